Context: an optimization exercise on an open-source flow, tuned for few clock cycles per item. The choices shown serve that exercise and are no tape-out recipe. The RTL was checked by simulation tests, not by an equivalence proof against the original design. Order is by start time. A run may have started before the one above it ended, and the first run may already hold edits. Not every run is shown, and edits may drop behaviour that the tests do not exercise. Power figures rest on the tool's default switching activity, not on a simulated workload.

==> constraint.sdc <==
create_clock -name core_clock -period 5.0 [get_ports {clk}]
set_input_delay 1.0000 -clock core_clock [delete_from_list [all_inputs] [get_ports {clk}]]
set_output_delay 1.0000 -clock core_clock [all_outputs]
set_load 0.01 [all_outputs]
==> design.v <==
module sdram_controller(
	input 	wire 		clk,
	input	wire		arst_n,
	output reg			init_done,
	input	wire [24:0]		dbus_address,
	input	wire [6:0]		dbus_burstcount,
	input	wire 			dbus_read,
	output	wire 			dbus_readdatavalid,
	output	wire [15:0]		dbus_readdata,
	input	wire			dbus_write,
	input	wire [15:0]		dbus_writedata,
	input	wire [1:0]		dbus_byteenable,
	output	wire			dbus_waitrequest,
	output	reg				sdram_CKE,
	output	wire			sdram_nCS,
	output	wire			sdram_nRAS,
	output	wire			sdram_nCAS,
	output	wire			sdram_nWE,
	output	reg  [1:0]		sdram_BA,
	output	reg  [12:0]		sdram_ADDR,
	output	wire [1:0]		sdram_DM,
	input	wire [15:0]		sdram_DQ_in,
	output	wire [15:0]		sdram_DQ_out,
	output	wire			sdram_DQ_oe
);
localparam 	CMD_NOP = 4'b0111,
			CMD_ACT = 4'b0011,
			CMD_RD  = 4'b0101,
			CMD_WR  = 4'b0100,
			CMD_BST = 4'b0110,
			CMD_PRE = 4'b0010,
			CMD_REF = 4'b0001,
			CMD_LMR = 4'b0000;
localparam [12:0] INIT_WAIT_CKS = 13'd5556;	 
localparam [8:0]  INIT_EXTRA_REFS = 9'd256;	 
localparam [17:0] REF_INTERVAL = 18'd434;
localparam [17:0] REF_CREDIT_LMR = 18'd560;	 
localparam [17:0] REF_FORCE_BELOW = 18'd256;
localparam	PH_IDLE = 2'd0,	 
			PH_PREP = 2'd1,	 
			PH_WDATA = 2'd2,	 
			PH_RDATA = 2'd3;	 
localparam	IS_WAIT = 3'd0,
			IS_PRE  = 3'd1,
			IS_REF  = 3'd2,
			IS_LMR  = 3'd3,
			IS_XREF = 3'd4;
reg [3:0] command;
assign sdram_nCS  = command[3];
assign sdram_nRAS = command[2];
assign sdram_nCAS = command[1];
assign sdram_nWE  = command[0];
reg [2:0]  init_step;
reg [12:0] init_cnt;
reg [8:0]  init_refs;
reg [1:0]  phase;
reg        prev_vis;		 
reg        r_rd;
reg [1:0]  r_bank;
reg [12:0] r_row;
reg [8:0]  r_col;
reg [6:0]  r_len;
reg [6:0]  r_cnt;			 
reg [1:0]  mru;				 
reg [3:0]  bank_open;
reg [12:0] bank_row [0:3];
reg [2:0]  act_age [0:3];	 
reg [2:0]  pre_age [0:3];	 
reg [2:0]  wr_age  [0:3];	 
reg [2:0]  lastact_age;
reg [2:0]  ref_age;
reg [2:0]  lmr_age;
reg [2:0]  rdend_age;		 
reg        wb_run;			 
reg        rb_run;			 
reg [5:0]  rb_left;			 
reg [2:0]  rd_pipe;			 
reg [17:0] ref_credit;
reg        ref_force;
wire in_req = dbus_read | dbus_write;
wire idle_req = (phase == PH_IDLE) && prev_vis && in_req && !ref_force;
wire        cur_valid = init_done && (idle_req || (phase == PH_PREP));
wire        cur_rd   = (phase == PH_IDLE) ? dbus_read : r_rd;
wire [1:0]  cur_bank = (phase == PH_IDLE) ? dbus_address[11:10] : r_bank;
wire [12:0] cur_row  = (phase == PH_IDLE) ? dbus_address[24:12] : r_row;
wire [8:0]  cur_col  = (phase == PH_IDLE) ? dbus_address[9:1] : r_col;
wire        cur_len1 = (phase == PH_IDLE) ? (dbus_burstcount == 7'd1) : (r_len == 7'd1);
wire [3:0] row_eq;
genvar gb;
generate for (gb = 0; gb < 4; gb = gb + 1) begin : g_eq
	assign row_eq[gb] = bank_open[gb] && (bank_row[gb] == cur_row);
end endgenerate
wire hit    = row_eq[cur_bank];
wire open_y = bank_open[cur_bank];
wire g_ok = (ref_age >= 3'd5) && (lmr_age >= 3'd2);
wire [3:0] rw_ok, pre_ok, act_ok;
generate for (gb = 0; gb < 4; gb = gb + 1) begin : g_ok_b
	assign rw_ok[gb]  = act_age[gb] >= 3'd2;
	assign pre_ok[gb] = (act_age[gb] >= 3'd3) && (wr_age[gb] >= 3'd4);
	assign act_ok[gb] = (pre_age[gb] >= 3'd3) && (act_age[gb] >= 3'd4);
end endgenerate
wire pre_glob_ok = (rdend_age >= 3'd5) && !rb_run;
wire pre_all_ok  = pre_glob_ok && (&(~bank_open | pre_ok));
wire act_glob_ok = (lastact_age >= 3'd2) && (ref_age >= 3'd6);
wire can_rw  = hit && rw_ok[cur_bank] && !rb_run && (rd_pipe == 3'd0) &&
               (cur_rd || (phase != PH_IDLE) || !cur_len1);
wire can_pre = open_y && !hit && pre_ok[cur_bank] && pre_glob_ok;
wire can_act = !open_y && act_ok[cur_bank] && act_glob_ok;
wire do_bst = rb_run && (rb_left == 6'd0);
wire do_req = !do_bst && cur_valid && g_ok && (can_rw || can_pre || can_act);
wire ref_slot = !do_bst && !do_req && ref_force && (phase == PH_IDLE) && g_ok && init_done;
wire any_open = |bank_open;
wire ref_all_closed_ok;
assign ref_all_closed_ok = !any_open &&
	(pre_age[0] >= 3'd2) && (pre_age[1] >= 3'd2) && (pre_age[2] >= 3'd2) && (pre_age[3] >= 3'd2) &&
	(act_age[0] >= 3'd4) && (act_age[1] >= 3'd4) && (act_age[2] >= 3'd4) && (act_age[3] >= 3'd4);
wire do_ref_pre = ref_slot && any_open && pre_all_ok;
wire do_ref     = ref_slot && ref_all_closed_ok;
wire [1:0] keep = cur_valid ? cur_bank : mru;
wire [3:0] stale = bank_open & ~(4'b0001 << keep) & pre_ok;
wire bg_ok = !do_bst && !do_req && !ref_force && init_done && g_ok && pre_glob_ok &&
             (phase != PH_WDATA) && (stale != 4'd0);
wire [1:0] bg_bank = stale[0] ? 2'd0 : stale[1] ? 2'd1 : stale[2] ? 2'd2 : 2'd3;
wire req_rw  = do_req && can_rw;
wire req_pre = do_req && !can_rw && can_pre;
wire req_act = do_req && !can_rw && !can_pre;
wire req_rd  = req_rw && cur_rd;
wire req_wr  = req_rw && !cur_rd;
wire req_pre_all = req_pre && pre_all_ok;
wire take = req_wr || (phase == PH_WDATA);
assign dbus_waitrequest = !take;
assign sdram_DQ_oe = take;
assign sdram_DQ_out = dbus_writedata;
assign sdram_DM = take ? ~dbus_byteenable : (wb_run ? 2'b11 : 2'b00);
assign dbus_readdata = sdram_DQ_in;
assign dbus_readdatavalid = rd_pipe[2] && (phase == PH_RDATA);
wire init_cmd_ok = g_ok;
wire i_pre = !init_done && (init_step == IS_PRE);
wire i_ref = !init_done && (init_step == IS_REF || init_step == IS_XREF) && init_cmd_ok && ref_all_closed_ok;
wire i_lmr = !init_done && (init_step == IS_LMR) && init_cmd_ok;
wire issue_ref = i_ref || do_ref;
wire issue_pre_all = i_pre || do_ref_pre || req_pre_all;
wire issue_pre_one = (req_pre && !req_pre_all) || bg_ok;
wire [1:0] pre_bank = bg_ok ? bg_bank : cur_bank;
always @* begin
	command = CMD_NOP;
	sdram_BA = 2'd0;
	sdram_ADDR = 13'd0;
	if (i_lmr) begin
		command = CMD_LMR;
		sdram_ADDR = 13'b0000000110111;
	end else if (issue_ref) begin
		command = CMD_REF;
	end else if (issue_pre_all) begin
		command = CMD_PRE;
		sdram_ADDR[10] = 1'b1;
	end else if (do_bst) begin
		command = CMD_BST;
	end else if (req_rw) begin
		command = cur_rd ? CMD_RD : CMD_WR;
		sdram_BA = cur_bank;
		sdram_ADDR = {4'd0, cur_col};
	end else if (req_act) begin
		command = CMD_ACT;
		sdram_BA = cur_bank;
		sdram_ADDR = cur_row;
	end else if (issue_pre_one) begin
		command = CMD_PRE;
		sdram_BA = pre_bank;
	end
end
function [2:0] sat_inc(input [2:0] a);
	sat_inc = (a == 3'd7) ? a : a + 3'd1;
endfunction
wire [3:0] pre_mask = i_pre ? 4'b1111 : issue_pre_all ? bank_open :
                      issue_pre_one ? (4'b0001 << pre_bank) & bank_open : 4'd0;
wire [17:0] credit_next = ref_credit - 18'd1 + (issue_ref ? REF_INTERVAL : 18'd0);
wire w_last = (r_cnt == r_len - 7'd1);
integer b;
always @(posedge clk or negedge arst_n) begin
	if (!arst_n) begin
		init_done <= 1'b0;
		sdram_CKE <= 1'b0;
		init_step <= IS_WAIT;
		init_cnt <= INIT_WAIT_CKS;
		init_refs <= 9'd0;
		phase <= PH_IDLE;
		prev_vis <= 1'b0;
		r_rd <= 1'b0;
		r_bank <= 2'd0;
		r_row <= 13'd0;
		r_col <= 9'd0;
		r_len <= 7'd0;
		r_cnt <= 7'd0;
		mru <= 2'd0;
		bank_open <= 4'd0;
		for (b = 0; b < 4; b = b + 1) begin
			bank_row[b] <= 13'd0;
			act_age[b] <= 3'd7;
			pre_age[b] <= 3'd7;
			wr_age[b] <= 3'd7;
		end
		lastact_age <= 3'd7;
		ref_age <= 3'd7;
		lmr_age <= 3'd7;
		rdend_age <= 3'd7;
		wb_run <= 1'b0;
		rb_run <= 1'b0;
		rb_left <= 6'd0;
		rd_pipe <= 3'd0;
		ref_credit <= 18'd0;
		ref_force <= 1'b0;
	end else begin
		sdram_CKE <= 1'b1;
		prev_vis <= in_req;
		lastact_age <= sat_inc(lastact_age);
		ref_age <= sat_inc(ref_age);
		lmr_age <= sat_inc(lmr_age);
		rdend_age <= sat_inc(rdend_age);
		for (b = 0; b < 4; b = b + 1) begin
			act_age[b] <= sat_inc(act_age[b]);
			pre_age[b] <= pre_mask[b] ? 3'd1 : sat_inc(pre_age[b]);
			wr_age[b] <= sat_inc(wr_age[b]);
		end
		bank_open <= bank_open & ~pre_mask;
		if (issue_ref) ref_age <= 3'd1;
		if (i_lmr) lmr_age <= 3'd1;
		if (!init_done) begin
			case (init_step)
				IS_WAIT: begin
					if (init_cnt == 13'd0) init_step <= IS_PRE;
					else init_cnt <= init_cnt - 13'd1;
				end
				IS_PRE: init_step <= IS_REF;
				IS_REF: if (i_ref) begin
					init_refs <= init_refs + 9'd1;
					if (init_refs == 9'd1) begin
						init_step <= IS_LMR;
						init_refs <= 9'd0;
					end
				end
				IS_LMR: if (i_lmr) init_step <= IS_XREF;
				IS_XREF: if (i_ref) begin
					init_refs <= init_refs + 9'd1;
					if (init_refs == INIT_EXTRA_REFS - 9'd1) init_done <= 1'b1;
				end
				default: ;
			endcase
		end
		if (i_lmr)
			ref_credit <= REF_CREDIT_LMR;
		else if (init_step == IS_XREF)
			ref_credit <= credit_next;
		if (init_step == IS_XREF)
			ref_force <= credit_next < REF_FORCE_BELOW;
		rd_pipe <= {rd_pipe[1:0], (req_rd || (rb_run && rb_left != 6'd0))};
		if (rb_run && rb_left != 6'd0) rb_left <= rb_left - 6'd1;
		if (do_bst) begin
			rb_run <= 1'b0;
			rdend_age <= 3'd1;
		end
		if (phase == PH_IDLE && init_done && in_req && !ref_force) begin
			r_rd <= dbus_read;
			r_bank <= dbus_address[11:10];
			r_row <= dbus_address[24:12];
			r_col <= dbus_address[9:1];
			r_len <= dbus_burstcount;
			r_cnt <= 7'd0;
			phase <= PH_PREP;
		end
		if (req_act) begin
			bank_open[cur_bank] <= 1'b1;
			bank_row[cur_bank] <= cur_row;
			act_age[cur_bank] <= 3'd1;
			lastact_age <= 3'd1;
		end
		if (req_rd) begin
			rb_run <= 1'b1;
			rb_left <= (phase == PH_IDLE) ? dbus_burstcount[5:0] - 6'd1 : r_len[5:0] - 6'd1;
			wb_run <= 1'b0;
			mru <= cur_bank;
			phase <= PH_RDATA;
		end
		if (req_wr) begin
			wb_run <= 1'b1;
			mru <= cur_bank;
			r_cnt <= 7'd1;
			phase <= (phase == PH_PREP && r_len == 7'd1) ? PH_IDLE : PH_WDATA;
		end
		if (take) wr_age[cur_bank] <= 3'd1;
		if (phase == PH_WDATA) begin
			r_cnt <= r_cnt + 7'd1;
			if (w_last) phase <= PH_IDLE;
		end
		if (issue_pre_all || issue_pre_one || do_bst) wb_run <= 1'b0;
		if (phase == PH_RDATA && rd_pipe[2]) begin
			r_cnt <= r_cnt + 7'd1;
			if (w_last) phase <= PH_IDLE;
		end
	end
end
endmodule
==> config.mk <==
export PLATFORM = sky130hd
export DESIGN_NAME = sdram_controller
export DESIGN_NICKNAME = sdram_controller
export VERILOG_FILES = /design/flow/design.v
export SDC_FILE = /design/flow/constraint.sdc
export NUM_CORES = 4
export LEC_CHECK = 0
export CAP_MARGIN = 20
export CORE_MARGIN = 2
export CORE_UTILIZATION = 40
export SLEW_MARGIN = 20
==> run.sh <==
#!/bin/bash
# synth_recipe.tcl (not shown) runs the flow's synth.tcl, then flattens the netlist and writes it again
# the make line also repeats each setting of config.mk as NAME=value (left out here)
make -C /OpenROAD-flow-scripts/flow DESIGN_CONFIG=/design/flow/config.mk WORK_HOME=/design/flow/orfs CLKGATE_MAP_FILE= SYNTH_SCRIPT=/design/flow/synth_recipe.tcl finish
==> qor.txt, run 1 <==
status -> no timing/DRC/antenna violations
Layout Nets -> 1648
area grow syn2layout -> 22.1%
core area -> 31500 um2
Ys Warns -> 5
die width -> 183 um
period utilisation layout -> 98.3%
clock sink count -> 205
Num CTS Buffers -> 24
worst min-delay path class -> flip-flop to flip-flop
Die Y -> 183 um
Max Used Layer -> met5
DR vias/cell -> 5.48
shortest period the worst path allows -> 4.92 ns
vias in the first global route -> 10500
via count -> 10600
layout cells sized above 1 -> 22.3%
total length of routed wires -> 34900 um
Final WS setup -> 0.0842 ns
commonest non-fill, non-tap cell in the layout -> dfrtp_1
Worst Hold Depth -> 0
Setup crit end kind -> output port
CTS tree -> yes
Critical Path, Cell by Cell -> clkdlybuf4s50_1 -> buf_4 -> nor4b_2 -> a31oi_1 -> buf_4 -> a31oi_2 -> nor4_4 -> buf_4 -> buf_4 -> and3_4 -> buf_4 -> or4_4 -> o21ai_2 -> buf_2
RSZ-0062 raised after global routing -> yes
cell mode on critical path -> buf_4
library cells used by synthesis -> 85
diode count -> 0
Worst slew margin -> 47.7%
Layout fillers -> 2950
cell area after synthesis -> 12800 um2
drt drc -> 0
Pre-antenna DRT Iters -> 6
row cnt -> 65
worst endpoint required time -> 4.00 ns
final antenna-violating net count -> 0
Fin Hold WS -> 0.369 ns
Post-DP HPWL -> 25900 um
register area share after synthesis -> 40.7%
Pleak -> 6.94 nW
Worst setup SP type -> input pin
Post-synth top flop -> dfrtp_1
setup violators final -> 0
Clk pin slew, worst setup/hold paths -> 0.06 ns
Critical-path top delay cell -> clkdlybuf4s50_1
Post-Syn Instances -> 1379
number of synthesized register bits -> 205
CTS Root Cell -> clkbuf_16
largest stage delay on the critical path -> 0.56 ns
Avg Cell Area, Syn -> 9.27 um2
Async SR Flop Fraction -> 100%
die area -> 33400 um2
syn nets -> 1513
Clk Latency, worst-skew pair -> 0.53 ns
Arrival @ worst endpoint -> 3.92 ns
max_cap viols -> 0
Iter 0 DRT Violations -> 582
R2R cell count -> 21
Hold Buf Count CTS -> 0
Met3 Wirelength -> 1510 um
crit path kind -> input pin to output port
final number of hold-violating endpoints -> 0
initial antenna violation count -> 1
global-route wire length before repair -> 55600 um
I/O Buffers -> 61
Setup Slack @ Placement -> -0.702 ns
Max VDD drop -> 0.240 mV
I/O pin cnt -> 128
gpl congestion -> 0.927
Least-Margin Pin Slew -> 0.763 ns
H-tree levels -> 1
All-Layer GR Usage -> 20.7%
fmax -> 203 MHz
number of synthesized flops with an enable pin -> 0
largest net degree at the start of global routing -> 91
global route overflow -> 0
clock skew -> 0.0251 ns
Initial Util -> 40.6%
maximum buffer depth of the clock tree -> 3
most frequent cells in the layout -> 150 x dfrtp_1, 133 x nand2_1, 126 x buf_4
DRT met1 WL -> 15300 um
metal2 WL -> 17000 um
pwr/cell area -> 237 nW/um2
crit-path max FO -> 6
wire per inst -> 18.0 um
Slew Limit Fails -> 0
[metrics by stage]
stage	cell area, um2	power [mW]	util, %	cells	setup TNS, ns
after global routing	15600	3.83	49.6	1934	-0.294
after CTS	15300	3.72	48.7	1926	0
after detailed placement	14400	2.05	45.7	1878	-11.10
after global placement	14400	2.04	45.7	1878	-10.31
after floorplan	12800	1.92	-	1379	0
final	15600	3.69	49.6	1934	0
[repair_timing]
action / in CTS / in global routing
cloned: 0 / 0
pin swaps: 20 / 28
setup endpoints to repair: 20 / 25
gates resized for setup: 92 / 45
buffers inserted: 4 / 8
[per-layer routing]
metal  global-route usage (%)  vias to the layer above
met1                     26.9                     5177
met2                     35.8                      210
met5                        0                        -
li1                         -                     5147
met3                     3.13                       69
met4                     6.03                        2
[cell usage after synthesis (all sizes together) (40+ instances only)]
library cell    n  share of area (%)
nand2         135                4.0
clkbuf         44                1.3
nand3          40                1.6
dfstp          55                 11
nor2           95                2.8
inv            93                2.7
dfrtp         150                 29
buf            44                2.5
xor2           46                3.2
ha             63                6.2
a21oi          66                2.6
o21ai         113                4.5
xnor2          59                4.0
[cells by family after synthesis]
group           Yosys count  synth area share, %
fa+ha+maj                64                 6.33
mux                      64                 5.79
compound gates          348                 18.0
other cells               2               0.0588
flops                   205                 40.7
xor+xnor                105                 7.20
buf+inv                 181                 6.52
simple gates            410                 15.4
[cell type report]
| class | instances | area (um2) | area share (%) |
|---|---|---|---|
| Timing Repair Buffer | 197 | 1650 | 10.6 |
| Inverter | 93 | 349 | 2.24 |
| Clock inverter | 3 | 30.0 | 0.193 |
| Multi-Input combinational cell | 993 | 7160 | 45.9 |
| Tap cell | 402 | 503 | 3.23 |
| Sequential cell | 205 | 5200 | 33.3 |
| Clock buffer | 41 | 704 | 4.52 |
[power by group]
part           switching (mW)  internal, mW
combinational           0.170         0.140
sequential             0.0169          1.71
clock                   0.702         0.956
total                   0.888          2.80
[final timing paths]
check,startpoint,to,slack [ns]
max,dbus_address[10],sdram_BA[1],0.08
min,rd_pipe[1],rd_pipe[2],0.37
max reg2reg,bank_open[3],ref_force,0.18
min in group asynchronous,arst_n,r_row[12],0.53
max in group asynchronous,arst_n,rdend_age[1],3.49
min reg2reg,rd_pipe[1],rd_pipe[2],0.37
[sequential cells by signal, summed over array words and instances (netlist names), 4 cells and up]
signal      flops
pre_age        12
r_len           7
bank_row       52
r_row          13
r_cnt           7
bank_open       4
act_age        12
init_cnt       13
wr_age         12
ref_credit     18
rb_left         6
r_col           9
init_refs       9
[critical path: cells and delay by family]
| family | cells | cell delay [ns] |
|---|---|---|
| AO/OA/AOI/OAI | 3 | 0.40 |
| buffers and inverters | 7 | 1.52 |
| AND/OR/NAND/NOR | 4 | 0.99 |
Testbench counts, summed over its fixed seeds: cycles 151,226, words 130,938.
==> run 2: changes to the inputs <==
--- a/design.v
+++ b/design.v
@@ -55,6 +55,9 @@
 reg [8:0]  init_refs;
 reg [1:0]  phase;
 reg        prev_vis;		 
+reg        sh_rd, sh_wr;
+reg [23:0] sh_addr;
+reg [6:0]  sh_len;
 reg        r_rd;
 reg [1:0]  r_bank;
 reg [12:0] r_row;
@@ -106,9 +109,15 @@
                (cur_rd || (phase != PH_IDLE) || !cur_len1);
 wire can_pre = open_y && !hit && pre_ok[cur_bank] && pre_glob_ok;
 wire can_act = !open_y && act_ok[cur_bank] && act_glob_ok;
+wire [1:0]  sh_bank = sh_addr[10:9];
+wire        sh_same_old = !r_rd && (r_len == 7'd1) && ({r_row, r_bank, r_col} == sh_addr);
+wire        sh_hit = bank_open[sh_bank] && (bank_row[sh_bank] == sh_addr[23:11]);
+wire early = init_done && (phase == PH_IDLE) && !ref_force && sh_wr && !sh_rd &&
+             (sh_len == 7'd1) && !sh_same_old && sh_hit && rw_ok[sh_bank] &&
+             !rb_run && (rd_pipe == 3'd0) && g_ok;
 wire do_bst = rb_run && (rb_left == 6'd0);
-wire do_req = !do_bst && cur_valid && g_ok && (can_rw || can_pre || can_act);
-wire ref_slot = !do_bst && !do_req && ref_force && (phase == PH_IDLE) && g_ok && init_done;
+wire do_req = !early && !do_bst && cur_valid && g_ok && (can_rw || can_pre || can_act);
+wire ref_slot = !early && !do_bst && !do_req && ref_force && (phase == PH_IDLE) && g_ok && init_done;
 wire any_open = |bank_open;
 wire ref_all_closed_ok;
 assign ref_all_closed_ok = !any_open &&
@@ -118,7 +127,7 @@
 wire do_ref     = ref_slot && ref_all_closed_ok;
 wire [1:0] keep = cur_valid ? cur_bank : mru;
 wire [3:0] stale = bank_open & ~(4'b0001 << keep) & pre_ok;
-wire bg_ok = !do_bst && !do_req && !ref_force && init_done && g_ok && pre_glob_ok &&
+wire bg_ok = !early && !do_bst && !do_req && !ref_force && init_done && g_ok && pre_glob_ok &&
              (phase != PH_WDATA) && (stale != 4'd0);
 wire [1:0] bg_bank = stale[0] ? 2'd0 : stale[1] ? 2'd1 : stale[2] ? 2'd2 : 2'd3;
 wire req_rw  = do_req && can_rw;
@@ -127,7 +136,7 @@
 wire req_rd  = req_rw && cur_rd;
 wire req_wr  = req_rw && !cur_rd;
 wire req_pre_all = req_pre && pre_all_ok;
-wire take = req_wr || (phase == PH_WDATA);
+wire take = early || req_wr || (phase == PH_WDATA);
 assign dbus_waitrequest = !take;
 assign sdram_DQ_oe = take;
 assign sdram_DQ_out = dbus_writedata;
@@ -146,7 +155,11 @@
 	command = CMD_NOP;
 	sdram_BA = 2'd0;
 	sdram_ADDR = 13'd0;
-	if (i_lmr) begin
+	if (early) begin
+		command = CMD_WR;
+		sdram_BA = sh_bank;
+		sdram_ADDR = {4'd0, sh_addr[8:0]};
+	end else if (i_lmr) begin
 		command = CMD_LMR;
 		sdram_ADDR = 13'b0000000110111;
 	end else if (issue_ref) begin
@@ -186,6 +199,10 @@
 		init_refs <= 9'd0;
 		phase <= PH_IDLE;
 		prev_vis <= 1'b0;
+		sh_rd <= 1'b0;
+		sh_wr <= 1'b0;
+		sh_addr <= 24'd0;
+		sh_len <= 7'd0;
 		r_rd <= 1'b0;
 		r_bank <= 2'd0;
 		r_row <= 13'd0;
@@ -213,6 +230,10 @@
 	end else begin
 		sdram_CKE <= 1'b1;
 		prev_vis <= in_req;
+		sh_rd <= dbus_read;
+		sh_wr <= dbus_write;
+		sh_addr <= dbus_address[24:1];
+		sh_len <= dbus_burstcount;
 		lastact_age <= sat_inc(lastact_age);
 		ref_age <= sat_inc(ref_age);
 		lmr_age <= sat_inc(lmr_age);
@@ -259,7 +280,7 @@
 			rb_run <= 1'b0;
 			rdend_age <= 3'd1;
 		end
-		if (phase == PH_IDLE && init_done && in_req && !ref_force) begin
+		if (phase == PH_IDLE && init_done && in_req && !ref_force && !early) begin
 			r_rd <= dbus_read;
 			r_bank <= dbus_address[11:10];
 			r_row <= dbus_address[24:12];
@@ -287,7 +308,16 @@
 			r_cnt <= 7'd1;
 			phase <= (phase == PH_PREP && r_len == 7'd1) ? PH_IDLE : PH_WDATA;
 		end
-		if (take) wr_age[cur_bank] <= 3'd1;
+		if (take) wr_age[early ? sh_bank : cur_bank] <= 3'd1;
+		if (early) begin
+			wb_run <= 1'b1;
+			mru <= sh_bank;
+			r_rd <= 1'b0;
+			r_bank <= sh_bank;
+			r_row <= sh_addr[23:11];
+			r_col <= sh_addr[8:0];
+			r_len <= 7'd1;
+		end
 		if (phase == PH_WDATA) begin
 			r_cnt <= r_cnt + 7'd1;
 			if (w_last) phase <= PH_IDLE;
==> qor.txt, run 2 <==
Num CTS Buffers -> 29 (was 24)
crit-path max FO -> 8 (was 6)
setup violators final -> 23 (was 0)
wire per inst -> 20.8 um (was 18.0 um)
initial antenna violation count -> 0 (was 1)
Async SR Flop Fraction -> 100% (unchanged)
cell with the most instances after synthesis -> dfrtp_1 (unchanged)
Worst setup SP type -> flip-flop (was input pin)
max_cap viols -> 0 (unchanged)
RSZ-0062 raised after global routing -> yes (unchanged)
most frequent cells in the layout -> 275 x buf_4, 180 x dfrtp_1, 175 x nand2_1 (was 150 x dfrtp_1, 133 x nand2_1, 126 x buf_4)
Die Y -> 199 um (was 183 um)
gpl congestion -> 0.959 (was 0.927)
Fin Hold WS -> 0.351 ns (was 0.369 ns)
met2 Use GR -> 45.5% (was 35.8%)
diode count -> 0 (unchanged)
total power -> 4.66 mW (was 3.69 mW)
CP bufs+invs -> 18 (was 7)
largest register by flop count -> bank_row (unchanged)
number of synthesized flops with an enable pin -> 0 (unchanged)
global route overflow -> 0 (unchanged)
cell mode on critical path -> buf_4 (unchanged)
drt drc -> 0 (unchanged)
pwr/cell area -> 231 nW/um2 (was 237 nW/um2)
Pleak -> 8.95 nW (was 6.94 nW)
CP delay by family, top -> buffers and inverters (unchanged)
Final WS setup -> -0.295 ns (was 0.0842 ns)
synth cell count leaders -> 183 x dfrtp_1, 181 x nand2_1, 133 x nor2_1 (was 150 x dfrtp_1, 135 x nand2_1, 111 x o21ai_0)
largest net degree at the start of global routing -> 84 (was 91)
area share of the largest cell type after synthesis -> 30.3% (was 29.4%)
Initial Util -> 40.4% (was 40.6%)
die width -> 199 um (was 183 um)
period utilisation layout -> 106% (was 98.3%)
Iter 0 DRT Violations -> 969 (was 582)
Clk Latency, worst-skew pair -> 0.57 ns (was 0.53 ns)
Slew Limit Fails -> 0 (unchanged)
Worst slew margin -> 44.4% (was 47.7%)
syn nets -> 1812 (was 1513)
clock sink count -> 238 (was 205)
Ys Warns -> 5 (unchanged)
register area share after synthesis -> 39.8% (was 40.7%)
via count -> 13800 (was 10600)
total length of routed wires -> 52300 um (was 34900 um)
Clk pin slew, worst setup/hold paths -> 0.07 ns (was 0.06 ns)
crit path kind -> flip-flop to flip-flop (was input pin to output port)
largest stage delay on the critical path -> 0.39 ns (was 0.56 ns)
Largest regs -> bank_row x52, sh_addr x24, ref_credit x18 (was bank_row x52, ref_credit x18)
busiest grt layer -> met2 (unchanged)
largest cells by area after synthesis -> dfrtp_1 30%, dfstp_2 9.5%, ha_1 5.4% (was dfrtp_1 29%, dfstp_2 11%, ha_1 6.2%)
global-route met1 utilization -> 34.2% (was 26.9%)
Post-Syn Instances -> 1676 (was 1379)
fmax -> 189 MHz (was 203 MHz)
final number of hold-violating endpoints -> 0 (unchanged)
Layout Check Fails -> negative setup slack
vias in the first global route -> 13900 (was 10500)
area grow syn2layout -> 32.9% (was 22.1%)
GR Layer Usage met3 -> 3.78% (was 3.13%)
core area -> 37500 um2 (was 31500 um2)
flip-flop count of the largest register after layout -> 52 (unchanged)
row cnt -> 71 (was 65)
worst endpoint required time -> 5.51 ns (was 4.00 ns)
Max VDD drop -> 0.254 mV (was 0.240 mV)
Layout Nets -> 2113 (was 1648)
Setup crit end kind -> flip-flop (was output port)
layout cells sized above 1 -> 29.3% (was 22.3%)
commonest non-fill, non-tap cell in the layout -> buf_4 (was dfrtp_1)
CTS Root Cell -> clkbuf_16 (unchanged)
Post-synth top flop -> dfrtp_1 (unchanged)
Pre-antenna DRT Iters -> 6 (unchanged)
All-Layer GR Usage -> 26.8% (was 20.7%)
Avg Cell Area, Syn -> 9.03 um2 (was 9.27 um2)
DR vias/cell -> 5.48 (about the same)
Layout fillers -> 3434 (was 2950)
shortest period the worst path allows -> 5.30 ns (was 4.92 ns)
final antenna-violating net count -> 0 (unchanged)
CTS tree -> yes (unchanged)
I/O pin cnt -> 128 (unchanged)
Synth area leader -> dfrtp_1 (unchanged)
global-route wire length before repair -> 80800 um (was 55600 um)
die area -> 39400 um2 (was 33400 um2)
worst min-delay path class -> input pin to async pin (was flip-flop to flip-flop)
maximum buffer depth of the clock tree -> 3 (unchanged)
status -> finished with violations (was no timing/DRC/antenna violations)
clock skew -> 0.0109 ns (was 0.0251 ns)
I/O Buffers -> 61 (unchanged)
cell area after synthesis -> 15100 um2 (was 12800 um2)
Least-Margin Pin Slew -> 0.833 ns (was 0.763 ns)
Post-DP HPWL -> 38500 um (was 25900 um)
Arrival @ worst endpoint -> 5.80 ns (was 3.92 ns)
library cells used by synthesis -> 89 (was 85)
H-tree levels -> 1 (unchanged)
Critical-path top delay cell -> dfrtp_1 (was clkdlybuf4s50_1)
number of synthesized register bits -> 238 (was 205)
[run 2: area by class of cell]
cell class / instances / area (um2) / area share, %
well taps: 511 / 639 / 3.18
clock buffers: 42 / 835 / 4.15
repair buffers: 379 / 3190 / 15.9
inverters: 86 / 323 / 1.60
multi-input cells: 1243 / 8910 / 44.3
flip-flops and latches: 238 / 6030 / 30.0
clock inverters: 12 / 193 / 0.957
[run 2: timing repair]
| action | CTS | global route |
|---|---|---|
| buffers inserted | 58 | 22 |
| pin swaps | 54 | 28 |
| gates resized for setup | 223 | 70 |
| hold endpoints to repair | 0 | 0 |
| hold buffers | 0 | 0 |
| setup endpoints to repair | 24 | 31 |
| cloned | 1 | 0 |
[run 2: logic make-up (layout without fill, tap and decap cells)]
kind of cell	after synthesis	count (layout)	share of synthesized area [%]
adder cells (fa/ha/maj)	66	66	5.51
flip-flops	238	238	39.8
buffers and inverters	195	519	5.93
other	2	2	0.0496
AND/OR/NAND/NOR	572	572	18.4
multiplexers	78	78	6.12
XOR/XNOR	143	143	8.27
AO/OA/AOI/OAI	382	382	15.9
[run 2: worst paths after layout]
| check | startpoint | endpoint | slack [ns] | depth (start not counted) |
|---|---|---|---|---|
| min in group core_clock | rd_pipe[1] | rd_pipe[2] | 0.38 | 0 |
| min reg2reg | rd_pipe[1] | rd_pipe[2] | 0.38 | 0 |
| min | arst_n | bank_row[0][7] | 0.35 | 1 |
| max in group asynchronous | arst_n | bank_row[3][6] | 3.59 | 2 |
| max | phase[1] | pre_age[1][0] | -0.30 | 28 |
| max reg2reg | phase[1] | pre_age[1][0] | -0.30 | 28 |
[run 2: stage by stage]
step / instances / instance area [um2] / utilization, % / TNS, ns / worst slack (ns)
2_1_floorplan: 1676 / 15100 / - / 0 / 0.0257
3_3_place_gp: 2382 / 17700 / 47.1 / -17.19 / -0.998
3_5_place_dp: 2382 / 17700 / 47.1 / -17.44 / -0.965
4_1_cts: 2492 / 19700 / 52.5 / -1.89 / -0.257
5_1_grt: 2511 / 20100 / 53.7 / -5.92 / -0.362
6_report: 2511 / 20100 / 53.7 / -3.30 / -0.295
[run 2: worst reg2reg max path, delay by kind of cell, from the launching register on]
kind | cells | cell delay, ns
buffers and inverters | 18 | 2.30
AO/OA/AOI/OAI | 7 | 1.77
AND/OR/NAND/NOR | 3 | 0.79
flip-flops | 1 | 0.39
[run 2: metal layers]
| metal | part of all wire [%] | vias to the layer above |
|---|---|---|
| met5 | 0 | - |
| met4 | 4.7 | 0 |
| met3 | 4.5 | 127 |
| met2 | 48 | 381 |
| met1 | 43 | 6762 |
| li1 | - | 6488 |
[run 2: where the power goes]
part	switching, mW	internal [mW]	total (mW)
logic	0.211	0.175	0.386
registers	0.0246	1.96	1.99
clock network	0.873	1.41	2.28
total	1.11	3.55	4.66
Testbench counts for the RTL of run 2, summed over its fixed seeds: cycles 151,115, words 130,938.
==> run 3: changes to the inputs <==
==> design.v (replaced) <==
module sdram_controller(
	input 	wire 		clk,
	input	wire		arst_n,
	output reg			init_done,
	input	wire [24:0]		dbus_address,
	input	wire [6:0]		dbus_burstcount,
	input	wire 			dbus_read,
	output	wire 			dbus_readdatavalid,
	output	wire [15:0]		dbus_readdata,
	input	wire			dbus_write,
	input	wire [15:0]		dbus_writedata,
	input	wire [1:0]		dbus_byteenable,
	output	wire			dbus_waitrequest,
	output	reg				sdram_CKE,
	output	wire			sdram_nCS,
	output	wire			sdram_nRAS,
	output	wire			sdram_nCAS,
	output	wire			sdram_nWE,
	output	reg  [1:0]		sdram_BA,
	output	reg  [12:0]		sdram_ADDR,
	output	wire [1:0]		sdram_DM,
	input	wire [15:0]		sdram_DQ_in,
	output	wire [15:0]		sdram_DQ_out,
	output	wire			sdram_DQ_oe
);
localparam 	CMD_NOP = 4'b0111,
			CMD_ACT = 4'b0011,
			CMD_RD  = 4'b0101,
			CMD_WR  = 4'b0100,
			CMD_BST = 4'b0110,
			CMD_PRE = 4'b0010,
			CMD_REF = 4'b0001,
			CMD_LMR = 4'b0000;
localparam [12:0] INIT_WAIT_CKS = 13'd5556;	 
localparam [8:0]  INIT_EXTRA_REFS = 9'd256;	 
localparam [17:0] REF_INTERVAL = 18'd434;
localparam [17:0] REF_CREDIT_LMR = 18'd560;	 
localparam [17:0] REF_FORCE_BELOW = 18'd256;
localparam	PH_IDLE = 2'd0,	 
			PH_PREP = 2'd1,	 
			PH_WDATA = 2'd2,	 
			PH_RDATA = 2'd3;	 
localparam	IS_WAIT = 3'd0,
			IS_PRE  = 3'd1,
			IS_REF  = 3'd2,
			IS_LMR  = 3'd3,
			IS_XREF = 3'd4;
reg [3:0] command;
assign sdram_nCS  = command[3];
assign sdram_nRAS = command[2];
assign sdram_nCAS = command[1];
assign sdram_nWE  = command[0];
reg [2:0]  init_step;
reg [12:0] init_cnt;
reg [8:0]  init_refs;
reg [1:0]  phase;
reg        prev_vis;		 
reg        sh_rd, sh_wr;
reg [23:0] sh_addr;
reg [6:0]  sh_len;
reg        r_rd;
reg [1:0]  r_bank;
reg [12:0] r_row;
reg [8:0]  r_col;
reg [6:0]  r_len;
reg [6:0]  r_cnt;			 
reg [1:0]  mru;				 
reg [3:0]  bank_open;
reg [12:0] bank_row [0:3];
reg [2:0]  act_age [0:3];	 
reg [2:0]  pre_age [0:3];	 
reg [2:0]  wr_age  [0:3];	 
reg [2:0]  lastact_age;
reg [2:0]  ref_age;
reg [2:0]  lmr_age;
reg [2:0]  rdend_age;		 
reg        wb_run;			 
reg        rb_run;			 
reg [5:0]  rb_left;			 
reg [2:0]  rd_pipe;			 
reg [17:0] ref_credit;
reg        ref_force;
wire in_req = dbus_read | dbus_write;
wire g_ok = (ref_age >= 3'd5) && (lmr_age >= 3'd2);
wire pre_glob_ok = (rdend_age >= 3'd5) && !rb_run;
wire act_glob_ok = (lastact_age >= 3'd2) && (ref_age >= 3'd6);
wire bus_ok = !rb_run && (rd_pipe == 3'd0);
wire [3:0] rw_ok, pre_ok, act_ok;		 
wire [3:0] rw_okx, pre_okx, act_okx;	 
genvar gb;
generate for (gb = 0; gb < 4; gb = gb + 1) begin : g_ok_b
	assign rw_ok[gb]  = act_age[gb] >= 3'd2;
	assign pre_ok[gb] = (act_age[gb] >= 3'd3) && (wr_age[gb] >= 3'd4);
	assign act_ok[gb] = (pre_age[gb] >= 3'd3) && (act_age[gb] >= 3'd4);
	assign rw_okx[gb]  = rw_ok[gb] && bus_ok;
	assign pre_okx[gb] = bank_open[gb] && pre_ok[gb] && pre_glob_ok;
	assign act_okx[gb] = !bank_open[gb] && act_ok[gb] && act_glob_ok;
end endgenerate
wire pre_all_ok = pre_glob_ok && (&(~bank_open | pre_ok));
wire [1:0]  sh_bank = sh_addr[10:9];
wire        sh_same_old = !r_rd && (r_len == 7'd1) && ({r_row, r_bank, r_col} == sh_addr);
wire        sh_hit = bank_open[sh_bank] && (bank_row[sh_bank] == sh_addr[23:11]);
wire early = init_done && (phase == PH_IDLE) && !ref_force && sh_wr && !sh_rd &&
             (sh_len == 7'd1) && !sh_same_old && sh_hit && rw_okx[sh_bank] && g_ok;
wire do_bst = rb_run && (rb_left == 6'd0);
wire [3:0] p_eqv;
wire [3:0] i_eqv;
generate for (gb = 0; gb < 4; gb = gb + 1) begin : g_eq
	assign p_eqv[gb] = bank_open[gb] && (bank_row[gb] == r_row);
	assign i_eqv[gb] = bank_open[gb] && (bank_row[gb] == dbus_address[24:12]);
end endgenerate
wire p_go  = init_done && (phase == PH_PREP) && g_ok && !do_bst;
wire p_rw  = p_eqv[r_bank] && rw_okx[r_bank];
wire p_pre = !p_eqv[r_bank] && pre_okx[r_bank];
wire p_act = act_okx[r_bank];
wire p_rw_f  = p_go && p_rw;
wire p_pre_f = p_go && p_pre;
wire p_act_f = p_go && p_act;
wire p_fire  = p_rw_f || p_pre_f || p_act_f;
wire [1:0] i_bank = dbus_address[11:10];
wire       i_len1 = (dbus_burstcount == 7'd1);
wire idle_base = init_done && (phase == PH_IDLE) && prev_vis && !ref_force && !early && g_ok;
wire i_go = idle_base && in_req;
wire [3:0] i_rwv, i_prev;
generate for (gb = 0; gb < 4; gb = gb + 1) begin : g_iv
	assign i_rwv[gb]  = i_eqv[gb] && rw_okx[gb] && (dbus_read || !i_len1);
	assign i_prev[gb] = !i_eqv[gb] && pre_okx[gb];
end endgenerate
wire i_rw  = i_rwv[i_bank];
wire i_pre = i_prev[i_bank];
wire i_act = act_okx[i_bank];
wire i_rw_f  = i_go && i_rw;
wire i_pre_f = i_go && i_pre;
wire i_act_f = i_go && i_act;
wire i_fire  = i_rw_f || i_pre_f || i_act_f;
wire ref_slot = ref_force && (phase == PH_IDLE) && g_ok && init_done && !early && !do_bst;
wire any_open = |bank_open;
wire ref_all_closed_ok = !any_open &&
	(pre_age[0] >= 3'd2) && (pre_age[1] >= 3'd2) && (pre_age[2] >= 3'd2) && (pre_age[3] >= 3'd2) &&
	(act_age[0] >= 3'd4) && (act_age[1] >= 3'd4) && (act_age[2] >= 3'd4) && (act_age[3] >= 3'd4);
wire do_ref_pre = ref_slot && any_open && pre_all_ok;
wire do_ref     = ref_slot && ref_all_closed_ok;
wire [1:0] keep = (phase == PH_PREP) ? r_bank : mru;
wire [3:0] stale = bank_open & ~(4'b0001 << keep) & pre_ok;
wire bg_ok = !early && !do_bst && !p_fire && !(idle_base && in_req) && !ref_force && init_done &&
             g_ok && pre_glob_ok && (phase != PH_WDATA) && (stale != 4'd0);
wire [1:0] bg_bank = stale[0] ? 2'd0 : stale[1] ? 2'd1 : stale[2] ? 2'd2 : 2'd3;
wire init_pre = !init_done && (init_step == IS_PRE);
wire init_ref = !init_done && (init_step == IS_REF || init_step == IS_XREF) && g_ok && ref_all_closed_ok;
wire init_lmr = !init_done && (init_step == IS_LMR) && g_ok;
wire [1:0]  f_bank = (phase == PH_IDLE) ? i_bank : r_bank;
wire [12:0] f_row  = (phase == PH_IDLE) ? dbus_address[24:12] : r_row;
wire f_act = i_act_f || p_act_f;
wire f_rd  = (i_rw_f && dbus_read) || (p_rw_f && r_rd);
wire f_wr  = (i_rw_f && !dbus_read) || (p_rw_f && !r_rd);
wire f_pre = i_pre_f || p_pre_f;
wire issue_ref = init_ref || do_ref;
wire issue_pre_all = init_pre || do_ref_pre || (f_pre && pre_all_ok);
wire issue_pre_one = (f_pre && !pre_all_ok) || bg_ok;
wire [1:0] pre_bank = bg_ok ? bg_bank : f_bank;
wire take = early || (phase == PH_WDATA) || (p_rw_f && !r_rd) || (i_rw_f && !dbus_read);
assign dbus_waitrequest = !take;
assign sdram_DQ_oe = take;
assign sdram_DQ_out = dbus_writedata;
assign sdram_DM = take ? ~dbus_byteenable : (wb_run ? 2'b11 : 2'b00);
assign dbus_readdata = sdram_DQ_in;
assign dbus_readdatavalid = rd_pipe[2] && (phase == PH_RDATA);
reg [3:0]  r_cmd;
reg [1:0]  r_ba;
reg [12:0] r_addr;
always @* begin
	r_cmd = CMD_NOP;
	r_ba = 2'd0;
	r_addr = 13'd0;
	if (early) begin
		r_cmd = CMD_WR;
		r_ba = sh_bank;
		r_addr = {4'd0, sh_addr[8:0]};
	end else if (init_lmr) begin
		r_cmd = CMD_LMR;
		r_addr = 13'b0000000110111;
	end else if (issue_ref) begin
		r_cmd = CMD_REF;
	end else if (init_pre || do_ref_pre || (p_pre_f && pre_all_ok)) begin
		r_cmd = CMD_PRE;
		r_addr[10] = 1'b1;
	end else if (do_bst) begin
		r_cmd = CMD_BST;
	end else if (p_rw_f) begin
		r_cmd = r_rd ? CMD_RD : CMD_WR;
		r_ba = r_bank;
		r_addr = {4'd0, r_col};
	end else if (p_act_f) begin
		r_cmd = CMD_ACT;
		r_ba = r_bank;
		r_addr = r_row;
	end else if (p_pre_f || bg_ok) begin
		r_cmd = CMD_PRE;
		r_ba = p_pre_f ? r_bank : bg_bank;
	end
end
always @* begin
	command = r_cmd;
	sdram_BA = r_ba;
	sdram_ADDR = r_addr;
	if (i_fire) begin
		sdram_BA = i_bank;
		if (i_rw) begin
			command = dbus_read ? CMD_RD : CMD_WR;
			sdram_ADDR = {4'd0, dbus_address[9:1]};
		end else if (i_act) begin
			command = CMD_ACT;
			sdram_ADDR = dbus_address[24:12];
		end else begin
			command = CMD_PRE;
			sdram_ADDR = {2'b00, pre_all_ok, 10'd0};
		end
	end
end
function [2:0] sat_inc(input [2:0] a);
	sat_inc = (a == 3'd7) ? a : a + 3'd1;
endfunction
wire [3:0] pre_mask = init_pre ? 4'b1111 : issue_pre_all ? bank_open :
                      issue_pre_one ? (4'b0001 << pre_bank) & bank_open : 4'd0;
wire [17:0] credit_next = ref_credit - 18'd1 + (issue_ref ? REF_INTERVAL : 18'd0);
wire w_last = (r_cnt == r_len - 7'd1);
integer b;
always @(posedge clk or negedge arst_n) begin
	if (!arst_n) begin
		init_done <= 1'b0;
		sdram_CKE <= 1'b0;
		init_step <= IS_WAIT;
		init_cnt <= INIT_WAIT_CKS;
		init_refs <= 9'd0;
		phase <= PH_IDLE;
		prev_vis <= 1'b0;
		sh_rd <= 1'b0;
		sh_wr <= 1'b0;
		sh_addr <= 24'd0;
		sh_len <= 7'd0;
		r_rd <= 1'b0;
		r_bank <= 2'd0;
		r_row <= 13'd0;
		r_col <= 9'd0;
		r_len <= 7'd0;
		r_cnt <= 7'd0;
		mru <= 2'd0;
		bank_open <= 4'd0;
		for (b = 0; b < 4; b = b + 1) begin
			bank_row[b] <= 13'd0;
			act_age[b] <= 3'd7;
			pre_age[b] <= 3'd7;
			wr_age[b] <= 3'd7;
		end
		lastact_age <= 3'd7;
		ref_age <= 3'd7;
		lmr_age <= 3'd7;
		rdend_age <= 3'd7;
		wb_run <= 1'b0;
		rb_run <= 1'b0;
		rb_left <= 6'd0;
		rd_pipe <= 3'd0;
		ref_credit <= 18'd0;
		ref_force <= 1'b0;
	end else begin
		sdram_CKE <= 1'b1;
		prev_vis <= in_req;
		sh_rd <= dbus_read;
		sh_wr <= dbus_write;
		sh_addr <= dbus_address[24:1];
		sh_len <= dbus_burstcount;
		lastact_age <= sat_inc(lastact_age);
		ref_age <= sat_inc(ref_age);
		lmr_age <= sat_inc(lmr_age);
		rdend_age <= sat_inc(rdend_age);
		for (b = 0; b < 4; b = b + 1) begin
			act_age[b] <= sat_inc(act_age[b]);
			pre_age[b] <= pre_mask[b] ? 3'd1 : sat_inc(pre_age[b]);
			wr_age[b] <= sat_inc(wr_age[b]);
		end
		bank_open <= bank_open & ~pre_mask;
		if (issue_ref) ref_age <= 3'd1;
		if (init_lmr) lmr_age <= 3'd1;
		if (!init_done) begin
			case (init_step)
				IS_WAIT: begin
					if (init_cnt == 13'd0) init_step <= IS_PRE;
					else init_cnt <= init_cnt - 13'd1;
				end
				IS_PRE: init_step <= IS_REF;
				IS_REF: if (init_ref) begin
					init_refs <= init_refs + 9'd1;
					if (init_refs == 9'd1) begin
						init_step <= IS_LMR;
						init_refs <= 9'd0;
					end
				end
				IS_LMR: if (init_lmr) init_step <= IS_XREF;
				IS_XREF: if (init_ref) begin
					init_refs <= init_refs + 9'd1;
					if (init_refs == INIT_EXTRA_REFS - 9'd1) init_done <= 1'b1;
				end
				default: ;
			endcase
		end
		if (init_lmr)
			ref_credit <= REF_CREDIT_LMR;
		else if (init_step == IS_XREF)
			ref_credit <= credit_next;
		if (init_step == IS_XREF)
			ref_force <= credit_next < REF_FORCE_BELOW;
		rd_pipe <= {rd_pipe[1:0], (f_rd || (rb_run && rb_left != 6'd0))};
		if (rb_run && rb_left != 6'd0) rb_left <= rb_left - 6'd1;
		if (do_bst) begin
			rb_run <= 1'b0;
			rdend_age <= 3'd1;
		end
		if (phase == PH_IDLE && init_done && in_req && !ref_force && !early) begin
			r_rd <= dbus_read;
			r_bank <= dbus_address[11:10];
			r_row <= dbus_address[24:12];
			r_col <= dbus_address[9:1];
			r_len <= dbus_burstcount;
			r_cnt <= 7'd0;
			phase <= PH_PREP;
		end
		if (f_act) begin
			bank_open[f_bank] <= 1'b1;
			bank_row[f_bank] <= f_row;
			act_age[f_bank] <= 3'd1;
			lastact_age <= 3'd1;
		end
		if (f_rd) begin
			rb_run <= 1'b1;
			rb_left <= (phase == PH_IDLE) ? dbus_burstcount[5:0] - 6'd1 : r_len[5:0] - 6'd1;
			wb_run <= 1'b0;
			mru <= f_bank;
			phase <= PH_RDATA;
		end
		if (f_wr) begin
			wb_run <= 1'b1;
			mru <= f_bank;
			r_cnt <= 7'd1;
			phase <= (phase == PH_PREP && r_len == 7'd1) ? PH_IDLE : PH_WDATA;
		end
		if (take) wr_age[early ? sh_bank : f_bank] <= 3'd1;
		if (early) begin
			wb_run <= 1'b1;
			mru <= sh_bank;
			r_rd <= 1'b0;
			r_bank <= sh_bank;
			r_row <= sh_addr[23:11];
			r_col <= sh_addr[8:0];
			r_len <= 7'd1;
		end
		if (phase == PH_WDATA) begin
			r_cnt <= r_cnt + 7'd1;
			if (w_last) phase <= PH_IDLE;
		end
		if (issue_pre_all || issue_pre_one || do_bst) wb_run <= 1'b0;
		if (phase == PH_RDATA && rd_pipe[2]) begin
			r_cnt <= r_cnt + 7'd1;
			if (w_last) phase <= PH_IDLE;
		end
	end
end
endmodule
==> qor.txt, run 3 <==
global route overflow -> 0 (unchanged)
Arrival @ worst endpoint -> 3.89 ns (was 5.80 ns)
drt drc -> 0 (unchanged)
crit path kind -> flip-flop to output port (was flip-flop to flip-flop)
Layout Nets -> 1854 (was 2113)
status -> no timing/DRC/antenna violations (was finished with violations)
CTS Root Cell -> clkbuf_16 (unchanged)
All-Layer GR Usage -> 23.7% (was 26.8%)
shortest period the worst path allows -> 4.89 ns (was 5.30 ns)
I/O pin cnt -> 128 (unchanged)
Iter 0 DRT Violations -> 763 (was 969)
initial antenna violation count -> 0 (unchanged)
commonest non-fill, non-tap cell in the layout -> dfrtp_1 (was buf_4)
maximum buffer depth of the clock tree -> 3 (unchanged)
Largest regs -> bank_row x52, sh_addr x24, ref_credit x18 (unchanged)
total power -> 4.28 mW (was 4.66 mW)
layout cells sized above 1 -> 20.3% (was 29.3%)
largest register by flop count -> bank_row (unchanged)
fin util -> 48.0% (was 53.7%)
gpl congestion -> 0.913 (was 0.959)
die area -> 40900 um2 (was 39400 um2)
core area -> 38700 um2 (was 37500 um2)
clock sink count -> 238 (unchanged)
global-route wire length before repair -> 75400 um (was 80800 um)
Hold Buf Count CTS -> 0 (unchanged)
largest net degree at the start of global routing -> 113 (was 84)
total length of routed wires -> 48200 um (was 52300 um)
crit-path max FO -> 27 (was 8)
Layout fillers -> 3675 (was 3434)
fmax -> 205 MHz (was 189 MHz)
max_cap viols -> 0 (unchanged)
synth cell count leaders -> 183 x dfrtp_1, 132 x nor2_1, 127 x xnor2_1 (was 183 x dfrtp_1, 181 x nand2_1, 133 x nor2_1)
Pre-antenna DRT Iters -> 5 (was 6)
row cnt -> 72 (was 71)
number of synthesized register bits -> 238 (unchanged)
final number of hold-violating endpoints -> 0 (unchanged)
final antenna-violating net count -> 0 (unchanged)
I/O Buffers -> 61 (unchanged)
setup violators final -> 0 (was 23)
Fin Hold WS -> 0.397 ns (was 0.351 ns)
pwr/cell area -> 230 nW/um2 (was 231 nW/um2)
Sum Neg Setup Slack -> 0 ns (was -3.30 ns)
die width -> 202 um (was 199 um)
Post-DP HPWL -> 35400 um (was 38500 um)
worst endpoint required time -> 4.00 ns (was 5.51 ns)
area grow syn2layout -> 18.2% (was 32.9%)
Post-synth top flop -> dfrtp_1 (unchanged)
wire per inst -> 21.4 um (was 20.8 um)
area share of the largest cell type after synthesis -> 29.1% (was 30.3%)
DR vias/cell -> 5.71 (was 5.48)
Worst setup SP type -> flip-flop (unchanged)
clock skew -> 0.0471 ns (was 0.0109 ns)
register area share after synthesis -> 38.3% (was 39.8%)
vias in the first global route -> 12700 (was 13900)
Setup crit end kind -> output port (was flip-flop)
largest cells by area after synthesis -> dfrtp_1 29%, dfstp_2 9.2%, xnor2_1 7.1% (was dfrtp_1 30%, dfstp_2 9.5%, ha_1 5.4%)
period utilisation layout -> 97.7% (was 106%)
Pleak -> 8.12 nW (was 8.95 nW)
number of synthesized flops with an enable pin -> 0 (unchanged)
largest stage delay on the critical path -> 0.57 ns (was 0.39 ns)
cell with the most instances after synthesis -> dfrtp_1 (unchanged)
H-tree levels -> 1 (unchanged)
Critical Path, Cell by Cell -> inv_1 -> ha_1 -> or3_4 -> mux4_2 -> and4_4 -> nand4_1 -> buf_6 -> buf_16 -> and3_4 -> a22o_1 -> clkdlybuf4s50_1
worst min-delay path class -> flip-flop to flip-flop (was input pin to async pin)
area of the multi-input gates -> 9090 um2 (was 8910 um2)
Max VDD drop -> 0.229 mV (was 0.254 mV)
Num CTS Buffers -> 27 (was 29)
register area -> 6020 um2 (was 6030 um2)
Initial Util -> 40.6% (was 40.4%)
Slew Limit Fails -> 0 (unchanged)
Clk pin slew, worst setup/hold paths -> 0.07 ns (about the same)
Async SR Flop Fraction -> 100% (unchanged)
Least-Margin Pin Slew -> 1.10 ns (was 0.833 ns)
Post-Syn Instances -> 1614 (was 1676)
Die Y -> 202 um (was 199 um)
most frequent cells in the layout -> 183 x dfrtp_1, 128 x nor2_1, 123 x xnor2_1 (was 275 x buf_4, 180 x dfrtp_1, 175 x nand2_1)
Critical-path top delay cell -> dfstp_2 (was dfrtp_1)
library cells used by synthesis -> 82 (was 89)
Synth area leader -> dfrtp_1 (unchanged)
diode count -> 0 (unchanged)
Clk Latency, worst-skew pair -> 0.58 ns (was 0.57 ns)
Worst slew margin -> 26.6% (was 44.4%)
CTS tree -> yes (unchanged)
via count -> 12900 (was 13800)
cell area after synthesis -> 15700 um2 (was 15100 um2)
Ys Warns -> 5 (unchanged)
flip-flop count of the largest register after layout -> 52 (unchanged)
Avg Cell Area, Syn -> 9.73 um2 (was 9.03 um2)
syn nets -> 1753 (was 1812)
==> run 3: final timing paths <==
kind	startpoint	end	slack, ns	cells past startpoint
worst max-delay path	act_age[1][0]	sdram_ADDR[11]	0.11	11
worst min-delay path	rd_pipe[0]	rd_pipe[1]	0.40	0
worst max register to register	ref_age[0]	ref_force	0.25	20
worst min register to register	rd_pipe[0]	rd_pipe[1]	0.40	0
max in group asynchronous	arst_n	wr_age[2][0]	3.49	2
min in group asynchronous	arst_n	ref_credit[4]	0.42	1
==> run 3: final cells by class <==
class                           instances  share of cell area (%)
Tap cell                              518                    3.49
Clock inverter                          6                   0.202
Clock buffer                           42                    4.71
Timing Repair Buffer                  184                    8.88
Sequential cell                       238                    32.4
Multi-Input combinational cell       1198                    48.9
Inverter                               66                    1.35
==> run 3: power by group <==
| part | switching [mW] | leakage (nW) | internal [mW] |
|---|---|---|---|
| logic | 0.149 | 4.84 | 0.111 |
| registers | 0.0209 | 2.83 | 1.95 |
| clock network | 0.853 | 0.454 | 1.20 |
| total | 1.02 | 8.12 | 3.25 |
==> run 3: worst max-delay path, delay by kind of cell (launching register included) <==
| family | cells | cell delay [ns] |
|---|---|---|
| fa+ha+maj | 1 | 0.19 |
| buf+inv | 4 | 0.93 |
| simple gates | 4 | 0.91 |
| flops | 1 | 0.57 |
| mux | 1 | 0.55 |
| compound gates | 1 | 0.17 |
==> run 3: repair_timing <==
action	4_1_cts	5_1_grt
resized for setup	57	35
cloned	1	0
hold endpoints to repair	0	0
pin swaps	11	13
setup buffers	6	7
setup endpoints to repair	22	18
==> run 3: cells by family after synthesis <==
kind of cell	count (synthesis)	synth area share (%)
DFF	238	38.3
other	2	0.0478
AOI/OAI and AO/OA	276	11.9
and+or+nand+nor	498	16.0
adders and majority gates	69	5.54
muxes	145	10.9
buffers and inverters	178	5.52
xor gates and xnor gates	208	11.7
==> run 3: routing by layer <==
metal  global-route usage [%]  part of all wire (%)
met4                     8.71                   4.2
met2                     39.1                    47
met1                     31.4                    43
met5                    0.119                     0
met3                     3.63                   6.3
==> run 3: per-stage QoR <==
step           instances  setup slack (ns)  instance area (um2)
6_report            2252             0.113                18600
4_1_cts             2245            -0.133                18400
3_3_place_gp        2190            -0.571                17200
3_5_place_dp        2190            -0.537                17200
5_1_grt             2252           -0.0201                18600
2_1_floorplan       1614             0.291                15700
Testbench counts for the RTL of run 3, summed over its fixed seeds: cycles 151,115, words 130,938.
==> run 4: changes to the inputs <==
--- a/config.mk
+++ b/config.mk
@@ -8,4 +8,7 @@
 export CAP_MARGIN = 20
 export CORE_MARGIN = 2
 export CORE_UTILIZATION = 40
+export GPL_TIMING_DRIVEN = 1
+export SETUP_SLACK_MARGIN = 0.2
 export SLEW_MARGIN = 20
+export TNS_END_PERCENT = 100
==> qor.txt, run 4 <==
Initial Util -> 40.6% (unchanged)
Clk Latency, worst-skew pair -> 0.58 ns (about the same)
initial antenna violation count -> 0 (unchanged)
largest register by flop count -> bank_row (unchanged)
number of synthesized register bits -> 238 (unchanged)
crit path kind -> flip-flop to output port (unchanged)
maximum buffer depth of the clock tree -> 3 (unchanged)
Pre-antenna DRT Iters -> 5 (unchanged)
synth cell count leaders -> 183 x dfrtp_1, 132 x nor2_1, 127 x xnor2_1 (unchanged)
cell with the most instances after synthesis -> dfrtp_1 (unchanged)
Worst Hold Depth -> 0 (unchanged)
Post-DP HPWL -> 35400 um (unchanged)
clock sink count -> 238 (unchanged)
Ys Warns -> 5 (unchanged)
CTS Root Cell -> clkbuf_16 (unchanged)
Least-Margin Pin Slew -> 1.12 ns (was 1.10 ns)
setup violators final -> 0 (unchanged)
die width -> 202 um (unchanged)
largest cells by area after synthesis -> dfrtp_1 29%, dfstp_2 9.2%, xnor2_1 7.1% (unchanged)
Slew Limit Fails -> 0 (unchanged)
status -> no timing/DRC/antenna violations (unchanged)
die area -> 40900 um2 (unchanged)
Iter 0 DRT Violations -> 882 (was 763)
commonest non-fill, non-tap cell in the layout -> dfrtp_1 (unchanged)
total length of routed wires -> 49300 um (was 48200 um)
Setup crit end kind -> output port (unchanged)
design area -> 19000 um2 (was 18600 um2)
I/O pin cnt -> 128 (unchanged)
Hold Buf Count CTS -> 0 (unchanged)
library cells used by synthesis -> 82 (unchanged)
crit-path max FO -> 3 (was 27)
final antenna-violating net count -> 0 (unchanged)
cell area after synthesis -> 15700 um2 (unchanged)
max_cap viols -> 0 (unchanged)
I/O Buffers -> 61 (unchanged)
period utilisation layout -> 96.9% (was 97.7%)
global-route wire length before repair -> 76400 um (was 75400 um)
Async SR Flop Fraction -> 100% (unchanged)
Fin Hold WS -> 0.397 ns (about the same)
Die Y -> 202 um (unchanged)
global route overflow -> 0 (unchanged)
DR vias/cell -> 5.68 (was 5.71)
pwr/cell area -> 225 nW/um2 (was 230 nW/um2)
Post-synth top flop -> dfrtp_1 (unchanged)
worst min-delay path class -> flip-flop to flip-flop (unchanged)
vias in the first global route -> 12900 (was 12700)
flip-flop count of the largest register after layout -> 52 (unchanged)
Cell Area, Placed -> 17200 um2 (unchanged)
clock skew -> 0.0468 ns (was 0.0471 ns)
area share of the largest cell type after synthesis -> 29.1% (unchanged)
most frequent cells in the layout -> 179 x dfrtp_1, 128 x nor2_1, 125 x buf_4 (was 183 x dfrtp_1, 128 x nor2_1, 123 x xnor2_1)
All-Layer GR Usage -> 24.0% (was 23.7%)
syn nets -> 1753 (unchanged)
CTS tree -> yes (unchanged)
shortest period the worst path allows -> 4.85 ns (was 4.89 ns)
final number of hold-violating endpoints -> 0 (unchanged)
row cnt -> 72 (unchanged)
number of synthesized flops with an enable pin -> 0 (unchanged)
fin util -> 49.2% (was 48.0%)
R2R cell count -> 21 (was 20)
Largest regs -> bank_row x52, sh_addr x24, ref_credit x18 (unchanged)
worst endpoint required time -> 4.00 ns (about the same)
via count -> 12900 (about the same)
Worst setup SP type -> flip-flop (unchanged)
register area share after synthesis -> 38.3% (unchanged)
Pleak -> 8.32 nW (was 8.12 nW)
Layout fillers -> 3609 (was 3675)
largest net degree at the start of global routing -> 113 (unchanged)
fmax -> 206 MHz (was 205 MHz)
RSZ-0062 raised after global routing -> yes
gpl congestion -> 0.913 (unchanged)
Avg Cell Area, Syn -> 9.73 um2 (unchanged)
drt drc -> 0 (unchanged)
Arrival @ worst endpoint -> 3.85 ns (was 3.89 ns)
diode count -> 0 (unchanged)
H-tree levels -> 1 (unchanged)
Layout Nets -> 1882 (was 1854)
layout cells sized above 1 -> 23.9% (was 20.3%)
core area -> 38700 um2 (unchanged)
Worst slew margin -> 25.5% (was 26.6%)
wire per inst -> 21.6 um (was 21.4 um)
Max VDD drop -> 0.227 mV (was 0.229 mV)
Clk pin slew, worst setup/hold paths -> 0.06 ns (was 0.07 ns)
Post-Syn Instances -> 1614 (unchanged)
Synth area leader -> dfrtp_1 (unchanged)
Num CTS Buffers -> 27 (unchanged)
area grow syn2layout -> 21.2% (was 18.2%)
==> run 4: changes by cell type in the layout (fill, tap and decap cells not counted), sizes merged <==
cell / change
dlymetal6s2s: -1
clkdlybuf4s15: +1
clkdlybuf4s50: -6
clkbuf: +6
dlygate4sd2: -5
bufbuf: +3
buf: +30
==> run 4: final timing paths <==
kind,end,slack [ns],from
max,sdram_BA[1],0.15,act_age[0][0]
max reg2reg,ref_force,0.42,ref_age[1]
max in group asynchronous,wr_age[2][0],3.48,arst_n
min reg2reg,rd_pipe[1],0.40,rd_pipe[0]
min,rd_pipe[1],0.40,rd_pipe[0]
min in group asynchronous,ref_credit[9],0.42,arst_n
==> run 4: cells by family after synthesis <==
logic type	after synthesis	share of synthesized area, %
simple gates	498	16.0
compound gates	276	11.9
flops	238	38.3
xor+xnor	208	11.7
buf+inv	178	5.52
mux	145	10.9
fa+ha+maj	69	5.54
other cells	2	0.0478
==> run 4: worst max-delay path, stage by stage, from the launching register on <==
cell	delay (ns)
dfstp_2	0.53
inv_1	0.05
ha_1	0.18
or3_4	0.34
mux4_2	0.53
and4_4	0.18
and4_4	0.17
buf_12	0.12
nor3_4	0.21
buf_6	0.15
nand3_4	0.09
a2111oi_4	0.33
a221o_1	0.23
buf_2	0.15
==> run 4: per-layer routing <==
metal / wire, um / global-route usage, %
met4: 2040 / 9.72
met1: 21300 / 31.6
met3: 2680 / 4.14
met5: 0 / 0.119
met2: 23200 / 39.3
==> run 4: final cells by class <==
type	instances	area, um2	share of cell area [%]
inverter	66	251	1.32
sequential	238	6030	31.7
tap	518	648	3.40
clock inverter	6	37.5	0.197
multi-input combinational	1198	9260	48.6
timing repair buffer	212	1940	10.2
clock buffer	42	875	4.59
==> run 4: through the flow <==
stage          total power [mW]  setup TNS, ns  std cells  worst slack [ns]
2_1_floorplan              2.13              0       1614             0.291
3_3_place_gp               2.25          -7.21       2190            -0.571
3_5_place_dp               2.25          -6.78       2190            -0.537
4_1_cts                    4.33              0       2264             0.131
5_1_grt                    4.43       -0.00254       2280          -0.00254
6_report                   4.29              0       2280             0.153
==> run 4: power breakdown <==
group	switching, mW	internal [mW]	total [mW]
Clock	0.855	1.20	2.05
Sequential	0.0205	1.95	1.97
Combinational	0.153	0.117	0.270
Total	1.03	3.26	4.29
==> run 4: repair_timing <==
item                                    in CTS  in global routing
setup buffers                               22                 16
gates cloned                                 4                  0
pin swaps                                   19                 29
gates resized for setup                    103                 79
endpoints found under the setup margin      25                 25
==> run 5: changes to the inputs <==
--- a/design.v
+++ b/design.v
@@ -54,10 +54,10 @@
 reg [12:0] init_cnt;
 reg [8:0]  init_refs;
 reg [1:0]  phase;
-reg        prev_vis;		 
 reg        sh_rd, sh_wr;
 reg [23:0] sh_addr;
 reg [6:0]  sh_len;
+reg [3:0]  sh_roweq;		 
 reg        r_rd;
 reg [1:0]  r_bank;
 reg [12:0] r_row;
@@ -99,15 +99,14 @@
 wire pre_all_ok = pre_glob_ok && (&(~bank_open | pre_ok));
 wire [1:0]  sh_bank = sh_addr[10:9];
 wire        sh_same_old = !r_rd && (r_len == 7'd1) && ({r_row, r_bank, r_col} == sh_addr);
-wire        sh_hit = bank_open[sh_bank] && (bank_row[sh_bank] == sh_addr[23:11]);
+wire [3:0]  i_eqv = bank_open & sh_roweq;
+wire        sh_hit = i_eqv[sh_bank];
 wire early = init_done && (phase == PH_IDLE) && !ref_force && sh_wr && !sh_rd &&
              (sh_len == 7'd1) && !sh_same_old && sh_hit && rw_okx[sh_bank] && g_ok;
 wire do_bst = rb_run && (rb_left == 6'd0);
 wire [3:0] p_eqv;
-wire [3:0] i_eqv;
 generate for (gb = 0; gb < 4; gb = gb + 1) begin : g_eq
 	assign p_eqv[gb] = bank_open[gb] && (bank_row[gb] == r_row);
-	assign i_eqv[gb] = bank_open[gb] && (bank_row[gb] == dbus_address[24:12]);
 end endgenerate
 wire p_go  = init_done && (phase == PH_PREP) && g_ok && !do_bst;
 wire p_rw  = p_eqv[r_bank] && rw_okx[r_bank];
@@ -117,13 +116,18 @@
 wire p_pre_f = p_go && p_pre;
 wire p_act_f = p_go && p_act;
 wire p_fire  = p_rw_f || p_pre_f || p_act_f;
-wire [1:0] i_bank = dbus_address[11:10];
-wire       i_len1 = (dbus_burstcount == 7'd1);
-wire idle_base = init_done && (phase == PH_IDLE) && prev_vis && !ref_force && !early && g_ok;
-wire i_go = idle_base && in_req;
+wire [1:0] i_bank = sh_bank;
+wire       i_len1 = (sh_len == 7'd1);
+wire       sh_req = sh_rd ^ sh_wr;
+wire       sh_old = ({sh_rd, sh_wr, sh_len} == {r_rd, !r_rd, r_len}) &&
+                    ({r_row, r_bank, r_col} == sh_addr);
+wire       sh_match = ({dbus_read, dbus_write, dbus_burstcount, dbus_address[24:1]} ==
+                       {sh_rd, sh_wr, sh_len, sh_addr});
+wire idle_cand = init_done && (phase == PH_IDLE) && !ref_force && !early && g_ok && sh_req && !sh_old;
+wire i_go = idle_cand && sh_match;
 wire [3:0] i_rwv, i_prev;
 generate for (gb = 0; gb < 4; gb = gb + 1) begin : g_iv
-	assign i_rwv[gb]  = i_eqv[gb] && rw_okx[gb] && (dbus_read || !i_len1);
+	assign i_rwv[gb]  = i_eqv[gb] && rw_okx[gb] && (sh_rd || !i_len1);
 	assign i_prev[gb] = !i_eqv[gb] && pre_okx[gb];
 end endgenerate
 wire i_rw  = i_rwv[i_bank];
@@ -142,23 +146,23 @@
 wire do_ref     = ref_slot && ref_all_closed_ok;
 wire [1:0] keep = (phase == PH_PREP) ? r_bank : mru;
 wire [3:0] stale = bank_open & ~(4'b0001 << keep) & pre_ok;
-wire bg_ok = !early && !do_bst && !p_fire && !(idle_base && in_req) && !ref_force && init_done &&
+wire bg_ok = !early && !do_bst && !p_fire && !idle_cand && !ref_force && init_done &&
              g_ok && pre_glob_ok && (phase != PH_WDATA) && (stale != 4'd0);
 wire [1:0] bg_bank = stale[0] ? 2'd0 : stale[1] ? 2'd1 : stale[2] ? 2'd2 : 2'd3;
 wire init_pre = !init_done && (init_step == IS_PRE);
 wire init_ref = !init_done && (init_step == IS_REF || init_step == IS_XREF) && g_ok && ref_all_closed_ok;
 wire init_lmr = !init_done && (init_step == IS_LMR) && g_ok;
 wire [1:0]  f_bank = (phase == PH_IDLE) ? i_bank : r_bank;
-wire [12:0] f_row  = (phase == PH_IDLE) ? dbus_address[24:12] : r_row;
+wire [12:0] f_row  = (phase == PH_IDLE) ? sh_addr[23:11] : r_row;
 wire f_act = i_act_f || p_act_f;
-wire f_rd  = (i_rw_f && dbus_read) || (p_rw_f && r_rd);
-wire f_wr  = (i_rw_f && !dbus_read) || (p_rw_f && !r_rd);
+wire f_rd  = (i_rw_f && sh_rd) || (p_rw_f && r_rd);
+wire f_wr  = (i_rw_f && !sh_rd) || (p_rw_f && !r_rd);
 wire f_pre = i_pre_f || p_pre_f;
 wire issue_ref = init_ref || do_ref;
 wire issue_pre_all = init_pre || do_ref_pre || (f_pre && pre_all_ok);
 wire issue_pre_one = (f_pre && !pre_all_ok) || bg_ok;
 wire [1:0] pre_bank = bg_ok ? bg_bank : f_bank;
-wire take = early || (phase == PH_WDATA) || (p_rw_f && !r_rd) || (i_rw_f && !dbus_read);
+wire take = early || (phase == PH_WDATA) || (p_rw_f && !r_rd) || (i_rw_f && !sh_rd);
 assign dbus_waitrequest = !take;
 assign sdram_DQ_oe = take;
 assign sdram_DQ_out = dbus_writedata;
@@ -206,11 +210,11 @@
 	if (i_fire) begin
 		sdram_BA = i_bank;
 		if (i_rw) begin
-			command = dbus_read ? CMD_RD : CMD_WR;
-			sdram_ADDR = {4'd0, dbus_address[9:1]};
+			command = sh_rd ? CMD_RD : CMD_WR;
+			sdram_ADDR = {4'd0, sh_addr[8:0]};
 		end else if (i_act) begin
 			command = CMD_ACT;
-			sdram_ADDR = dbus_address[24:12];
+			sdram_ADDR = sh_addr[23:11];
 		end else begin
 			command = CMD_PRE;
 			sdram_ADDR = {2'b00, pre_all_ok, 10'd0};
@@ -222,7 +226,8 @@
 endfunction
 wire [3:0] pre_mask = init_pre ? 4'b1111 : issue_pre_all ? bank_open :
                       issue_pre_one ? (4'b0001 << pre_bank) & bank_open : 4'd0;
-wire [17:0] credit_next = ref_credit - 18'd1 + (issue_ref ? REF_INTERVAL : 18'd0);
+wire [17:0] credit_dec = ref_credit - 18'd1;
+wire [17:0] credit_inc = ref_credit + (REF_INTERVAL - 18'd1);
 wire w_last = (r_cnt == r_len - 7'd1);
 integer b;
 always @(posedge clk or negedge arst_n) begin
@@ -233,11 +238,11 @@
 		init_cnt <= INIT_WAIT_CKS;
 		init_refs <= 9'd0;
 		phase <= PH_IDLE;
-		prev_vis <= 1'b0;
 		sh_rd <= 1'b0;
 		sh_wr <= 1'b0;
 		sh_addr <= 24'd0;
 		sh_len <= 7'd0;
+		sh_roweq <= 4'b1111;
 		r_rd <= 1'b0;
 		r_bank <= 2'd0;
 		r_row <= 13'd0;
@@ -264,11 +269,13 @@
 		ref_force <= 1'b0;
 	end else begin
 		sdram_CKE <= 1'b1;
-		prev_vis <= in_req;
 		sh_rd <= dbus_read;
 		sh_wr <= dbus_write;
 		sh_addr <= dbus_address[24:1];
 		sh_len <= dbus_burstcount;
+		for (b = 0; b < 4; b = b + 1)
+			sh_roweq[b] <= (f_act && f_bank == b) ? (f_row == dbus_address[24:12]) :
+			                                       (bank_row[b] == dbus_address[24:12]);
 		lastact_age <= sat_inc(lastact_age);
 		ref_age <= sat_inc(ref_age);
 		lmr_age <= sat_inc(lmr_age);
@@ -306,9 +313,9 @@
 		if (init_lmr)
 			ref_credit <= REF_CREDIT_LMR;
 		else if (init_step == IS_XREF)
-			ref_credit <= credit_next;
+			ref_credit <= issue_ref ? credit_inc : credit_dec;
 		if (init_step == IS_XREF)
-			ref_force <= credit_next < REF_FORCE_BELOW;
+			ref_force <= (ref_credit < REF_FORCE_BELOW) && !issue_ref;
 		rd_pipe <= {rd_pipe[1:0], (f_rd || (rb_run && rb_left != 6'd0))};
 		if (rb_run && rb_left != 6'd0) rb_left <= rb_left - 6'd1;
 		if (do_bst) begin
@@ -332,7 +339,7 @@
 		end
 		if (f_rd) begin
 			rb_run <= 1'b1;
-			rb_left <= (phase == PH_IDLE) ? dbus_burstcount[5:0] - 6'd1 : r_len[5:0] - 6'd1;
+			rb_left <= (phase == PH_IDLE) ? sh_len[5:0] - 6'd1 : r_len[5:0] - 6'd1;
 			wb_run <= 1'b0;
 			mru <= f_bank;
 			phase <= PH_RDATA;
==> qor.txt, run 5 <==
status -> no timing/DRC/antenna violations (unchanged)
All-Layer GR Usage -> 22.0% (was 24.0%)
Fin Hold WS -> 0.385 ns (was 0.397 ns)
fmax -> 210 MHz (was 206 MHz)
xor/xnor share of the synthesized area -> 13.9% (was 11.7%)
Post-synth top flop -> dfrtp_1 (unchanged)
largest stage delay on the critical path -> 0.56 ns (was 0.53 ns)
hold worst-path end -> rd_pipe[1] (unchanged)
Post-DP HPWL -> 33100 um (was 35400 um)
crit path kind -> input pin to output port (was flip-flop to output port)
Ys Warns -> 5 (unchanged)
core area -> 37800 um2 (was 38700 um2)
vias in the first global route -> 12300 (was 12900)
die width -> 200 um (was 202 um)
flip-flop count of the largest register after layout -> 52 (unchanged)
Largest regs -> bank_row x52, sh_addr x24, ref_credit x18 (unchanged)
design area -> 18300 um2 (was 19000 um2)
final antenna-violating net count -> 0 (unchanged)
Pre-antenna DRT Iters -> 5 (unchanged)
Iter 0 DRT Violations -> 866 (was 882)
Synth Area in Compound Gates -> 12.1% (was 11.9%)
Clk pin slew, worst setup/hold paths -> 0.06 ns (about the same)
Post-Synth Adder-Cell Area -> 4.83% (was 5.54%)
Num CTS Buffers -> 29 (was 27)
library cells used by synthesis -> 84 (was 82)
Setup crit end kind -> output port (unchanged)
CTS tree -> yes (unchanged)
Max VDD drop -> 0.316 mV (was 0.227 mV)
clock sink count -> 241 (was 238)
DR vias/cell -> 5.61 (was 5.68)
Post-Syn Instances -> 1565 (was 1614)
Crit Reg-Reg Startpoint -> bank_open[0] (was ref_age[1])
crit-path max FO -> 6 (was 3)
period utilisation layout -> 95.0% (was 96.9%)
total length of routed wires -> 44900 um (was 49300 um)
Async SR Flop Fraction -> 100% (unchanged)
commonest non-fill, non-tap cell in the layout -> dfrtp_1 (unchanged)
CTS Root Cell -> clkbuf_16 (unchanged)
row cnt -> 71 (was 72)
layout cells sized above 1 -> 23.4% (was 23.9%)
Avg Cell Area, Syn -> 9.87 um2 (was 9.73 um2)
global route overflow -> 0 (unchanged)
Layout Nets -> 1801 (was 1882)
clock skew -> 0.0204 ns (was 0.0468 ns)
area share of the largest cell type after synthesis -> 29.5% (was 29.1%)
pwr/cell area -> 243 nW/um2 (was 225 nW/um2)
mux contribution to synthesized area -> 8.82% (was 10.9%)
Pleak -> 7.74 nW (was 8.32 nW)
worst min-delay path class -> flip-flop to flip-flop (unchanged)
Clk Latency, worst-skew pair -> 0.58 ns (about the same)
main combinational cell family by area after synthesis -> simple AND/OR/NAND/NOR gates (unchanged)
Slew Limit Fails -> 0 (unchanged)
max_cap viols -> 0 (unchanged)
Worst setup SP type -> input pin (was flip-flop)
Critical Path, Cell by Cell -> clkdlybuf4s50_1 -> xnor2_1 -> buf_4 -> nand3_1 -> nor4_4 -> and3_1 -> and4_4 -> o21ai_0 -> nand3_1 -> clkdlybuf4s50_1 (was inv_1 -> ha_1 -> or3_4 -> mux4_2 -> and4_4 -> and4_4 -> buf_12 -> nor3_4 -> buf_6 -> nand3_4 -> a2111oi_4 -> a221o_1 -> buf_2)
most frequent cells in the layout -> 174 x dfrtp_1, 159 x xnor2_1, 125 x buf_4 (was 179 x dfrtp_1, 128 x nor2_1, 125 x buf_4)
final number of hold-violating endpoints -> 0 (unchanged)
non-filler cells, final -> 2206 (was 2280)
number of synthesized flops with an enable pin -> 0 (unchanged)
area grow syn2layout -> 18.8% (was 21.2%)
Layout fillers -> 3575 (was 3609)
wire per inst -> 20.3 um (was 21.6 um)
Least-Margin Pin Slew -> 1.07 ns (was 1.12 ns)
global-route wire length before repair -> 70400 um (was 76400 um)
gpl congestion -> 0.915 (was 0.913)
maximum buffer depth of the clock tree -> 3 (unchanged)
Initial Util -> 40.8% (was 40.6%)
Cell Area, Placed -> 17000 um2 (was 17200 um2)
I/O Buffers -> 61 (unchanged)
largest cells by area after synthesis -> dfrtp_1 29%, dfstp_2 10%, xnor2_1 9.1% (was dfrtp_1 29%, dfstp_2 9.2%, xnor2_1 7.1%)
Arrival @ worst endpoint -> 3.75 ns (was 3.85 ns)
setup violators final -> 0 (unchanged)
Hold Buf Count CTS -> 0 (unchanged)
worst endpoint required time -> 4.00 ns (about the same)
synth cell count leaders -> 182 x dfrtp_1, 161 x xnor2_1, 122 x nor2_1 (was 183 x dfrtp_1, 132 x nor2_1, 127 x xnor2_1)
R2R cell count -> 15 (was 21)
initial antenna violation count -> 0 (unchanged)
Worst R2R End -> ref_credit[16] (was ref_force)
RSZ-0062 raised after global routing -> yes (unchanged)
H-tree levels -> 1 (unchanged)
placed cells -> 2141 (was 2190)
Worst slew margin -> 27.1% (was 25.5%)
die area -> 40200 um2 (was 40900 um2)
Synth area leader -> dfrtp_1 (unchanged)
register area share after synthesis -> 39.5% (was 38.3%)
shortest period the worst path allows -> 4.75 ns (was 4.85 ns)
r2r setup slk -> 0.52 ns (was 0.42 ns)
via count -> 12400 (was 12900)
Critical-path top delay cell -> clkdlybuf4s50_1 (was dfstp_2)
largest net degree at the start of global routing -> 118 (was 113)
diode count -> 0 (unchanged)
hold path start -> rd_pipe[0] (unchanged)
syn nets -> 1694 (was 1753)
largest register by flop count -> bank_row (unchanged)
Die Y -> 200 um (was 202 um)
cell with the most instances after synthesis -> dfrtp_1 (unchanged)
Synth Area in Simple Gates -> 15.7% (was 16.0%)
number of synthesized register bits -> 241 (was 238)
I/O pin cnt -> 128 (unchanged)
cell area after synthesis -> 15400 um2 (was 15700 um2)
drt drc -> 0 (unchanged)
Worst Hold Depth -> 0 (unchanged)
[run 5: cell types whose count changed after synthesis, sizes merged, moves of 8 or more]
cell and delta:
a21o -8, a21oi -17, a22oi -8, and3 -8
ha -10, inv -23, mux2i -10, mux4 -12
nor2 -14, nor4b +8, o21ai +16, xnor2 +36
[run 5: timing repair]
action,in CTS,in global routing
setup buffers,6,5
setup endpoints to repair,22,22
pin swaps,5,5
gates resized for setup,65,27
hold endpoints to repair,0,0
[run 5: cell type report]
type,instances,area [um2],area share [%]
multi-input combinational,1170,8850,48.3
sequential,241,6110,33.3
tap,511,639,3.48
clock inverter,16,165,0.900
timing repair buffer,188,1580,8.61
clock buffer,38,840,4.58
inverter,42,158,0.859
[run 5: worst max-delay path by stage]
stage / from / to
2_1_floorplan: dbus_address[18] / sdram_DM[0]
3_3_place_gp: dbus_address[10] / sdram_ADDR[3]
3_5_place_dp: dbus_address[10] / sdram_BA[1]
4_1_cts: ref_age[0] / sdram_ADDR[5]
5_1_grt: r_len[1] / sdram_ADDR[3]
6_report: dbus_address[22] / sdram_ADDR[5]
[run 5: routing by layer]
| layer | vias to the layer above | track usage, % | wire (um) |
|---|---|---|---|
| met5 | - | 0.238 | 0 |
| met4 | 0 | 8.17 | 1580 |
| met3 | 90 | 2.99 | 2210 |
| met2 | 356 | 36.2 | 20900 |
| met1 | 6134 | 29.6 | 20200 |
| li1 | 5791 | - | - |
[run 5: cells by family (layout without fill, tap and decap cells)]
group	Yosys count	in the layout
other cells	2	2
xor+xnor	241	241
simple gates	468	468
buf+inv	154	284
compound gates	276	276
mux	124	124
flops	241	241
fa+ha+maj	59	59
[run 5: where the power goes]
part / leakage, nW / internal (mW) / switching, mW / total, mW
registers: 2.84 / 1.97 / 0.0210 / 1.99
clock network: 0.498 / 1.33 / 0.885 / 2.22
logic: 4.41 / 0.110 / 0.142 / 0.252
[run 5: per-stage QoR]
stage / utilization (%) / total power, mW / setup TNS [ns] / worst slack, ns
floorplan: - / 2.13 / 0 / 0.614
global placement: 44.8 / 2.27 / -0.532 / -0.128
detailed placement: 44.8 / 2.27 / -0.249 / -0.0871
CTS: 48.1 / 4.51 / 0 / 0.206
global route: 48.5 / 4.61 / 0 / 0.105
finish: 48.5 / 4.46 / 0 / 0.249
[run 5: worst max-delay path, delay by kind of cell]
kind,cells,cell delay [ns]
AND/OR/NAND/NOR,5,1.09
AO/OA/AOI/OAI,1,0.09
buffers and inverters,3,1.22
XOR/XNOR,1,0.36
Testbench counts for the RTL of run 5, summed over its fixed seeds: cycles 151,135, words 130,938.
==> run 6: changes to the inputs <==
--- a/config.mk
+++ b/config.mk
@@ -8,7 +8,4 @@
 export CAP_MARGIN = 20
 export CORE_MARGIN = 2
 export CORE_UTILIZATION = 40
-export GPL_TIMING_DRIVEN = 1
-export SETUP_SLACK_MARGIN = 0.2
 export SLEW_MARGIN = 20
-export TNS_END_PERCENT = 100
==> qor.txt, run 6 <==
status -> no timing/DRC/antenna violations (unchanged)
setup violators final -> 0 (unchanged)
largest register by flop count -> bank_row (unchanged)
number of synthesized flops with an enable pin -> 0 (unchanged)
placed cells -> 2141 (unchanged)
Least-Margin Pin Slew -> 1.08 ns (was 1.07 ns)
I/O pin cnt -> 128 (unchanged)
shortest period the worst path allows -> 4.91 ns (was 4.75 ns)
Worst slew margin -> 26.2% (was 27.1%)
most frequent cells in the layout -> 174 x dfrtp_1, 160 x xnor2_1, 118 x nor2_1, 118 x buf_4, 89 x nand2_1 (was 174 x dfrtp_1, 159 x xnor2_1, 125 x buf_4)
cell area after synthesis -> 15400 um2 (unchanged)
flip-flop count of the largest register after layout -> 52 (unchanged)
CTS Root Cell -> clkbuf_16 (unchanged)
Pleak -> 7.70 nW (was 7.74 nW)
CTS tree -> yes (unchanged)
row cnt -> 71 (unchanged)
Worst setup SP type -> input pin (unchanged)
All-Layer GR Usage -> 21.9% (was 22.0%)
Slew Limit Fails -> 0 (unchanged)
crit path kind -> input pin to output port (unchanged)
max_cap viols -> 0 (unchanged)
non-filler cells, final -> 2198 (was 2206)
Iter 0 DRT Violations -> 875 (was 866)
Setup crit end kind -> output port (unchanged)
layout cells sized above 1 -> 22.5% (was 23.4%)
area grow syn2layout -> 18.3% (was 18.8%)
Post-synth top flop -> dfrtp_1 (unchanged)
initial antenna violation count -> 0 (unchanged)
Critical Path, Cell by Cell -> clkdlybuf4s50_1 -> xnor2_1 -> buf_4 -> nand4_1 -> nor4_1 -> and3_1 -> and4_2 -> o21ai_0 -> nand3_1 -> clkdlybuf4s50_1 (was clkdlybuf4s50_1 -> xnor2_1 -> buf_4 -> nand3_1 -> nor4_4 -> and3_1 -> and4_4 -> o21ai_0 -> nand3_1 -> clkdlybuf4s50_1)
fin util -> 48.3% (was 48.5%)
Largest regs -> bank_row x52, sh_addr x24, ref_credit x18 (unchanged)
largest net degree at the start of global routing -> 118 (unchanged)
hold path start -> rd_pipe[0] (unchanged)
largest cells by area after synthesis -> dfrtp_1 29%, dfstp_2 10%, xnor2_1 9.1% (unchanged)
worst endpoint required time -> 4.00 ns (about the same)
Sum Neg Setup Slack -> 0 ns (unchanged)
clock skew -> 0.0198 ns (was 0.0204 ns)
clock sink count -> 241 (unchanged)
Layout fillers -> 3577 (was 3575)
die width -> 200 um (unchanged)
Hold Buf Count CTS -> 0 (unchanged)
syn nets -> 1694 (unchanged)
cell mode on critical path -> clkdlybuf4s50_1
hold worst-path end -> rd_pipe[1] (unchanged)
pwr/cell area -> 244 nW/um2 (was 243 nW/um2)
synth cell count leaders -> 182 x dfrtp_1, 161 x xnor2_1, 122 x nor2_1 (unchanged)
RSZ-0062 raised after global routing -> no (was yes)
Clk Latency, worst-skew pair -> 0.58 ns (about the same)
DR vias/cell -> 5.67 (was 5.61)
die area -> 40200 um2 (unchanged)
area share of the largest cell type after synthesis -> 29.5% (unchanged)
number of synthesized register bits -> 241 (unchanged)
global route overflow -> 0 (unchanged)
Die Y -> 200 um (unchanged)
Max VDD drop -> 0.315 mV (was 0.316 mV)
Synth area leader -> dfrtp_1 (unchanged)
drt drc -> 0 (unchanged)
Pre-antenna DRT Iters -> 7 (was 5)
global-route wire length before repair -> 70300 um (was 70400 um)
final number of hold-violating endpoints -> 0 (unchanged)
Worst R2R End -> ref_credit[16] (unchanged)
final antenna-violating net count -> 0 (unchanged)
largest stage delay on the critical path -> 0.57 ns (was 0.56 ns)
I/O Buffers -> 61 (unchanged)
register area share after synthesis -> 39.5% (unchanged)
crit-path max FO -> 6 (unchanged)
library cells used by synthesis -> 84 (unchanged)
core area -> 37800 um2 (unchanged)
Post-DP HPWL -> 33100 um (unchanged)
total length of routed wires -> 45100 um (was 44900 um)
Post-Syn Instances -> 1565 (unchanged)
Initial Util -> 40.8% (unchanged)
cell with the most instances after synthesis -> dfrtp_1 (unchanged)
Async SR Flop Fraction -> 100% (unchanged)
Crit Reg-Reg Startpoint -> bank_open[0] (unchanged)
Layout Nets -> 1793 (was 1801)
commonest non-fill, non-tap cell in the layout -> dfrtp_1 (unchanged)
worst min-delay path class -> flip-flop to flip-flop (unchanged)
wire per inst -> 20.5 um (was 20.3 um)
fmax -> 204 MHz (was 210 MHz)
R2R cell count -> 15 (unchanged)
Clk pin slew, worst setup/hold paths -> 0.06 ns (about the same)
total power -> 4.46 mW (about the same)
vias in the first global route -> 12200 (was 12300)
Critical-path top delay cell -> clkdlybuf4s50_1 (unchanged)
via count -> 12500 (was 12400)
gpl congestion -> 0.915 (unchanged)
diode count -> 0 (unchanged)
Avg Cell Area, Syn -> 9.87 um2 (unchanged)
Arrival @ worst endpoint -> 3.91 ns (was 3.75 ns)
Num CTS Buffers -> 29 (unchanged)
register area -> 6110 um2 (unchanged)
Ys Warns -> 5 (unchanged)
maximum buffer depth of the clock tree -> 3 (unchanged)
Worst Hold Depth -> 0 (unchanged)
H-tree levels -> 1 (unchanged)
r2r setup slk -> 0.52 ns (about the same)
area of the multi-input gates -> 8810 um2 (was 8850 um2)
period utilisation layout -> 98.3% (was 95.0%)
[run 6: cell counts after synthesis]
Identical to the previous run, type by type.
[run 6: worst max-delay path: cells and delay by family]
kind | cells | cell delay, ns
simple gates | 5 | 1.25
buf+inv | 3 | 1.21
xor+xnor | 1 | 0.34
compound gates | 1 | 0.10
[run 6: kinds of logic after synthesis]
group | Yosys count | synth area share [%]
simple gates | 468 | 15.7
compound gates | 276 | 12.1
xor+xnor | 241 | 13.9
flops | 241 | 39.5
buf+inv | 154 | 5.18
mux | 124 | 8.82
fa+ha+maj | 59 | 4.83
other cells | 2 | 0.0486
[run 6: what timing repair did]
action                                  CTS  global route
endpoints found under the setup margin   13            17
buffers inserted                          2             1
gates resized for setup                  45            26
pin swaps                                 4             3
[run 6: layer usage]
metal  GRT usage (%)  up-vias  part of all wire, %
met1            29.6     6196                   45
li1                -     5786                    -
met2            36.2      391                   47
met5           0.238        -                    0
met3            2.94       89                  4.9
met4            7.94        0                  3.4
[run 6: report_power, final]
group	switching, mW	internal, mW	total (mW)
registers	0.0207	1.97	1.99
logic	0.142	0.110	0.251
clock network	0.891	1.33	2.22
[run 6: cell type report]
class	count	area share (%)
timing repair buffer	180	8.43
tap	511	3.50
sequential	241	33.5
clock buffer	38	4.60
clock inverter	16	0.904
multi-input combinational	1170	48.2
inverter	42	0.863
[run 6: stage by stage]
step | hold slack, ns | setup slack, ns | area [um2]
6_report | 0.385 | 0.0874 | 18300
3_5_place_dp | 0.368 | -0.0871 | 17000
4_1_cts | 0.386 | 0.0148 | 18200
2_1_floorplan | 0.354 | 0.614 | 15400
3_3_place_gp | 0.363 | -0.128 | 17000
5_1_grt | 0.406 | 0.0113 | 18300
[run 6: worst max path at each step]
stage | start | endpoint | slack [ns] | cells past startpoint
global placement | dbus_address[10] | sdram_ADDR[3] | -0.13 | 12
global route | r_len[1] | sdram_ADDR[9] | 0.01 | 12
detailed placement | dbus_address[10] | sdram_BA[1] | -0.09 | 12
finish | dbus_address[20] | sdram_ADDR[5] | 0.09 | 10
floorplan | dbus_address[18] | sdram_DM[0] | 0.61 | 11
CTS | act_age[3][1] | sdram_ADDR[10] | 0.01 | 10

==> afterwards: timing with drivers on the ports <==
How much do the figures lean on ideal ports? The routed layouts below were timed once more, with nothing changed but the port constraints. Step 1: set_driving_cell puts a clkbuf_16 on clk and a buf_2 on each other input, an assumption about the parent block. Step 2 adds t to the input delays and takes it off the output delays; t is the mean of the earliest and latest rising clock arrival at the registers after step 1. Input paths then give back, and output paths get back, about the clock's delay inside the block. Three values: ideal ports, drivers, drivers and shift; two values: the first two.
run	t (ns)	setup WS [ns]	hold slack, ns	worst setup path after step 2	latest minus earliest clock arrival (ns)
run 1	0.565	0.084 / 0.054 / -0.071	0.369 / 0.369 / 0.369	input to register	0.025 / 0.025
run 2	0.623	-0.295 / -0.295 / -0.887	0.351 / 0.345 / 0.382	input to register	0.011 / 0.011
run 3	0.609	0.113 / 0.063 / 0.091	0.397 / 0.397 / 0.397	input to output	0.047 / 0.047
run 4	0.609	0.153 / 0.102 / 0.213	0.397 / 0.397 / 0.397	input to output	0.047 / 0.047
run 5	0.623	0.249 / 0.218 / 0.218	0.385 / 0.385 / 0.385	input to output	0.020 / 0.020
run 6	0.626	0.087 / 0.065 / 0.065	0.385 / 0.385 / 0.385	input to output	0.019 / 0.020
With both steps, setup timing fails in run 1, where it was met with ideal ports. The setup slack of run 2, which loses most, moves by 0.000 ns with the drivers and by -0.592 ns with both steps.
